Source: an optimization exercise on an open RTL-to-GDS flow (aim: small area). Production flows keep margins and buffers that such runs may drop.
Where RTL was checked, it was by simulation tests only, not by an equivalence proof against the original.
Runs are listed by start time; runs that overlapped did not see each other's results, and the first one shown may already differ from the original design.
Some runs may be left out. An edit can pass the tests and still lose a function that they never use.
The RTL of runs 2 and 3 was laid out without a check of its function.
Power figures rest on the tool's default switching activity, not on a simulated workload.

[flow/config.mk]
export PLATFORM = sky130hd
export DESIGN_NAME = riscv32i_cpu
export DESIGN_NICKNAME = riscv32i_cpu
export VERILOG_FILES = /design/flow/design.v
export SDC_FILE = /design/flow/constraint.sdc
export NUM_CORES = 4
export LEC_CHECK = 0
export CAP_MARGIN = 20
export CORE_MARGIN = 2
export CORE_UTILIZATION = 40
export SETUP_SLACK_MARGIN = 1.0
export SLEW_MARGIN = 20
[flow/constraint.sdc]
create_clock -name core_clock -period 15.0 [get_ports {clk}]
set_input_delay 3.0000 -clock core_clock [delete_from_list [all_inputs] [get_ports {clk}]]
set_output_delay 3.0000 -clock core_clock [all_outputs]
set_load 0.01 [all_outputs]
[flow/run.sh]
#!/bin/bash
# synth_recipe.tcl (not shown) runs the flow's synth.tcl, then flattens the netlist and writes it again
# the make line also repeats each setting of config.mk as NAME=value (left out here)
make -C /OpenROAD-flow-scripts/flow DESIGN_CONFIG=/design/flow/config.mk WORK_HOME=/design/flow/orfs CLKGATE_MAP_FILE= SYNTH_SCRIPT=/design/flow/synth_recipe.tcl finish
[flow/design.v]
`timescale 1ns / 1ps
module adder #(parameter WIDTH = 32) (
    input       [WIDTH-1:0] a, b,
    output      [WIDTH-1:0] sum
);
assign sum = a + b;
endmodule
`timescale 1ns / 1ps
module mux2 #(parameter WIDTH = 8) (
    input       [WIDTH-1:0] d0, d1,
    input       sel,
    output      [WIDTH-1:0] y
);
assign y = sel ? d1 : d0;
endmodule
`timescale 1ns / 1ps
module mux4 #(parameter WIDTH = 8) (
    input       [WIDTH-1:0] d0, d1, d2, d3,
    input       [1:0] sel,
    output      [WIDTH-1:0] y
);
assign y = sel[1] ? (sel[0] ? d3 : d2) : (sel[0] ? d1 : d0);
endmodule
`timescale 1ns / 1ps
module reset_ff #(parameter WIDTH = 8) (
    input       clk, rst,
    input       stall_en,
    input       [WIDTH-1:0] d,
    output reg  [WIDTH-1:0] q
);
always @(posedge clk) begin
    if (rst) q <= 0;
    else if (!stall_en) q <= d;
end
endmodule
`timescale 1ns / 1ps
module imm_extend (
    input  [31:7]     instr,
    input  [ 1:0]     immsrc,
    output reg [31:0] immext
);
always @(*) begin
    case(immsrc)
        2'b00:   immext = {{20{instr[31]}}, instr[31:20]};
        2'b01:   immext = {{20{instr[31]}}, instr[31:25], instr[11:7]};
        2'b10:   immext = {{20{instr[31]}}, instr[7], instr[30:25], instr[11:8], 1'b0};
        2'b11:   immext = {{12{instr[31]}}, instr[19:12], instr[20], instr[30:21], 1'b0};
        default: immext = 32'bx;  
    endcase
end
endmodule
`timescale 1ns / 1ps
module reg_file #(parameter DATA_WIDTH = 32) (
    input       clk,
    input       wr_en, stall_en,
    input       [4:0] rd_addr1, rd_addr2, wr_addr,
    input       [DATA_WIDTH-1:0] wr_data,
    output      [DATA_WIDTH-1:0] rd_data1, rd_data2
);
reg [DATA_WIDTH-1:0] reg_file_arr [0:31];
always @(posedge clk) begin
    if (wr_en && !stall_en) reg_file_arr[wr_addr] <= wr_data;
end
assign rd_data1 = ( rd_addr1 != 0 ) ? reg_file_arr[rd_addr1] : 0;
assign rd_data2 = ( rd_addr2 != 0 ) ? reg_file_arr[rd_addr2] : 0;
endmodule
`timescale 1ns / 1ps
module alu #(parameter WIDTH = 32) (
    input signed [WIDTH-1:0] a, b,        
    input        [3:0] alu_ctrl,          
    output reg   [WIDTH-1:0] alu_out,     
    output       zero, overflow           
);
wire unsigned [WIDTH-1:0] ua = a;          
wire unsigned [WIDTH-1:0] ub = b;          
always @(*) begin
    case (alu_ctrl)
        4'b0000:  alu_out = a + b;           
        4'b0001:  alu_out = a + ~b + 1;      
        4'b0010:  alu_out = a & b;           
        4'b0011:  alu_out = a | b;           
        4'b0100:  alu_out = a ^ b;           
        4'b0101:  begin                       
                     if (a[31] != b[31]) alu_out = a[31] ? 1 : 0;
                     else alu_out = overflow;
                 end
        4'b0110:  alu_out = overflow;        
        4'b0111:  alu_out = a << b[4:0];     
        4'b1000:  alu_out = a >> b[4:0];     
        4'b1001:  alu_out = a >>> b[4:0];    
        default:  alu_out = 0;
    endcase
end
assign overflow = (ua < ub) ? 1'b1 : 1'b0;
assign zero = (alu_out == 0) ? 1'b1 : 1'b0;
endmodule
`timescale 1ns / 1ps
module alu_decoder (
    input            opb5,
    input [2:0]      funct3,
    input            funct7b5,
    input [1:0]      ALUOp,
    output reg [3:0] ALUControl
);
always @(*) begin
    case (ALUOp)
        2'b00: ALUControl = 4'b0000;              
        2'b01: ALUControl = 4'b0001;              
        default:
            case (funct3)  
                3'b000: begin
                    if   (funct7b5 & opb5) ALUControl = 4'b0001;  
                    else ALUControl = 4'b0000;  
                end
                3'b001:  ALUControl = 4'b0111;  
                3'b010:  ALUControl = 4'b0101;  
                3'b011:  ALUControl = 4'b0110;  
                3'b100:  ALUControl = 4'b0100;  
                3'b101:  begin
                    if   (funct7b5) ALUControl = 4'b1001;  
                    else ALUControl = 4'b1000;  
                end
                3'b110:  ALUControl = 4'b0011;  
                3'b111:  ALUControl = 4'b0010;  
                default: ALUControl = 4'bxxxx;  
            endcase
    endcase
end
endmodule
`timescale 1ns / 1ps
module main_decoder (
    input  [6:0] op,
    input  [2:0] funct3,
    input        Zero, ALUR31, Overflow,
    output [1:0] ResultSrc,
    output       MemWrite, Branch, ALUSrc,
    output       RegWrite, Jump, Jalr,
    output [1:0] ImmSrc,
    output [1:0] ALUOp
);
reg [10:0] controls;
reg TakeBranch;
always @(*) begin
    TakeBranch = 0;
    casez (op)
        7'b0000011: controls = 11'b1_00_1_0_01_00_0_0;  
        7'b0100011: controls = 11'b0_01_1_1_00_00_0_0;  
        7'b0110011: controls = 11'b1_xx_0_0_00_10_0_0;  
        7'b1100011: begin  
            controls = 11'b0_10_0_0_00_01_0_0;
            case (funct3)
                3'b000: TakeBranch =      Zero;  
                3'b001: TakeBranch =     !Zero;  
                3'b100: TakeBranch =    ALUR31;  
                3'b101: TakeBranch =   !ALUR31;  
                3'b110: TakeBranch =  Overflow;  
                3'b111: TakeBranch = !Overflow;  
            endcase
        end
        7'b0010011: controls = 11'b1_00_1_0_00_10_0_0;  
        7'b1101111: controls = 11'b1_11_0_0_10_00_1_0;  
        7'b1100111: controls = 11'b1_00_1_0_10_00_0_1;  
        7'b0?10111: controls = 11'b1_xx_x_0_11_xx_0_0;  
        default:    controls = 11'bx_xx_x_x_xx_xx_x_x;  
    endcase
end
assign Branch = TakeBranch;
assign {RegWrite, ImmSrc, ALUSrc, MemWrite, ResultSrc, ALUOp, Jump, Jalr} = controls;
endmodule
`timescale 1ns / 1ps
module controller (
    input [6:0]  op,
    input [2:0]  funct3,
    input        funct7b5,
    input        Zero, ALUR31, Overflow,
    output       [1:0] ResultSrc,
    output       MemWrite,
    output       PCSrc, ALUSrc,
    output       RegWrite, Jump, Jalr,
    output [1:0] ImmSrc,
    output [3:0] ALUControl
);
wire [1:0] ALUOp;
wire       Branch;
main_decoder    md (op, funct3, Zero, ALUR31, Overflow, ResultSrc, MemWrite, Branch,
                    ALUSrc, RegWrite, Jump, Jalr, ImmSrc, ALUOp);
alu_decoder     ad (op[5], funct3, funct7b5, ALUOp, ALUControl);
assign PCSrc = Branch | Jump;
endmodule
`timescale 1ns / 1ps
module datapath (
    input         clk, reset,
    input         Stall,
    input [1:0]   ResultSrc,
    input         PCSrc, ALUSrc,
    input         RegWrite,
    input [1:0]   ImmSrc,
    input [3:0]   ALUControl,
    input         Jalr,
    output        Zero, ALUR31, Overflow,
    output [31:0] PC,
    input  [31:0] Instr,
    output [31:0] Mem_WrAddr, Mem_WrData,
    input  [31:0] ReadData,
    output [31:0] Result
);
wire [31:0] PCNext, PCPlus4, PCTarget, AuiPC, UIResult, JalrNext;
wire [31:0] ImmExt, SrcA, SrcB, WriteData, ALUResult;
reset_ff #(32) pcreg(clk, reset, Stall, PCNext, PC);
adder          pcadd4(PC, 32'd4, PCPlus4);
adder          pcaddbranch(PC, ImmExt, PCTarget);
mux2 #(32)     pcmux(PCPlus4, PCTarget, PCSrc, JalrNext);
mux2 #(32)     jalrmux(JalrNext, ALUResult, Jalr, PCNext);
reg_file       rf (clk, RegWrite && !reset, Stall, Instr[19:15], Instr[24:20], Instr[11:7], Result, SrcA, WriteData);
imm_extend     ext (Instr[31:7], ImmSrc, ImmExt);
mux2 #(32)     srcbmux(WriteData, ImmExt, ALUSrc, SrcB);
alu            alu (SrcA, SrcB, ALUControl, ALUResult, Zero, Overflow);
adder #(32)    auipc({Instr[31:12], 12'b0}, PC, AuiPC);
mux2 #(32)     uiresult(AuiPC, {Instr[31:12], 12'b0}, Instr[5], UIResult);
mux4 #(32)     resultmux(ALUResult, ReadData, PCPlus4, UIResult, ResultSrc, Result);
assign ALUR31 = (SrcA[31] != SrcB[31]) ? SrcA[31] : ALUResult[31];
assign Mem_WrData = WriteData;
assign Mem_WrAddr = ALUResult;
endmodule
`timescale 1ns / 1ps
module riscv_cpu (
    input         clk, reset,
    input         Stall,
    output [31:0] PC,
    input  [31:0] Instr,
    output        MemWrite,
    output [31:0] Mem_WrAddr, Mem_WrData,
    input  [31:0] ReadData,
    output [31:0] Result
);
wire        ALUSrc, RegWrite, Jump, Jalr, Zero, ALUR31, Overflow;
wire [1:0]  ResultSrc, ImmSrc;
wire [3:0]  ALUControl;
controller  c   (Instr[6:0], Instr[14:12], Instr[30], Zero, ALUR31, Overflow,
                ResultSrc, MemWrite, PCSrc, ALUSrc, RegWrite, Jump, Jalr,
                ImmSrc, ALUControl);
datapath    dp  (clk, reset, Stall, ResultSrc, PCSrc,
                ALUSrc, RegWrite, ImmSrc, ALUControl, Jalr,
                Zero, ALUR31, Overflow, PC, Instr, Mem_WrAddr, Mem_WrData, ReadData, Result);
endmodule
`timescale 1ns / 1ps
module data_mem #(parameter DATA_WIDTH = 32, ADDR_WIDTH = 32, MEM_SIZE = 64) (
    input       clk,
    input       wr_en,
    input       stall_en,
    input [2:0] funct3,
    input       [ADDR_WIDTH-1:0] wr_addr, wr_data,
    output reg  [DATA_WIDTH-1:0] rd_data_mem
);
reg [DATA_WIDTH-1:0] data_ram [0:MEM_SIZE-1];
wire [ADDR_WIDTH-1:0] word_addr = wr_addr[DATA_WIDTH-1:2] % 64;
always @(posedge clk) begin
    if (wr_en && !stall_en) begin
        case (funct3)
            3'b000: begin  
                case(wr_addr[1:0])
                    2'b00: data_ram[word_addr][ 7: 0] = wr_data[7:0];
                    2'b01: data_ram[word_addr][15: 8] = wr_data[7:0];
                    2'b10: data_ram[word_addr][23:16] = wr_data[7:0];
                    2'b11: data_ram[word_addr][31:24] = wr_data[7:0];
                endcase
            end
            3'b001: begin  
                case(wr_addr[1])
                    1'b0: data_ram[word_addr][15: 0] = wr_data[15:0];
                    1'b1: data_ram[word_addr][31:16] = wr_data[15:0];
                endcase
            end
            3'b010: data_ram[word_addr] <= wr_data;  
        endcase
    end
end
always @(*) begin
    rd_data_mem = 0;
    begin
        case (funct3)
            3'b000: begin  
                case (wr_addr[1:0])
                    2'b00: rd_data_mem = {{24{data_ram[word_addr][ 7]}}, data_ram[word_addr][ 7: 0]};
                    2'b01: rd_data_mem = {{24{data_ram[word_addr][15]}}, data_ram[word_addr][15: 8]};
                    2'b10: rd_data_mem = {{24{data_ram[word_addr][23]}}, data_ram[word_addr][23:16]};
                    2'b11: rd_data_mem = {{24{data_ram[word_addr][31]}}, data_ram[word_addr][31:24]};
                endcase
            end
            3'b001: begin  
                case (wr_addr[1])
                    1'b0: rd_data_mem = {{16{data_ram[word_addr][15]}}, data_ram[word_addr][15: 0]};
                    1'b1: rd_data_mem = {{16{data_ram[word_addr][31]}}, data_ram[word_addr][31:16]};
                endcase
            end
            3'b100: begin  
                case (wr_addr[1:0])
                    2'b00: rd_data_mem = {24'b0, data_ram[word_addr][ 7: 0]};
                    2'b01: rd_data_mem = {24'b0, data_ram[word_addr][15: 8]};
                    2'b10: rd_data_mem = {24'b0, data_ram[word_addr][23:16]};
                    2'b11: rd_data_mem = {24'b0, data_ram[word_addr][31:24]};
                endcase
            end
            3'b101: begin  
                case (wr_addr[1])
                    1'b0: rd_data_mem = {16'b0, data_ram[word_addr][15: 0]};
                    1'b1: rd_data_mem = {16'b0, data_ram[word_addr][31:16]};
                endcase
            end
            3'b010: rd_data_mem = data_ram[word_addr];  
        endcase
    end
end
endmodule
`timescale 1ns / 1ps
module riscv32i_cpu (
    input         clk, reset,
    input         Stall,
    input  [31:0] Instr,
    input         Ext_MemWrite,
    input  [31:0] Ext_WriteData, Ext_DataAdr,
    output        MemWrite,
    output [31:0] WriteData, DataAdr, ReadData,
    output [31:0] PC, Result
);
wire [31:0] DataAdr_rv32, WriteData_rv32;
wire        MemWrite_rv32;
riscv_cpu rvcpu    (clk, reset, Stall, PC, Instr,
                    MemWrite_rv32, DataAdr_rv32,
                    WriteData_rv32, ReadData, Result);
wire [2:0] MemFunct3 = reset ? 3'b010 : Instr[14:12];
data_mem  datamem  (clk, MemWrite, Stall, MemFunct3, DataAdr, WriteData, ReadData);
assign MemWrite  = reset ? Ext_MemWrite : MemWrite_rv32;
assign WriteData = (Ext_MemWrite && reset) ? Ext_WriteData : WriteData_rv32;
assign DataAdr   = reset ? Ext_DataAdr : DataAdr_rv32;
endmodule
==> results of run 1 <==
## placed cells by master (no fill, tap or decap), types with 35 or more instances in the layout
cell type,instances
a22oi_1,99
inv_1,147
mux2i_1,395
xnor2_1,59
o31ai_1,35
ha_1,143
o22a_1,45
mux2_2,98
o21ai_1,36
buf_4,1107
nand2b_1,45
clkbuf_1,61
edfxtp_1,3072
nor2_1,838
nor3_1,130
a21oi_1,334
clkinv_2,54
a31oi_1,118
nor2_4,39
and3_1,54
o211ai_1,168
nand3_1,294
a221oi_1,49
nor2_2,47
o22ai_1,412
nand2_1,1039
buf_6,67
mux4_2,445
nand4_1,53
o21ai_0,362
clkdlybuf4s50_1,185
o221ai_1,107
buf_12,134
a211oi_1,106
clkbuf_16,339
a21o_1,42
clkinv_1,66
## worst min-delay path: stages (launching register included)
cell and delay, ps:
dfxtp_1 390, nand2_1 100, o22ai_1 70
## cell families (layout without fill, tap and decap cells)
kind of cell             Yosys count  after routing  synth area share [%]
adder cells (fa/ha/maj)          153            153                  1.34
other                              0             24                     0
AND/OR/NAND/NOR                 2823           2823                  8.57
multiplexers                     959            959                  10.7
XOR/XNOR                          81             81                 0.490
buffers and inverters            930           2333                  3.19
flip-flops                      3104           3104                  64.1
AO/OA/AOI/OAI                   2441           2441                  11.7
## repair_timing
item	CTS	global route
buffers inserted	71	49
pin swaps	56	68
setup endpoints to repair	64	62
gates cloned	12	8
resized for setup	281	239
## power by group through the flow
stage / combinational (mW) / sequential (mW) / clock [mW]
after detailed placement: 5.84 / 10.1 / 0
after CTS: 6.03 / 9.91 / 8.02
after global routing: 6.45 / 9.91 / 8.33
final: 6.38 / 9.91 / 8.00
after floorplan: 2.49 / 10.1 / 0
after global placement: 5.82 / 10.1 / 0
## per-layer routing
layer | track usage (%) | share of wire (%) | routed length [µm] | vias up
li1 | - | - | - | 43800
met1 | 44.0 | 36 | 237000 | 56300
met2 | 53.9 | 45 | 295000 | 8043
met3 | 7.09 | 10 | 69100 | 1885
met4 | 25.3 | 8.8 | 58000 | 20
met5 | 0 | 0.020 | 132 | -
## worst paths after layout
kind,endpoint,slack (ps)
max reg2reg,rvcpu.dp.pcreg.q[2],4540
max,Result[19],630
min,rvcpu.dp.pcreg.q[27],610
min reg2reg,rvcpu.dp.pcreg.q[27],610
## flip-flops by register name, summed over array words and instances, names as in the netlist
signal	flops
rvcpu.dp.rf.reg_file_arr	1024
rvcpu.dp.pcreg.q	32
datamem.data_ram	2048
## per-stage QoR
stage | setup WS [ps] | hold slack (ps) | util (%)
6_report | 632 | 610 | 48.4
5_1_grt | 738 | 642 | 48.4
2_1_floorplan | 851 | 518 | -
3_3_place_gp | -1410 | 594 | 44.6
3_5_place_dp | -1180 | 605 | 44.6
4_1_cts | 921 | 611 | 48.0
## area by class of cell
cell class | count | area [µm²]
flip-flops and latches | 3104 | 92900
diodes | 24 | 60.1
inverters | 172 | 684
fillers | 31200 | 186000
repair inverters | 1 | 8.76
clock buffers | 392 | 8510
well taps | 4794 | 6000
repair buffers | 1589 | 15200
clock inverters | 179 | 1760
multi-input cells | 6457 | 49800
==> flow_metrics.tcl, run 1 <==
set metrics [dict create \
    routabilityCongestion 1.07 \
    grt_max_degree 91 \
    wl_um 659000 \
    ys_async_sr_fraction_pct 0 \
    grt_overflow 0 \
    finalSetupViolCount 0 \
    powerDensity_mw_per_mm2 139 \
    syn2layout_area_growth_pct 20.7 \
    hp-class "reg -> reg" \
    worst_slew_pin_slew_ps 1390 \
    cp.depth 32 \
    fin_cells 16700 \
    p_total_mw 24.3 \
    htree_levels 5 \
    drv_cap 0 \
    cp_common_cell "buf_4" \
    internal-power_mw 16.5 \
    cts.clk_slew.worst_paths_ps 60 \
    period_needed_ps 14370 \
    place_area_mm2 0.161 \
    fin_nets 11900 \
    avgRoutedWirePerCell_um 39.5 \
    rr_worst_depth 45 \
    synth_area_mm2 0.145 \
    synth_area_per_cell_um2 13.8 \
    cts-hold-fix-buffers 0 \
    p_leak_nw 59.0 \
    crit_arrival_ps 11370 \
    dieArea_mm2 0.367 \
    drt_iter0_markers 16500 \
    port_buffers 260 \
    antenna_found_initial 42 \
    yosys-top-cells-count "edfxtp_1 (3072), nand2_1 (1054), nor2_1 (922)" \
    cp-startpoint "Instr[15]" \
    grtUsageTotal_pct 35.0 \
    ys_warn_count 8 \
    die_h_um 606 \
    ys_seq_area_share_pct 64.1 \
    grt_pass1_wl_um 886000 \
    ant_nets 0 \
    synthCells 10500 \
    routed_via_density 6.59 \
    synth_edf_count 3072 \
    dpl.hpwl_um 450000 \
    synth_top_area_share_pct 63.7 \
    power.clock.fraction_pct 32.9 \
    die_w_um 606 \
    clk-insertion-delay-late_ps 990 \
    final_max_slew_viol_count 0 \
    ys_ff_latch 3104 \
    finalInstanceArea_mm2 0.175 \
    num_rows 221 \
    status "finished clean" \
    rsz0062_at_grt "yes" \
    synth_top_flop_cell "edfxtp_1" \
    tritoncts "done" \
    net-switching-power_mw 7.77 \
    placedCellCount 16000 \
    ys_types 131 \
    max_clock_freq_ghz 0.0696 \
    end_kind "output port" \
    cts.sinks 3104 \
    crit_required_ps 12000 \
    crit_type "in -> out" \
    fin_worst_skew_ps 89.5 \
    hp-start "rvcpu.dp.pcreg.q[27]" \
    crit_buf_inv 14 \
    drive_gt1_share_pct 23.9 \
    slew_headroom_pct 7.36 \
    pin_count 261 \
    worstPathMaxFanout 26 \
    peakVddDrop_mv 0.126 \
    yosysTopAreaCell "edfxtp_1" \
    reg2reg_from "rvcpu.dp.rf.reg_file_arr[15][0]" \
    power_frac_comb_pct 26.3 \
    seqPwrFrac_pct 40.8 \
    yosysMostFrequentCell "edfxtp_1" \
    cp_slowest_cell "o21ai_0" \
    clk_path_buf_depth 4 \
    cp-start-kind "input port" \
    max_stage_delay_ps 690 \
    hold_viol 0 \
    p_sw_share_pct 32.0 \
    cts_buffers 328 \
    num_vias 110000 \
    start_util_pct 40.1 \
    hold_path_depth 2 \
    core-area_mm2 0.361 \
    cts_root_buf "clkbuf_16" \
    synth_area_leaders "edfxtp_1 (64%), mux4_2 (6.9%), mux2i_1 (2.8%), nand2_1 (2.7%), nor2_1 (2.4%)" \
    crit_family "compound AO/OA/AOI/OAI gates" \
    fin_crit_sh_pct 95.8 \
    grt_pass1_vias 105000 \
    drt_first_pass_iters 6 \
    drcViolationCount 0 \
    setup_tns_ps 0 \
]
==> inputs of run 2 (changes only) <==
==> flow/design.v (replaced) <==
`timescale 1ns / 1ps
module riscv32i_cpu (
    input         clk, reset,
    input         Stall,
    input  [31:0] Instr,
    input         Ext_MemWrite,
    input  [31:0] Ext_WriteData, Ext_DataAdr,
    output        MemWrite,
    output [31:0] WriteData, DataAdr, ReadData,
    output [31:0] PC, Result
);
wire [2:0] f3 = Instr[14:12];
wire [4:0] rs1 = Instr[19:15];
wire [4:0] rs2 = Instr[24:20];
wire [4:0] rd  = Instr[11:7];
wire i_alu    =  Instr[4] & ~Instr[2];                           
wire i_upper  =  Instr[4] &  Instr[2];                           
wire i_load   = ~Instr[4] & ~Instr[6] & ~Instr[5];
wire i_store  = ~Instr[4] & ~Instr[6] &  Instr[5];
wire i_branch = ~Instr[4] &  Instr[6] & ~Instr[2];
wire i_jump   = ~Instr[4] &  Instr[6] &  Instr[2];               
wire i_jal    = i_jump & Instr[3];
wire i_jalr   = i_jump & ~Instr[3];
wire regwrite = ~(i_store | i_branch);
reg  [31:0] rf [1:31];
wire        rf_we = regwrite & ~reset & ~Stall;
genvar gi;
generate
    for (gi = 1; gi < 32; gi = gi + 1) begin : g_rf
        always @(posedge clk)
            if (rf_we && rd == gi) rf[gi] <= Result;
    end
endgenerate
wire [31:0] oh1 = reset ? 32'b0 : (32'b1 << rs1);
wire [31:0] oh2 = reset ? 32'b0 : (32'b1 << rs2);
reg  [31:0] rd1, rd2;
integer k;
always @(*) begin
    rd1 = {32{reset}} & Ext_DataAdr;
    rd2 = {32{reset}} & Ext_WriteData;
    for (k = 1; k < 32; k = k + 1) begin
        rd1 = rd1 | ({32{oh1[k]}} & rf[k]);
        rd2 = rd2 | ({32{oh2[k]}} & rf[k]);
    end
end
wire use_rs2 = ~reset & Instr[5] & ~Instr[2] & (Instr[4] | Instr[6]);    
wire [11:0] imm12 = {Instr[31:25], i_store ? Instr[11:7] : Instr[24:20]} & {12{~reset}};
wire [31:0] srcA = rd1;
wire [31:0] srcB = use_rs2 ? rd2 : {{20{imm12[11]}}, imm12};
wire sub = ~reset & (i_branch | (i_alu & (f3[1] | (Instr[5] & Instr[30]))));
wire [31:0] bx = srcB ^ {32{sub}};
wire [32:0] sum33 = {1'b0, srcA} + {1'b0, bx} + {32'b0, sub};
wire [31:0] sum = sum33[31:0];
wire ltu = ~sum33[32];
wire lt  = (srcA[31] ^ srcB[31]) ? srcA[31] : ltu;
wire [31:0] xr = srcA ^ srcB;
wire eq = ~|xr;
wire [4:0]  shamt = srcB[4:0];
wire        left  = ~f3[2];
wire        fill  = f3[2] & Instr[30] & srcA[31];
wire [31:0] arev;
wire [31:0] shr;
generate
    for (gi = 0; gi < 32; gi = gi + 1) begin : g_rev
        assign arev[gi] = srcA[31-gi];
    end
endgenerate
wire [31:0] sin = left ? arev : srcA;
wire [32:0] sext = $signed({fill, sin}) >>> shamt;
assign shr = sext[31:0];
wire [31:0] shl;
generate
    for (gi = 0; gi < 32; gi = gi + 1) begin : g_rev2
        assign shl[gi] = shr[31-gi];
    end
endgenerate
wire [7:0] f3oh = 8'b1 << f3;
wire [31:0] alures = ({32{f3oh[0]}} & sum)
                   | ({32{f3oh[1]}} & shl)
                   | {31'b0, f3oh[2] & lt}
                   | {31'b0, f3oh[3] & ltu}
                   | ({32{f3oh[4]}} & xr)
                   | ({32{f3oh[5]}} & shr)
                   | ({32{f3oh[6]}} & (srcA | srcB))
                   | ({32{f3oh[7]}} & (srcA & srcB));
wire take = i_jal | (i_branch & ((f3[2] ? (f3[1] ? ltu : lt) : eq) ^ f3[0]));
reg  [31:0] pc_q;
assign PC = pc_q;
wire [31:0] pc4 = {pc_q[31:2] + 30'd1, pc_q[1:0]};
wire [31:0] immpc;
assign immpc[0]     = 1'b0;
assign immpc[4:1]   = i_upper ? 4'b0 : (i_jal ? Instr[24:21] : Instr[11:8]);
assign immpc[10:5]  = i_upper ? 6'b0 : Instr[30:25];
assign immpc[11]    = i_upper ? 1'b0 : (i_jal ? Instr[20] : Instr[7]);
assign immpc[19:12] = i_branch ? {8{Instr[31]}} : Instr[19:12];
assign immpc[30:20] = i_upper ? Instr[30:20] : {11{Instr[31]}};
assign immpc[31]    = Instr[31];
wire [31:0] pcadd = pc_q + immpc;
wire [31:0] pcnext = i_jalr ? sum : (take ? pcadd : pc4);
always @(posedge clk)
    if (reset) pc_q <= 32'b0;
    else if (!Stall) pc_q <= pcnext;
assign MemWrite  = reset ? Ext_MemWrite : i_store;
assign DataAdr   = sum;
assign WriteData = rd2;
wire [5:0]  madr = sum[7:2];
wire [63:0] moh  = 64'b1 << madr;
wire        mem_we = MemWrite & ~Stall;
wire        m_w = reset | f3[1];
wire [3:0]  be;
assign be[0] = m_w | (~sum[1] & (f3[0] | ~sum[0]));
assign be[1] = m_w | (~sum[1] & (f3[0] |  sum[0]));
assign be[2] = m_w | ( sum[1] & (f3[0] | ~sum[0]));
assign be[3] = m_w | ( sum[1] & (f3[0] |  sum[0]));
wire [31:0] wlane;
assign wlane[7:0]   = rd2[7:0];
assign wlane[15:8]  = (~m_w & ~f3[0]) ? rd2[7:0] : rd2[15:8];
assign wlane[23:16] = m_w ? rd2[23:16] : rd2[7:0];
assign wlane[31:24] = m_w ? rd2[31:24] : (f3[0] ? rd2[15:8] : rd2[7:0]);
reg [31:0] dm [0:63];
generate
    for (gi = 0; gi < 64; gi = gi + 1) begin : g_dm
        always @(posedge clk) begin
            if (mem_we && moh[gi] && be[0]) dm[gi][7:0]   <= wlane[7:0];
            if (mem_we && moh[gi] && be[1]) dm[gi][15:8]  <= wlane[15:8];
            if (mem_we && moh[gi] && be[2]) dm[gi][23:16] <= wlane[23:16];
            if (mem_we && moh[gi] && be[3]) dm[gi][31:24] <= wlane[31:24];
        end
    end
endgenerate
reg [31:0] rw;
always @(*) begin
    rw = 32'b0;
    for (k = 0; k < 64; k = k + 1)
        rw = rw | ({32{moh[k]}} & dm[k]);
end
wire        l_w = f3[1];
wire        l_b = ~f3[1] & ~f3[0];
wire [1:0]  bsel = {sum[1] & ~l_w, sum[0] & l_b};
wire [7:0]  lo8 = bsel[1] ? (bsel[0] ? rw[31:24] : rw[23:16])
                          : (bsel[0] ? rw[15:8]  : rw[7:0]);
wire [7:0]  hi8h = (sum[1] & ~l_w) ? rw[31:24] : rw[15:8];
wire        sgn  = ~f3[2] & (l_b ? lo8[7] : hi8h[7]);
wire [31:0] ld;
assign ld[7:0]   = lo8;
assign ld[15:8]  = l_b ? {8{sgn}} : hi8h;
assign ld[31:16] = l_w ? rw[31:16] : {16{sgn}};
wire i_lui   = i_upper &  Instr[5];
wire i_auipc = i_upper & ~Instr[5];
assign Result = ({32{i_alu}}   & alures)
              | ({32{i_load}}  & ld)
              | ({32{i_jump}}  & pc4)
              | ({32{i_auipc}} & pcadd)
              | ({32{i_lui}}   & {Instr[31:12], 12'b0});
assign ReadData = Result;
endmodule
--- a/flow/config.mk
+++ b/flow/config.mk
@@ -7,6 +7,7 @@
 export LEC_CHECK = 0
 export CAP_MARGIN = 20
 export CORE_MARGIN = 2
-export CORE_UTILIZATION = 40
-export SETUP_SLACK_MARGIN = 1.0
+export CORE_UTILIZATION = 70
+export PLACE_DENSITY = 0.8
+export SETUP_SLACK_MARGIN = 0
 export SLEW_MARGIN = 20
==> run 2 against run 1 <==
  * The flow now stops in global routing
  * Synthesized cell count fell by 11%
  * Area after synthesis fell by 9.5%
==> flow_metrics.tcl, run 2 <==
set metrics [dict create \
    worstEpCategory "primary output" \
    yosysMostFrequentCell "edfxtp_1" \
    grtUsageTotal_pct 80.3 \
    cts-hold-fix-buffers 0 \
    grt_max_degree 69 \
    clk_path_buf_depth 4 \
    status "stopped before the end" \
    synthCells 9324 \
    ys_seq_area_share_pct 70.1 \
    placedCellCount 12200 \
    yosys-top-cells-count "edfxtp_1 (3040), a22oi_1 (1514), nand2_1 (710)" \
    port_buffers 258 \
    synth_top_area_share_pct 69.6 \
    ys_warn_count 3 \
    synth_edf_count 3040 \
    synth_area_mm2 0.131 \
    ys_ff_latch 3072 \
    crit_endpoint "ReadData[13]" \
    die_w_um 437 \
    ys_types 105 \
    routabilityCongestion 1.17 \
    cts_buffers 312 \
    start_util_pct 70.6 \
    grt_overflow 220 \
    num_rows 158 \
    failing_step "global routing" \
    yosysTopAreaCell "edfxtp_1" \
    tool.error "[ERROR GRT-0232] Routing congestion too high. Check the congestion heatmap in the GUI." \
    ys_async_sr_fraction_pct 0 \
    synth_top_flop_cell "edfxtp_1" \
    cts.sinks 3072 \
    pin_count 261 \
    htree_levels 5 \
    die_h_um 437 \
    dpl.hpwl_um 401000 \
    synth_area_per_cell_um2 14.1 \
    cts_root_buf "clkbuf_16" \
    synth_area_leaders "edfxtp_1 (70%), a22oi_1 (8.7%), nand2_1 (2.0%), nor2_1 (1.6%), and3_1 (1.3%)" \
]
-- run 2: power groups by stage --
stage / Sequential (mW) / Clock, mW / Combinational (mW)
CTS: 9.88 / 7.76 / 5.02
detailed placement: 10.1 / 0 / 4.86
global placement: 10.1 / 0 / 4.76
floorplan: 10.1 / 0 / 1.96
-- run 2: kinds of logic after synthesis --
family                     share of synthesized area, %
AOI/OAI and AO/OA                                  14.6
DFF                                                70.1
muxes                                              1.57
buffers and inverters                              2.48
adders and majority gates                          1.23
xor gates and xnor gates                          0.741
and+or+nand+nor                                    9.29
-- run 2: worst min-delay path by stage --
| stage | startpoint | end | slack [ps] | cells after the start |
|---|---|---|---|---|
| 2_1_floorplan | pc_q[31] | pc_q[31] | 530 | 2 |
| 3_3_place_gp | pc_q[31] | pc_q[31] | 550 | 2 |
| 3_5_place_dp | pc_q[31] | pc_q[31] | 550 | 2 |
| 4_1_cts | pc_q[31] | pc_q[31] | 560 | 2 |
-- run 2: timing repair --
item / 4_1_cts
cloned: 1
hold endpoints to repair: 0
setup endpoints to repair: 61
pin swaps: 5
gates resized for setup: 21
setup buffers: 6
-- run 2: stage by stage --
step	cell area [µm²]	setup WS (ps)	power, mW	setup TNS (ps)
2_1_floorplan	131000	455	12.0	0
3_3_place_gp	142000	-467	14.8	-1720
3_5_place_dp	142000	-697	14.9	-6980
4_1_cts	152000	7.53	22.7	0
-- run 2: per-layer routing --
layer / overflow / track usage, %
met5: 2 / 42.3
met4: 105 / 75.8
met2: 87 / 91.9
met1: 18 / 81.1
met3: 8 / 71.4
==> inputs of run 3 (changes only) <==
--- a/flow/design.v
+++ b/flow/design.v
@@ -33,16 +33,18 @@
 endgenerate
 wire [31:0] oh1 = reset ? 32'b0 : (32'b1 << rs1);
 wire [31:0] oh2 = reset ? 32'b0 : (32'b1 << rs2);
-reg  [31:0] rd1, rd2;
-integer k;
-always @(*) begin
-    rd1 = {32{reset}} & Ext_DataAdr;
-    rd2 = {32{reset}} & Ext_WriteData;
-    for (k = 1; k < 32; k = k + 1) begin
-        rd1 = rd1 | ({32{oh1[k]}} & rf[k]);
-        rd2 = rd2 | ({32{oh2[k]}} & rf[k]);
+wire [31:0] rd1, rd2;
+wire [1023:0] rf_p1, rf_p2;
+generate
+    for (gi = 1; gi < 32; gi = gi + 1) begin : g_rfcat
+        assign rf_p1[gi*32 +: 32] = rf[gi];
+        assign rf_p2[gi*32 +: 32] = rf[gi];
     end
-end
+endgenerate
+assign rf_p1[31:0] = Ext_DataAdr;
+assign rf_p2[31:0] = Ext_WriteData;
+onehot_mux #(32) rp1 ({oh1[31:1], reset}, rf_p1, rd1);
+onehot_mux #(32) rp2 ({oh2[31:1], reset}, rf_p2, rd2);
 wire use_rs2 = ~reset & Instr[5] & ~Instr[2] & (Instr[4] | Instr[6]);    
 wire [11:0] imm12 = {Instr[31:25], i_store ? Instr[11:7] : Instr[24:20]} & {12{~reset}};
 wire [31:0] srcA = rd1;
@@ -128,12 +130,14 @@
         end
     end
 endgenerate
-reg [31:0] rw;
-always @(*) begin
-    rw = 32'b0;
-    for (k = 0; k < 64; k = k + 1)
-        rw = rw | ({32{moh[k]}} & dm[k]);
-end
+wire [31:0]   rw;
+wire [2047:0] dm_cat;
+generate
+    for (gi = 0; gi < 64; gi = gi + 1) begin : g_dmcat
+        assign dm_cat[gi*32 +: 32] = dm[gi];
+    end
+endgenerate
+onehot_mux #(64) mp (moh, dm_cat, rw);
 wire        l_w = f3[1];
 wire        l_b = ~f3[1] & ~f3[0];
 wire [1:0]  bsel = {sum[1] & ~l_w, sum[0] & l_b};
@@ -154,3 +158,24 @@
               | ({32{i_lui}}   & {Instr[31:12], 12'b0});
 assign ReadData = Result;
 endmodule
+module onehot_mux #(parameter N = 32) (
+    input  [N-1:0]      sel,
+    input  [N*32-1:0]   d,
+    output [31:0]       q
+);
+localparam G = (N + 2) / 3;
+reg [G-1:0] t [0:31];       
+integer b, g, j;
+reg [31:0] qq;
+always @(*) begin
+    for (b = 0; b < 32; b = b + 1) begin
+        for (g = 0; g < G; g = g + 1) begin
+            t[b][g] = 1'b0;
+            for (j = 3*g; j < 3*g + 3; j = j + 1)
+                if (j < N) t[b][g] = t[b][g] | (sel[j] & d[j*32 + b]);
+        end
+        qq[b] = |t[b];
+    end
+end
+assign q = qq;
+endmodule
--- a/flow/config.mk
+++ b/flow/config.mk
@@ -8,6 +8,7 @@
 export CAP_MARGIN = 20
 export CORE_MARGIN = 2
 export CORE_UTILIZATION = 70
+export CTS_BUF_LIST = sky130_fd_sc_hd__clkbuf_4 sky130_fd_sc_hd__clkbuf_8
 export PLACE_DENSITY = 0.8
 export SETUP_SLACK_MARGIN = 0
 export SLEW_MARGIN = 20
==> run 3 against run 2 <==
  * The flow again stops in global routing
  * Area after synthesis hardly changed
  * Synthesized cell count shrank 0.71%
==> flow_metrics.tcl, run 3 <==
set metrics [dict create \
    clk_path_buf_depth 4 \
    status "stopped before the end" \
    grt_pass1_wl_um 1000000 \
    cts-hold-fix-buffers 0 \
    yosysMostFrequentCell "edfxtp_1" \
    synth_edf_count 3040 \
    grtUsageTotal_pct 78.2 \
    place_area_mm2 0.145 \
    yosys-top-cells-count "edfxtp_1 (3040), a22oi_1 (1270), nand2_1 (585)" \
    grt_pass1_vias 119000 \
    placedCellCount 12400 \
    synthCells 9258 \
    ys_warn_count 7 \
    htree_levels 5 \
    synth_top_flop_cell "edfxtp_1" \
    ys_async_sr_fraction_pct 0 \
    num_rows 158 \
    start_util_pct 70.6 \
    synth_area_leaders "edfxtp_1 (70%), a22oi_1 (7.3%), nand2_1 (1.7%), nor2_1 (1.6%), and3_1 (1.5%)" \
    ys_seq_area_share_pct 70.1 \
    synth_top_area_share_pct 69.6 \
    cts_buffers 463 \
    die_w_um 437 \
    synth_area_per_cell_um2 14.2 \
    tool.error "[ERROR GRT-0116] Global routing finished with congestion. Check the congestion regions in the DRC Viewer." \
    cts.sinks 3072 \
    pin_count 261 \
    dpl.hpwl_um 407000 \
    port_buffers 258 \
    synth_area_mm2 0.131 \
    grt_overflow 2 \
    failing_step "global routing" \
    grt_max_degree 69 \
    die_h_um 437 \
    yosysTopAreaCell "edfxtp_1" \
    ys_ff_latch 3072 \
    cts_root_buf "clkbuf_8" \
    ys_types 102 \
    routabilityCongestion 1.21 \
]
run 3: cell types whose count changed after synthesis, moves of 45 or more:
cell      change
a221oi_1     +58
nand2_1     -125
and3_1       +51
a222oi_1     +54
nand3_1      +47
a22oi_1     -244
nor3_1       -45
run 3: logic make-up after synthesis:
kind of cell	share of synthesized area, %
fa+ha+maj	1.23
simple gates	9.46
xor+xnor	0.741
compound gates	14.2
flops	70.1
mux	1.72
buf+inv	2.54
run 3: worst max path at each step:
| stage | start | endpoint | cells after the start |
|---|---|---|---|
| 2_1_floorplan | reset | Result[30] | 31 |
| 3_3_place_gp | Instr[22] | ReadData[2] | 33 |
| 3_5_place_dp | Instr[22] | ReadData[2] | 33 |
| 4_1_cts | Instr[21] | Result[0] | 33 |
run 3: power groups by stage:
stage          registers (mW)  logic [mW]  clock network [mW]
2_1_floorplan            10.1        1.84                   0
4_1_cts                  9.87        4.91                6.98
3_5_place_dp             10.0        4.77                   0
3_3_place_gp             10.0        4.66                   0
run 3: what timing repair did:
action                                  in CTS
resized for setup                           18
setup buffers                                0
endpoints found under the setup margin      51
endpoints found under the hold margin        0
run 3: per-layer routing:
layer  track usage (%)  GRT overflow
met1              79.9             0
met2              90.1             0
met3              67.8             0
met4              73.0             2
met5              44.7             0
run 3: metrics by stage:
stage               total power [mW]  worst slack, ps  util [%]
CTS                             21.8             14.2      82.8
detailed placement              14.8             -417      77.9
global placement                14.7             -396      77.8
floorplan                       11.9              164         -
==> inputs of run 4 (changes only) <==
==> flow/design.v (replaced) <==
`timescale 1ns / 1ps
module riscv32i_cpu (
    input         clk, reset,
    input         Stall,
    input  [31:0] Instr,
    input         Ext_MemWrite,
    input  [31:0] Ext_WriteData, Ext_DataAdr,
    output        MemWrite,
    output [31:0] WriteData, DataAdr, ReadData,
    output [31:0] PC, Result
);
wire [2:0] f3 = Instr[14:12];
wire [4:0] rs1 = Instr[19:15];
wire [4:0] rs2 = Instr[24:20];
wire [4:0] rd  = Instr[11:7];
wire i_alu    =  Instr[4] & ~Instr[2];                           
wire i_upper  =  Instr[4] &  Instr[2];                           
wire i_load   = ~Instr[4] & ~Instr[6] & ~Instr[5];
wire i_store  = ~Instr[4] & ~Instr[6] &  Instr[5];
wire i_branch = ~Instr[4] &  Instr[6] & ~Instr[2];
wire i_jump   = ~Instr[4] &  Instr[6] &  Instr[2];               
wire i_jal    = i_jump & Instr[3];
wire i_jalr   = i_jump & ~Instr[3];
wire i_auipc  = i_upper & ~Instr[5];
wire regwrite = ~(i_store | i_branch);
wire [31:0] rf [1:31];
wire        rf_we = regwrite & ~reset & ~Stall;
wire [31:0] rd_oh = 32'b1 << rd;
genvar gi, gb;
generate
    for (gi = 1; gi < 32; gi = gi + 1) begin : g_rf
        wire        we = rf_we & rd_oh[gi];
        wire        wn = ~we;
        wire [31:0] d;
        reg  [31:0] q;
        for (gb = 0; gb < 32; gb = gb + 1) begin : g_b
            hold_m u (we, wn, Result[gb], q[gb], d[gb]);
        end
        always @(posedge clk) q <= d;
        assign rf[gi] = q;
    end
endgenerate
wire [31:0] oh1 = (reset | i_upper) ? 32'b0 : (32'b1 << rs1);
wire [31:0] oh2 = reset ? 32'b0 : (32'b1 << rs2);
wire [31:0] rd1, rd2;
wire [1023:0] rf_p1, rf_p2;
generate
    for (gi = 1; gi < 32; gi = gi + 1) begin : g_rfcat
        assign rf_p1[gi*32 +: 32] = rf[gi];
        assign rf_p2[gi*32 +: 32] = rf[gi];
    end
endgenerate
assign rf_p1[31:0] = Ext_DataAdr;
wire [31:0] pc_q;
assign rf_p2[31:0] = Ext_WriteData;
onehot_mux #(33) rp1 ({i_auipc & ~reset, oh1[31:1], reset}, {pc_q, rf_p1}, rd1);
onehot_mux #(32) rp2 ({oh2[31:1], reset}, rf_p2, rd2);
wire use_rs2 = ~reset & Instr[5] & ~Instr[2] & (Instr[4] | Instr[6]);    
wire [31:0] imm;         
wire        imm_lo = ~reset & ~i_upper;
assign imm[4:0]   = {5{imm_lo}} & (i_store ? Instr[11:7] : Instr[24:20]);
assign imm[11:5]  = {7{imm_lo}} & Instr[31:25];
assign imm[30:12] = {19{~reset}} & (i_upper ? Instr[30:12] : {19{Instr[31]}});
assign imm[31]    = ~reset & Instr[31];
wire [31:0] srcA = rd1;
wire [31:0] srcB = use_rs2 ? rd2 : imm;
wire sub = ~reset & (i_branch | (i_alu & ~f3[2] & (f3[1] | (Instr[5] & Instr[30]))));
wire [31:0] bx = srcB ^ {32{sub}};
wire [31:0] sum, xr, an;            
wire        cout;                    
bk_add32 alu_add (srcA, bx, sub, sum, cout, xr, an);
wire ltu = ~cout;
wire lt  = (srcA[31] ^ srcB[31]) ? srcA[31] : ltu;
wire eq = &xr;
wire [4:0]  shamt = srcB[4:0];
wire        left  = ~f3[2];
wire        fill  = f3[2] & Instr[30] & srcA[31];
wire [31:0] shx [0:5];       
generate
    for (gi = 0; gi < 32; gi = gi + 1) begin : g_sh
        mux2i_m u0 (srcA[gi], srcA[31-gi], left, shx[0][gi]);
    end
endgenerate
genvar gk;
generate
    for (gk = 0; gk < 5; gk = gk + 1) begin : g_shl
        wire f = (gk % 2 == 0) ? ~fill : fill;
        for (gi = 0; gi < 32; gi = gi + 1) begin : g_b
            if (gi + (1 << gk) < 32)
                mux2i_m u (shx[gk][gi], shx[gk][gi + (1 << gk)], shamt[gk], shx[gk+1][gi]);
            else
                mux2i_m u (shx[gk][gi], f, shamt[gk], shx[gk+1][gi]);
        end
    end
endgenerate
wire [31:0] shr = shx[5];
wire [31:0] shl;
generate
    for (gi = 0; gi < 32; gi = gi + 1) begin : g_rev2
        assign shl[gi] = shr[31-gi];
    end
endgenerate
wire [7:0] f3oh = i_upper ? 8'b1 : (8'b1 << f3);
wire       r_alu = i_alu | i_upper;
wire       s_sum = r_alu & f3oh[0];
wire       s_shl = r_alu & f3oh[1];
wire       s_lt  = r_alu & f3oh[2];
wire       s_ltu = r_alu & f3oh[3];
wire       s_xr  = r_alu & (f3oh[4] | f3oh[6]);
wire       s_shr = r_alu & f3oh[5];
wire       s_an  = r_alu & (f3oh[6] | f3oh[7]);
wire take = i_jal | (i_branch & ((f3[2] ? (f3[1] ? ltu : lt) : eq) ^ f3[0]));
reg  [31:0] pc_r;
assign pc_q = pc_r;
assign PC = pc_r;
wire [31:0] pc4;                  
wire [32:3] ic;
assign pc4[1:0] = pc_r[1:0];
assign pc4[2]   = ~pc_r[2];
assign ic[3]    = pc_r[2];
generate
    for (gi = 3; gi < 32; gi = gi + 1) begin : g_inc
        ha_m u (pc_r[gi], ic[gi], pc4[gi], ic[gi+1]);
    end
endgenerate
wire [31:0] immpc;       
assign immpc[0]     = 1'b0;
assign immpc[4:1]   = i_jal ? Instr[24:21] : Instr[11:8];
assign immpc[10:5]  = Instr[30:25];
assign immpc[11]    = i_jal ? Instr[20] : Instr[7];
assign immpc[19:12] = i_jal ? Instr[19:12] : {8{Instr[31]}};
assign immpc[31:20] = {12{Instr[31]}};
wire [31:0] pcadd, pca_p, pca_g;
wire        pca_c;
bk_add32 pc_add (pc_r, immpc, 1'b0, pcadd, pca_c, pca_p, pca_g);
wire        s_pcadd = take & ~i_jalr;
wire        s_pc4   = ~(take | i_jalr);
wire [31:0] pcn_t;
generate
    for (gi = 0; gi < 32; gi = gi + 1) begin : g_pcn
        aoi222 u (i_jalr, sum[gi], s_pcadd, pcadd[gi], s_pc4, pc4[gi], pcn_t[gi]);
    end
endgenerate
wire [31:0] pcnext = ~(pcn_t | {32{reset}});
always @(posedge clk)
    if (reset || !Stall) pc_r <= pcnext;
assign MemWrite  = reset ? Ext_MemWrite : i_store;
assign DataAdr   = sum;
assign WriteData = rd2;
wire [5:0]  madr = sum[7:2];
wire [63:0] moh  = 64'b1 << madr;
wire        mem_we = MemWrite & ~Stall;
wire        m_w = reset | f3[1];
wire [3:0]  be;
assign be[0] = m_w | (~sum[1] & (f3[0] | ~sum[0]));
assign be[1] = m_w | (~sum[1] & (f3[0] |  sum[0]));
assign be[2] = m_w | ( sum[1] & (f3[0] | ~sum[0]));
assign be[3] = m_w | ( sum[1] & (f3[0] |  sum[0]));
wire [31:0] wlane;
assign wlane[7:0]   = rd2[7:0];
assign wlane[15:8]  = (~m_w & ~f3[0]) ? rd2[7:0] : rd2[15:8];
assign wlane[23:16] = m_w ? rd2[23:16] : rd2[7:0];
assign wlane[31:24] = m_w ? rd2[31:24] : (f3[0] ? rd2[15:8] : rd2[7:0]);
wire [31:0] rw;
wire [31:0] wword;
assign wword[7:0]   = be[0] ? wlane[7:0]   : rw[7:0];
assign wword[15:8]  = be[1] ? wlane[15:8]  : rw[15:8];
assign wword[23:16] = be[2] ? wlane[23:16] : rw[23:16];
assign wword[31:24] = be[3] ? wlane[31:24] : rw[31:24];
wire [31:0] dm [0:63];
generate
    for (gi = 0; gi < 64; gi = gi + 1) begin : g_dm
        wire        we = mem_we & moh[gi];
        wire        wn = ~we;
        wire [31:0] d;
        reg  [31:0] q;
        for (gb = 0; gb < 32; gb = gb + 1) begin : g_b
            hold_m u (we, wn, wword[gb], q[gb], d[gb]);
        end
        always @(posedge clk) q <= d;
        assign dm[gi] = q;
    end
endgenerate
wire [2047:0] dm_cat;
generate
    for (gi = 0; gi < 64; gi = gi + 1) begin : g_dmcat
        assign dm_cat[gi*32 +: 32] = dm[gi];
    end
endgenerate
onehot_mux #(64) mp (moh, dm_cat, rw);
wire        l_w = f3[1];
wire        l_b = ~f3[1] & ~f3[0];
wire [1:0]  bsel = {sum[1] & ~l_w, sum[0] & l_b};
wire [7:0]  lo8 = bsel[1] ? (bsel[0] ? rw[31:24] : rw[23:16])
                          : (bsel[0] ? rw[15:8]  : rw[7:0]);
wire [7:0]  hi8h = (sum[1] & ~l_w) ? rw[31:24] : rw[15:8];
wire        sgn  = ~f3[2] & (l_b ? lo8[7] : hi8h[7]);
wire [31:0] ld;
assign ld[7:0]   = lo8;
assign ld[15:8]  = l_b ? {8{sgn}} : hi8h;
assign ld[31:16] = l_w ? rw[31:16] : {16{sgn}};
wire [31:0] rt1, rt2, rt3;        
generate
    for (gi = 0; gi < 32; gi = gi + 1) begin : g_res
        aoi222 u1 (s_sum, sum[gi], s_shl, shl[gi], s_xr, xr[gi], rt1[gi]);
        aoi222 u2 (s_shr, shr[gi], s_an, an[gi], i_load, ld[gi], rt2[gi]);
        if (gi == 0)
            aoi222 u3 (i_jump, pc4[gi], s_lt, lt, s_ltu, ltu, rt3[gi]);
        else
            assign rt3[gi] = ~(i_jump & pc4[gi]);
    end
endgenerate
assign Result = ~(rt1 & rt2 & rt3);
assign ReadData = Result;
endmodule
module onehot_mux #(parameter N = 32) (
    input  [N-1:0]      sel,
    input  [N*32-1:0]   d,
    output [31:0]       q
);
localparam G = (N + 2) / 3;
localparam NP = 3 * G;
wire [NP-1:0] s = {{(NP-N){1'b0}}, sel};
genvar b, g;
generate
    for (b = 0; b < 32; b = b + 1) begin : g_bit
        wire [G-1:0] t;              
        for (g = 0; g < G; g = g + 1) begin : g_grp
            if (3*g + 2 < N)
                aoi222 u (s[3*g], d[(3*g)*32 + b], s[3*g+1], d[(3*g+1)*32 + b],
                          s[3*g+2], d[(3*g+2)*32 + b], t[g]);
            else if (3*g + 1 < N)
                aoi22 u (s[3*g], d[(3*g)*32 + b], s[3*g+1], d[(3*g+1)*32 + b], t[g]);
            else
                assign t[g] = ~(s[3*g] & d[(3*g)*32 + b]);
        end
        assign q[b] = ~&t;
    end
endgenerate
endmodule
module aoi222 (input a0, b0, a1, b1, a2, b2, output y);
assign y = ~((a0 & b0) | (a1 & b1) | (a2 & b2));
endmodule
module aoi22 (input a0, b0, a1, b1, output y);
assign y = ~((a0 & b0) | (a1 & b1));
endmodule
module mux2i_m (input a, b, s, output y);
assign y = ~(s ? b : a);
endmodule
module bk_add32 (
    input  [31:0] a, b,
    input         cin,
    output [31:0] s,
    output        cout,
    output [31:0] p, g       
);
genvar i;
generate
    for (i = 0; i < 32; i = i + 1) begin : g_ha
        ha_m u (a[i], b[i], p[i], g[i]);
    end
endgenerate
wire g0c;
gcell_m u_g0 (g[0], p[0], cin, g0c);
wire G1;
gcell_m u_1 (g[1], p[1], g0c, G1);
wire G2, P2;
gp_m u_2 (g[3], p[3], g[2], p[2], G2, P2);
wire G3, P3;
gp_m u_3 (g[5], p[5], g[4], p[4], G3, P3);
wire G4, P4;
gp_m u_4 (g[7], p[7], g[6], p[6], G4, P4);
wire G5, P5;
gp_m u_5 (g[9], p[9], g[8], p[8], G5, P5);
wire G6, P6;
gp_m u_6 (g[11], p[11], g[10], p[10], G6, P6);
wire G7, P7;
gp_m u_7 (g[13], p[13], g[12], p[12], G7, P7);
wire G8, P8;
gp_m u_8 (g[15], p[15], g[14], p[14], G8, P8);
wire G9, P9;
gp_m u_9 (g[17], p[17], g[16], p[16], G9, P9);
wire G10, P10;
gp_m u_10 (g[19], p[19], g[18], p[18], G10, P10);
wire G11, P11;
gp_m u_11 (g[21], p[21], g[20], p[20], G11, P11);
wire G12, P12;
gp_m u_12 (g[23], p[23], g[22], p[22], G12, P12);
wire G13, P13;
gp_m u_13 (g[25], p[25], g[24], p[24], G13, P13);
wire G14, P14;
gp_m u_14 (g[27], p[27], g[26], p[26], G14, P14);
wire G15, P15;
gp_m u_15 (g[29], p[29], g[28], p[28], G15, P15);
wire G16, P16;
gp_m u_16 (g[31], p[31], g[30], p[30], G16, P16);
wire G17;
gcell_m u_17 (G2, P2, G1, G17);
wire G18, P18;
gp_m u_18 (G4, P4, G3, P3, G18, P18);
wire G19, P19;
gp_m u_19 (G6, P6, G5, P5, G19, P19);
wire G20, P20;
gp_m u_20 (G8, P8, G7, P7, G20, P20);
wire G21, P21;
gp_m u_21 (G10, P10, G9, P9, G21, P21);
wire G22, P22;
gp_m u_22 (G12, P12, G11, P11, G22, P22);
wire G23, P23;
gp_m u_23 (G14, P14, G13, P13, G23, P23);
wire G24, P24;
gp_m u_24 (G16, P16, G15, P15, G24, P24);
wire G25;
gcell_m u_25 (G18, P18, G17, G25);
wire G26, P26;
gp_m u_26 (G20, P20, G19, P19, G26, P26);
wire G27, P27;
gp_m u_27 (G22, P22, G21, P21, G27, P27);
wire G28, P28;
gp_m u_28 (G24, P24, G23, P23, G28, P28);
wire G29;
gcell_m u_29 (G26, P26, G25, G29);
wire G30, P30;
gp_m u_30 (G28, P28, G27, P27, G30, P30);
wire G31;
gcell_m u_31 (G30, P30, G29, G31);
wire G32;
gcell_m u_32 (G27, P27, G29, G32);
wire G33;
gcell_m u_33 (G19, P19, G25, G33);
wire G34;
gcell_m u_34 (G21, P21, G29, G34);
wire G35;
gcell_m u_35 (G23, P23, G32, G35);
wire G36;
gcell_m u_36 (G3, P3, G17, G36);
wire G37;
gcell_m u_37 (G5, P5, G25, G37);
wire G38;
gcell_m u_38 (G7, P7, G33, G38);
wire G39;
gcell_m u_39 (G9, P9, G29, G39);
wire G40;
gcell_m u_40 (G11, P11, G34, G40);
wire G41;
gcell_m u_41 (G13, P13, G32, G41);
wire G42;
gcell_m u_42 (G15, P15, G35, G42);
wire G43;
gcell_m u_43 (g[2], p[2], G1, G43);
wire G44;
gcell_m u_44 (g[4], p[4], G17, G44);
wire G45;
gcell_m u_45 (g[6], p[6], G36, G45);
wire G46;
gcell_m u_46 (g[8], p[8], G25, G46);
wire G47;
gcell_m u_47 (g[10], p[10], G37, G47);
wire G48;
gcell_m u_48 (g[12], p[12], G33, G48);
wire G49;
gcell_m u_49 (g[14], p[14], G38, G49);
wire G50;
gcell_m u_50 (g[16], p[16], G29, G50);
wire G51;
gcell_m u_51 (g[18], p[18], G39, G51);
wire G52;
gcell_m u_52 (g[20], p[20], G34, G52);
wire G53;
gcell_m u_53 (g[22], p[22], G40, G53);
wire G54;
gcell_m u_54 (g[24], p[24], G32, G54);
wire G55;
gcell_m u_55 (g[26], p[26], G41, G55);
wire G56;
gcell_m u_56 (g[28], p[28], G35, G56);
wire G57;
gcell_m u_57 (g[30], p[30], G42, G57);
wire [32:0] c;
assign c[0] = cin;
assign c[1] = g0c;
assign c[2] = G1;
assign c[3] = G43;
assign c[4] = G17;
assign c[5] = G44;
assign c[6] = G36;
assign c[7] = G45;
assign c[8] = G25;
assign c[9] = G46;
assign c[10] = G37;
assign c[11] = G47;
assign c[12] = G33;
assign c[13] = G48;
assign c[14] = G38;
assign c[15] = G49;
assign c[16] = G29;
assign c[17] = G50;
assign c[18] = G39;
assign c[19] = G51;
assign c[20] = G34;
assign c[21] = G52;
assign c[22] = G40;
assign c[23] = G53;
assign c[24] = G32;
assign c[25] = G54;
assign c[26] = G41;
assign c[27] = G55;
assign c[28] = G35;
assign c[29] = G56;
assign c[30] = G42;
assign c[31] = G57;
assign c[32] = G31;
generate
    for (i = 0; i < 32; i = i + 1) begin : g_s
        xor2_m u (p[i], c[i], s[i]);
    end
endgenerate
assign cout = c[32];
endmodule
module ha_m (input a, b, output s, c);
assign s = a ^ b;
assign c = a & b;
endmodule
module gp_m (input gh, ph, gl, pl, output g, p);
assign g = gh | (ph & gl);
assign p = ph & pl;
endmodule
module gcell_m (input gh, ph, gl, output g);
assign g = gh | (ph & gl);
endmodule
module xor2_m (input a, b, output y);
assign y = a ^ b;
endmodule
module hold_m (input e, en, d, q, output y);
assign y = (e & d) | (en & q);
endmodule
==> flow/flow/run.sh (new file) <==
#!/bin/bash
# Own layout flow: the standard ORFS flow (standard.sh), with
#  - clock tree synthesis without dummy loads, clkbuf_8 leaf clusters of up to 12 sinks
#    within 45 um,
#  - port buffers of buf_2 instead of the default delay buffer (which repair can then
#    only resize to other delay cells),
#  - power recovery after global routing (downsizes gates off the critical paths).
# ORFS writes each step's full log under orfs/logs/; make's own output goes to flow.log.
set -euo pipefail
export CTS_ARGS="-sink_clustering_enable -repair_clock_nets -dont_use_dummy_load -buf_list sky130_fd_sc_hd__clkbuf_8 -sink_clustering_size 12 -sink_clustering_max_diameter 45"
export BUFFER_PORTS_ARGS="-buffer_cell sky130_fd_sc_hd__buf_2"
export RECOVER_POWER=100
bash standard.sh > flow.log 2>&1
==> flow/standard.sh (new file) <==
#!/bin/bash
# synth_recipe.tcl (not shown) runs the flow's synth.tcl, then flattens the netlist and writes it again
# the make line also repeats each setting of config.mk as NAME=value (left out here)
make -C /OpenROAD-flow-scripts/flow DESIGN_CONFIG=/design/flow/config.mk WORK_HOME=/design/flow/orfs CLKGATE_MAP_FILE= SYNTH_SCRIPT=/design/flow/synth_recipe.tcl "${@:-finish}"
==> flow/config.mk (replaced) <==
export PLATFORM = sky130hd
export DESIGN_NAME = riscv32i_cpu
export DESIGN_NICKNAME = riscv32i_cpu
export VERILOG_FILES = /design/flow/design.v
export SDC_FILE = /design/flow/constraint.sdc
export NUM_CORES = 4
export LEC_CHECK = 0
export CAP_MARGIN = 20
export CORE_MARGIN = 2
export CORE_UTILIZATION = 58
export PLACE_DENSITY = 0.68
export SETUP_SLACK_MARGIN = 0.5
export SLEW_MARGIN = 20
export SYNTH_HIERARCHICAL = 1
removed: flow/run.sh
==> run 4 against run 3 <==
  * The layout now fails its checks (capacitance limit, slew limit, setup timing)
  * Area after synthesis decreased by 11%
  * Synthesized cell count increased by 4.2%
==> flow_metrics.tcl, run 4 <==
set metrics [dict create \
    status "finished with violations" \
    failed_checks "capacitance limit, slew limit, setup timing" \
    max_stage_delay_ps 760 \
    crit_type "in -> out" \
    drcViolationCount 0 \
    peakVddDrop_mv 0.168 \
    finalSetupViolCount 18 \
    holdPathEnd "g_dm[25].q[30]" \
    grt_max_degree 65 \
    regToRegEndpoint "g_dm[59].q[17]" \
    num_vias 114000 \
    drive_gt1_share_pct 15.3 \
    antenna_found_initial 77 \
    clk_path_buf_depth 4 \
    p_leak_nw 51.5 \
    cts_buffers 357 \
    fin_worst_skew_ps 159 \
    ant_nets 0 \
    crit_arrival_ps 12150 \
    grtUsageTotal_pct 49.8 \
    clk-insertion-delay-late_ps 1150 \
    final_max_slew_viol_count 2159 \
    rsz0062_at_grt "yes" \
    tritoncts "done" \
    finalInstanceArea_mm2 0.134 \
    fin_nets 11000 \
    core-area_mm2 0.200 \
    routabilityCongestion 1.08 \
    cp_common_cell "a222oi_1" \
    wl_um 544000 \
    r2r_slack_ps 2960 \
    avgRoutedWirePerCell_um 40.3 \
    num_rows 164 \
    dieArea_mm2 0.205 \
    dpl.hpwl_um 345000 \
    grt_pass1_vias 103000 \
    end_kind "output port" \
    hp-start "g_dm[25].q[30]" \
    final_cell_mix "a22o_1 (3040), dfxtp_1 (3040), a222oi_1 (1441)" \
    crit_family "simple AND/OR/NAND/NOR gates" \
    htree_levels 5 \
    largest_reg_flops 2048 \
    cp-startpoint "Instr[23]" \
    powerDensity_mw_per_mm2 133 \
    rr_worst_depth 27 \
    die_h_um 453 \
    fillCellCount 15200 \
    drt_first_pass_iters 14 \
    drt_iter0_markers 28000 \
    worstPathMaxFanout 12 \
    reg2reg_from "g_rf[21].q[0]" \
    slew_headroom_pct -236 \
    grt_pass1_wl_um 757000 \
    cts.sinks 3072 \
    hold_path_depth 1 \
    syn2layout_area_growth_pct 14.7 \
    cp-start-kind "input port" \
    max_clock_freq_ghz 0.0660 \
    routed_via_density 8.43 \
    period_needed_ps 15150 \
    synthCells 9651 \
    reg_top3 "g_dm.q x2048, g_rf.q x992, pc_r x32" \
    die_w_um 453 \
    fin_crit_sh_pct 101 \
    cp_slowest_cell "a222oi_1" \
    drv_cap 36 \
    crit_buf_inv 6 \
    grt_overflow 0 \
    synth_area_per_cell_um2 12.1 \
    synth_area_mm2 0.117 \
    holdWs_ps 469 \
    port_buffers 258 \
    hp-class "reg -> reg" \
    hold_viol 0 \
    regMostFlops "g_dm.q" \
    pin_count 261 \
    start_util_pct 58.4 \
    worst_slew_pin_slew_ps 5040 \
    cts_root_buf "clkbuf_8" \
    worst_slack_ps -150 \
    crit_required_ps 12000 \
    cts.clk_slew.worst_paths_ps 50 \
    place_area_mm2 0.126 \
    ys_warn_count 7 \
    cp.depth 28 \
]
run 4: cell type report:
cell class	count	area, µm²	share of cell area [%]
Multi-Input combinational cell	6412	56300	42.1
Sequential cell	3072	61800	46.2
Antenna cell	52	130	0.0972
Inverter	77	289	0.216
Tap cell	2656	3320	2.48
Clock buffer	357	4910	3.67
Timing Repair Buffer	889	6980	5.22
run 4: metrics by stage:
stage | TNS (ps) | total power, mW | util [%] | cells | setup WS (ps)
2_1_floorplan | 0 | 11.4 | - | 9653 | 513
3_3_place_gp | -25440 | 12.5 | 63.0 | 12900 | -626
3_5_place_dp | -24460 | 12.7 | 63.1 | 12900 | -633
4_1_cts | 0 | 17.5 | 66.0 | 13300 | 502
5_1_grt | 0 | 18.2 | 66.9 | 13500 | 174
6_report | -978 | 17.9 | 66.9 | 13500 | -150
run 4: how the worst max path moves through the flow:
stage,to
after detailed placement,ReadData[16]
after global routing,ReadData[2]
final,ReadData[2]
after global placement,ReadData[16]
after CTS,Result[26]
after floorplan,Result[21]
run 4: power breakdown:
group	total (mW)	internal [mW]	leakage [nW]	switching (mW)
clock network	4.96	2.11	2.57	2.85
registers	9.76	9.14	25.0	0.625
logic	3.12	1.14	23.9	1.98
run 4: worst reg2reg max path, cell delays in order, from the launching register on:
cell	delay (ps)
dfxtp_1	340
a222oi_1	910
buf_4	240
nand4_1	130
or3_1	510
o2bb2ai_4	250
xnor2_2	240
ha_4	230
a21o_1	180
a21o_4	220
a21o_4	220
a21o_4	220
a21o_1	230
xor2_4	400
buf_8	180
nor2b_2	320
nand3_1	200
buf_6	200
clkbuf_4	150
nor2_1	1050
a222oi_1	440
nand4_1	220
nor4_1	80
nand2_1	390
mux2i_1	210
a21oi_4	190
clkbuf_1	3360
a22o_1	630
run 4: timing repair:
item	CTS	global route
buffers inserted	31	81
hold buffers	0	0
endpoints found under the setup margin	64	64
pin swaps	76	150
cloned	12	16
hold endpoints to repair	0	0
gates resized for setup	99	193
run 4: metal layers:
layer | global-route usage, % | part of all wire (%) | up-vias
li1 | - | - | 44900
met1 | 65.3 | 36 | 56000
met2 | 66.1 | 38 | 10800
met3 | 25.7 | 18 | 2177
met4 | 25.5 | 7.2 | 72
met5 | 0.956 | 0.17 | -
==> inputs of run 5 (changes only) <==
==> flow/run.sh (new file) <==
#!/bin/bash
# synth_recipe.tcl (not shown) runs the flow's synth.tcl, then flattens the netlist and writes it again
# the make line also repeats each setting of config.mk as NAME=value (left out here)
make -C /OpenROAD-flow-scripts/flow DESIGN_CONFIG=/design/flow/config.mk WORK_HOME=/design/flow/orfs CLKGATE_MAP_FILE= SYNTH_SCRIPT=/design/flow/synth_recipe.tcl finish
--- a/flow/config.mk
+++ b/flow/config.mk
@@ -8,6 +8,9 @@
 export CAP_MARGIN = 20
 export CORE_MARGIN = 2
 export CORE_UTILIZATION = 58
+export CTS_BUF_LIST = sky130_fd_sc_hd__clkbuf_16
+export CTS_CLUSTER_DIAMETER = 70
+export CTS_CLUSTER_SIZE = 22
 export PLACE_DENSITY = 0.68
 export SETUP_SLACK_MARGIN = 0.5
 export SLEW_MARGIN = 20
removed: flow/flow/run.sh
removed: flow/standard.sh
==> run 5 against run 4 <==
  * Now clean on timing, DRC and antenna
  * Setup slack gained 320 ps
  * Power up 1.9%
  * Sequential share of layout area down 1.5 points
  * First-iteration DRC count is 1.0% higher
  * Fmax increased by 2.2%
  * Combinational power is 4% higher
  * Critical path depth is 3 higher
  * Count of clock-buffer cells in the layout shrank 181
  * Largest cell class unchanged
==> flow_metrics.tcl, run 5 <==
set metrics [dict create \
    drive_gt1_share_pct 15.8 \
    num_vias 115000 \
    slew_headroom_pct 13.2 \
    ant_nets 0 \
    hold_viol 0 \
    reg_top3 "g_dm.q x2048, g_rf.q x992, pc_r x32" \
    ys_warn_count 7 \
    regMostFlops "g_dm.q" \
    grt_max_degree 65 \
    met2_length_um 211000 \
    synthCells 9651 \
    crit_arrival_ps 11830 \
    die_h_um 453 \
    final_max_slew_viol_count 0 \
    p_total_mw 18.2 \
    hp-class "reg -> reg" \
    worst_slew_pin_slew_ps 1300 \
    antenna_found_initial 69 \
    period_needed_ps 14830 \
    crit_required_ps 12000 \
    largest_reg_flops 2048 \
    cts_root_buf "clkbuf_16" \
    die_w_um 453 \
    fin_crit_sh_pct 98.8 \
    avgRoutedWirePerCell_um 39.6 \
    synth_area_mm2 0.117 \
    end_kind "output port" \
    highest_layer "met5" \
    max_clock_freq_ghz 0.0675 \
    grt_pass1_wl_um 762000 \
    final_core_util_pct 69.2 \
    finalSetupViolCount 0 \
    pin_count 261 \
    cp-start-kind "input port" \
    grtUsageTotal_pct 50.2 \
    dieArea_mm2 0.205 \
    crit_type "in -> out" \
    fin_nets 11200 \
    clk-insertion-delay-late_ps 890 \
    routabilityCongestion 1.06 \
    start_util_pct 58.4 \
    routed_via_density 8.30 \
    crit_buf_inv 8 \
    final_cell_mix "a22o_1 (3040), dfxtp_1 (3040), a222oi_1 (1441)" \
    grt_pass1_vias 104000 \
    worstPathMaxFanout 32 \
    htree_levels 4 \
    drv_cap 0 \
    synth_area_per_cell_um2 12.1 \
    drt_first_pass_iters 15 \
    status "finished clean" \
    clk_path_buf_depth 3 \
    cts_buffers 173 \
    peakVddDrop_mv 0.190 \
    drcViolationCount 0 \
    max_stage_delay_ps 770 \
    num_rows 164 \
    dpl.hpwl_um 354000 \
    met3RoutedLength_um 101000 \
    tritoncts "done" \
    core-area_mm2 0.200 \
    syn2layout_area_growth_pct 18.5 \
    port_buffers 258 \
    cp_slowest_cell "nor2_4" \
    grt_overflow 0 \
    powerDensity_mw_per_mm2 132 \
    wl_um 546000 \
    p_leak_nw 53.8 \
    setup_tns_ps 0 \
    met1Wirelength_um 195000 \
    cts.sinks 3072 \
    cts.clk_slew.worst_paths_ps 80 \
    crit_family "simple AND/OR/NAND/NOR gates" \
    cp_common_cell "buf_4" \
    drt_iter0_markers 28300 \
    rsz0062_at_grt "yes" \
    fin_worst_skew_ps 49.4 \
]
==> run 5: worst paths after layout <==
kind                     to  cells after the start  slack (ps)            from
max            ReadData[17]                     31         170       Instr[15]
min          g_dm[27].q[30]                      1         480  g_dm[27].q[30]
max reg2reg  g_rf[17].q[28]                     34        6390    g_rf[6].q[0]
min reg2reg  g_dm[27].q[30]                      1         480  g_dm[27].q[30]
==> run 5: metrics by stage <==
step	instance area (µm²)	worst slack, ps	hold WS, ps	instances
6_report	138000	175	475	13800
5_1_grt	138000	440	483	13800
4_1_cts	137000	523	476	13700
3_5_place_dp	132000	-475	451	13400
3_3_place_gp	131000	-473	450	13400
2_1_floorplan	117000	513	438	9653
==> run 5: layout make-up <==
class	instances	area (µm²)
clock buffers	176	4400
well taps	2656	3320
flip-flops and latches	3072	61800
fillers	14500	61600
clock inverters	62	796
inverters	77	289
repair buffers	1299	11600
multi-input cells	6392	55900
diodes	66	165
==> run 5: metal layers <==
metal	track usage [%]	up-vias
met3	26.4	2113
met2	66.8	10800
li1	-	45500
met4	26.3	70
met5	1.94	-
met1	64.9	56100
==> run 5: repair_timing <==
item                                    4_1_cts  5_1_grt
cloned                                        0        3
setup buffers                                 8       19
hold buffers                                  0        0
pin swaps                                    26       82
endpoints found under the setup margin       64       64
endpoints found under the hold margin         0        0
resized for setup                            74      118
==> run 5: report_power, final <==
part	total, mW	switching (mW)	internal [mW]
Combinational	3.26	1.97	1.29
Clock	5.16	2.89	2.28
Sequential	9.77	0.633	9.13
==> run 5: worst register-to-register path: cells and delay by family (launching register included) <==
kind                       cells  cell delay, ps
AOI/OAI and AO/OA             14            3960
and+or+nand+nor               10            2150
buffers and inverters          7            1410
DFF                            1             340
xor gates and xnor gates       2             330
adders and majority gates      1             310
==> inputs of run 6 (changes only) <==
--- a/flow/design.v
+++ b/flow/design.v
@@ -142,8 +142,15 @@
     end
 endgenerate
 wire [31:0] pcnext = ~(pcn_t | {32{reset}});
-always @(posedge clk)
-    if (reset || !Stall) pc_r <= pcnext;
+wire        pc_we = reset | ~Stall;
+wire        pc_wn = ~pc_we;
+wire [31:0] pc_d;
+generate
+    for (gi = 0; gi < 32; gi = gi + 1) begin : g_pcd
+        hold_m u (pc_we, pc_wn, pcnext[gi], pc_r[gi], pc_d[gi]);
+    end
+endgenerate
+always @(posedge clk) pc_r <= pc_d;
 assign MemWrite  = reset ? Ext_MemWrite : i_store;
 assign DataAdr   = sum;
 assign WriteData = rd2;
==> flow/flow/run.sh (new file) <==
#!/bin/bash
# Own layout flow: the standard ORFS flow (standard.sh), with
#  - clock tree synthesis without dummy loads, clkbuf_16 leaf clusters of up to 22 sinks
#    within 70 um,
#  - port buffers of buf_2 instead of the default delay buffer (which repair can then
#    only resize to other delay cells),
# ORFS writes each step's full log under orfs/logs/; make's own output goes to flow.log.
set -euo pipefail
export CTS_ARGS="-sink_clustering_enable -repair_clock_nets -dont_use_dummy_load -buf_list sky130_fd_sc_hd__clkbuf_16 -sink_clustering_size 22 -sink_clustering_max_diameter 70"
export BUFFER_PORTS_ARGS="-buffer_cell sky130_fd_sc_hd__buf_2"
bash standard.sh > flow.log 2>&1
==> flow/standard.sh (new file) <==
#!/bin/bash
# synth_recipe.tcl (not shown) runs the flow's synth.tcl, then flattens the netlist and writes it again
# the make line also repeats each setting of config.mk as NAME=value (left out here)
make -C /OpenROAD-flow-scripts/flow DESIGN_CONFIG=/design/flow/config.mk WORK_HOME=/design/flow/orfs CLKGATE_MAP_FILE= SYNTH_SCRIPT=/design/flow/synth_recipe.tcl "${@:-finish}"
--- a/flow/config.mk
+++ b/flow/config.mk
@@ -8,10 +8,7 @@
 export CAP_MARGIN = 20
 export CORE_MARGIN = 2
 export CORE_UTILIZATION = 58
-export CTS_BUF_LIST = sky130_fd_sc_hd__clkbuf_16
-export CTS_CLUSTER_DIAMETER = 70
-export CTS_CLUSTER_SIZE = 22
 export PLACE_DENSITY = 0.68
-export SETUP_SLACK_MARGIN = 0.5
+export SETUP_SLACK_MARGIN = 1.0
 export SLEW_MARGIN = 20
 export SYNTH_HIERARCHICAL = 1
removed: flow/run.sh
==> run 6 against run 5 <==
  * Still clean on timing, DRC and antenna
  * Utilization is 1.5 points lower
  * Sequential share of layout area up 0.77 points
  * Count of clock-buffer cells in the layout fell by 5
  * Cell count fell by 1.9%
  * Setup slack improved by 400 ps
  * Design area fell by 2.2%
  * Non-clock buffer count is 252 lower
  * Clock power is 8.9% lower
  * Fmax increased by 2.8%
  * Critical endpoint is now Result[17]
  * Largest cell class unchanged
==> flow_metrics.tcl, run 6 <==
set metrics [dict create \
    grt_overflow 0 \
    grt_max_degree 65 \
    reg2reg_from "g_rf[21].q[0]" \
    die_h_um 453 \
    dieArea_mm2 0.205 \
    routabilityCongestion 1.06 \
    synthCells 9713 \
    reg_top3 "g_dm.q x2048, g_rf.q x992, pc_r x32" \
    core-area_mm2 0.200 \
    cp-start-kind "input port" \
    period_needed_ps 14430 \
    tritoncts "done" \
    fillCellCount 15000 \
    max_stage_delay_ps 670 \
    regMostFlops "g_dm.q" \
    cts.clk_slew.worst_paths_ps 50 \
    antenna_found_initial 61 \
    worstPathMaxFanout 14 \
    drv_cap 0 \
    num_vias 113000 \
    final_max_slew_viol_count 0 \
    fin_crit_sh_pct 96.2 \
    synth_area_mm2 0.117 \
    status "finished clean" \
    p_leak_nw 52.4 \
    start_util_pct 58.4 \
    cts.sinks 3072 \
    powerDensity_mw_per_mm2 129 \
    finalSetupViolCount 0 \
    drcViolationCount 0 \
    mostFrequentLayoutCell "a22o_1" \
    dpl.hpwl_um 362000 \
    crit_type "in -> out" \
    max_clock_freq_ghz 0.0693 \
    num_rows 164 \
    drt_iter0_markers 26100 \
    synth_area_per_cell_um2 12.0 \
    regToRegEndpoint "g_rf[12].q[24]" \
    cts_buffers 171 \
    pin_count 261 \
    final_cell_mix "a22o_1 (3073), dfxtp_1 (3072), a222oi_1 (1441)" \
    hold_viol 0 \
    peakVddDrop_mv 0.139 \
    syn2layout_area_growth_pct 15.8 \
    grt_pass1_vias 105000 \
    cp_slowest_cell "nand4_1" \
    rsz0062_at_grt "yes" \
    grtUsageTotal_pct 51.3 \
    ant_nets 0 \
    ys_warn_count 7 \
    die_w_um 453 \
    drt_first_pass_iters 15 \
    holdWs_ps 472 \
    end_kind "output port" \
    largest_reg_flops 2048 \
    place_area_mm2 0.127 \
    crit_arrival_ps 11430 \
    crit_required_ps 12000 \
    wl_um 556000 \
    holdPathEnd "g_dm[49].q[0]" \
    cts_root_buf "clkbuf_16" \
    cp-startpoint "Instr[23]" \
    port_buffers 258 \
    slew_headroom_pct 9.89 \
    worst_slew_pin_slew_ps 1350 \
    avgRoutedWirePerCell_um 41.1 \
    hold_path_depth 1 \
    hp-start "g_dm[49].q[0]" \
    rr_worst_depth 35 \
    r2r_slack_ps 6050 \
    grt_pass1_wl_um 776000 \
    hp-class "reg -> reg" \
    drive_gt1_share_pct 16.5 \
    clk_path_buf_depth 3 \
    routed_via_density 8.38 \
    finalInstanceArea_mm2 0.135 \
    htree_levels 4 \
    fin_worst_skew_ps 89.3 \
    cts-hold-fix-buffers 0 \
    fin_nets 11000 \
    clk-insertion-delay-late_ps 890 \
]
run 6: per-layer routing:
layer	routed length, µm	track usage (%)	vias to the layer above
met3	82800	19.3	2579
met4	65600	47.2	24
met2	227000	73.9	10400
met5	331	0.700	-
met1	180000	58.7	55400
li1	-	-	45100
run 6: worst max-delay path, delay by kind of cell:
family	cells	cell delay [ps]
compound gates	11	3010
xor+xnor	2	670
fa+ha+maj	1	270
buf+inv	9	1450
simple gates	11	3000
run 6: timing repair:
action / CTS / global route
buffers inserted: 73 / 83
pin swaps: 110 / 190
endpoints found under the setup margin: 64 / 64
gates cloned: 9 / 5
gates resized for setup: 153 / 221
run 6: metrics by stage:
| stage | std cells | setup WS, ps | setup TNS (ps) | util, % | power (mW) |
|---|---|---|---|---|---|
| 2_1_floorplan | 9715 | 1000 | 0 | - | 11.2 |
| 3_3_place_gp | 13100 | -200 | -1640 | 63.6 | 12.4 |
| 3_5_place_dp | 13100 | -355 | -7510 | 63.7 | 12.5 |
| 4_1_cts | 13400 | 997 | 0 | 66.5 | 17.1 |
| 5_1_grt | 13500 | 693 | 0 | 67.6 | 17.8 |
| 6_report | 13500 | 573 | 0 | 67.7 | 17.4 |
run 6: area by class of cell:
cell class / instances / area [µm²] / share of cell area, %
Antenna cell: 57 / 143 / 0.105
Inverter: 77 / 289 / 0.214
Clock buffer: 171 / 4280 / 3.16
Multi-Input combinational cell: 6459 / 57000 / 42.2
Tap cell: 2656 / 3320 / 2.46
Sequential cell: 3072 / 61500 / 45.5
Timing Repair Buffer: 1047 / 8650 / 6.40
run 6: worst max-delay path by stage:
stage | to | slack [ps] | cells after the start
3_3_place_gp | Result[31] | -200 | 35
6_report | Result[17] | 570 | 34
5_1_grt | ReadData[25] | 690 | 38
4_1_cts | Result[26] | 1000 | 34
2_1_floorplan | Result[21] | 1000 | 33
3_5_place_dp | Result[31] | -360 | 37
run 6: where the power goes:
group	internal, mW	switching, mW	total, mW
Sequential	9.07	0.602	9.67
Combinational	1.17	1.89	3.06
Clock	2.02	2.67	4.70
==> inputs of run 7 (changes only) <==
--- a/flow/config.mk
+++ b/flow/config.mk
@@ -9,6 +9,6 @@
 export CORE_MARGIN = 2
 export CORE_UTILIZATION = 58
 export PLACE_DENSITY = 0.68
-export SETUP_SLACK_MARGIN = 1.0
+export SETUP_SLACK_MARGIN = 0.8
 export SLEW_MARGIN = 20
 export SYNTH_HIERARCHICAL = 1
==> run 7 against run 6 <==
  * Power is 0.69% lower
  * Sequential share of layout area is 0.10 points higher
  * Count of clock-buffer cells in the layout is 4 lower
  * Area after synthesis stayed put
  * Clock skew is 18 ps higher
  * Clock power is 1% lower
  * First-iteration DRC count is 0.51% higher
  * Flip-flop and latch count stayed put
==> flow_metrics.tcl, run 7 <==
set metrics [dict create \
    worst_slew_pin_slew_ps 1280 \
    fin_cells 13600 \
    clk_path_buf_depth 3 \
    cts_buffers 167 \
    crit_required_ps 12000 \
    crit_type "in -> out" \
    drv_cap 0 \
    cts_root_buf "clkbuf_16" \
    synthCells 9713 \
    cp_common_cell "buf_4" \
    max_clock_freq_ghz 0.0686 \
    cts.sinks 3072 \
    clk-insertion-delay-late_ps 890 \
    cts.clk_slew.worst_paths_ps 80 \
    holdWs_ps 475 \
    reg_top3 "g_dm.q x2048, g_rf.q x992, pc_r x32" \
    core-area_mm2 0.200 \
    drt_iter0_markers 26200 \
    synth_area_per_cell_um2 12.0 \
    fin_nets 11100 \
    cts-hold-fix-buffers 0 \
    wl_um 547000 \
    worstPathMaxFanout 10 \
    peakVddDrop_mv 0.134 \
    grt_overflow 0 \
    end_kind "output port" \
    dieArea_mm2 0.205 \
    powerDensity_mw_per_mm2 128 \
    status "finished clean" \
    period_needed_ps 14570 \
    avgRoutedWirePerCell_um 40.1 \
    grt_max_degree 65 \
    p_total_mw 17.3 \
    grtUsageTotal_pct 50.5 \
    antenna_found_initial 60 \
    syn2layout_area_growth_pct 15.6 \
    routed_via_density 8.36 \
    rsz0062_at_grt "yes" \
    p_leak_nw 52.6 \
    max_stage_delay_ps 830 \
    num_vias 114000 \
    cp-start-kind "input port" \
    hold_viol 0 \
    synth_area_mm2 0.117 \
    final_cell_mix "a22o_1 (3073), dfxtp_1 (3072), a222oi_1 (1441)" \
    die_w_um 453 \
    crit_arrival_ps 11570 \
    final_max_slew_viol_count 0 \
    drive_gt1_share_pct 16.7 \
    mostFrequentLayoutCell "a22o_1" \
    cp_slowest_cell "a222oi_1" \
    slew_headroom_pct 14.4 \
    num_rows 164 \
    dpl.hpwl_um 349000 \
    routabilityCongestion 1.12 \
    tritoncts "done" \
    grt_pass1_vias 105000 \
    final_core_util_pct 67.5 \
    placedCellCount 13300 \
    finalSetupViolCount 0 \
    grt_pass1_wl_um 766000 \
    pin_count 261 \
    port_buffers 258 \
    htree_levels 4 \
    die_h_um 453 \
    drt_first_pass_iters 17 \
    largest_reg_flops 2048 \
    drcViolationCount 0 \
    hp-class "reg -> reg" \
    setup_tns_ps 0 \
    fin_crit_sh_pct 97.2 \
    ys_warn_count 7 \
    fin_worst_skew_ps 107 \
    start_util_pct 58.4 \
    regMostFlops "g_dm.q" \
    ant_nets 0 \
]
[run 7: worst max-delay path: cells and delay by family]
kind / cells / cell delay, ps
AND/OR/NAND/NOR: 11 / 3220
AO/OA/AOI/OAI: 9 / 2920
adder cells (fa/ha/maj): 1 / 320
buffers and inverters: 11 / 1830
XOR/XNOR: 1 / 210
[run 7: metrics by stage]
| stage | setup WS, ps | instance area, µm² |
|---|---|---|
| finish | 427 | 135000 |
| global route | 702 | 135000 |
| CTS | 802 | 133000 |
| detailed placement | -82.9 | 128000 |
| global placement | -35.3 | 128000 |
| floorplan | 814 | 117000 |
[run 7: per-layer routing]
| layer | GRT usage (%) | part of all wire (%) | vias up |
|---|---|---|---|
| met5 | 0.396 | 0.084 | - |
| met1 | 60.5 | 33 | 55400 |
| met3 | 16.7 | 14 | 2685 |
| li1 | - | - | 45200 |
| met4 | 44.5 | 11 | 42 |
| met2 | 72.1 | 41 | 10600 |
[run 7: worst paths after layout]
check | startpoint | endpoint | slack [ps] | depth (start not counted)
worst min-delay path | g_dm[55].q[28] | g_dm[55].q[28] | 480 | 1
worst max-delay path | Instr[2] | Result[14] | 430 | 33
worst max register to register | g_rf[2].q[5] | g_rf[27].q[6] | 6230 | 29
worst min register to register | g_dm[55].q[28] | g_dm[55].q[28] | 480 | 1
[run 7: repair_timing]
action / 4_1_cts / 5_1_grt
setup endpoints to repair: 64 / 64
pin swaps: 24 / 113
hold endpoints to repair: 0 / 0
resized for setup: 56 / 136
setup buffers: 26 / 78
gates cloned: 1 / 13
[run 7: area by class of cell]
type	count	area, µm²
clock buffers	167	4180
diodes	43	108
fillers	15200	64900
flip-flops and latches	3072	61500
repair buffers	1143	9030
well taps	2656	3320
multi-input cells	6462	56500
inverters	77	289
[run 7: report_power, final]
group	switching (mW)	total (mW)	internal [mW]
sequential	0.598	9.66	9.07
clock	2.66	4.64	1.98
combinational	1.83	3.01	1.17
total	5.09	17.3	12.2

-- afterwards: timing with drivers on the ports --
How much do the figures lean on ideal ports? The routed layouts below were timed once more, with nothing changed but the port constraints. Step 1 (the two cells are an assumption about what drives the block):
set clk [get_ports {clk}]
set_driving_cell -lib_cell sky130_fd_sc_hd__clkbuf_16 $clk
set_driving_cell -lib_cell sky130_fd_sc_hd__buf_2 [delete_from_list [all_inputs] $clk]
Step 2 moves the port delays by t, midway between the first and last clock arrival at a register: inputs arrive t later, outputs are due t later. That takes back most of the time a late clock gives input paths. Three values: no drivers, after step 1, after step 2; two values: the first two.
run | t, ns | slack for setup (ns) | latest minus earliest clock arrival (ns) | worst register clock-pin slew, ns
run 1 | 1.042 | 0.632 / 0.469 / 0.469 | 0.090 / 0.089 | 0.07 / 0.07
run 4 | 1.179 | -0.150 / -0.225 / -0.225 | 0.159 / 0.159 | 0.09 / 0.09
run 5 | 0.958 | 0.175 / 0.144 / 0.144 | 0.050 / 0.050 | 0.10 / 0.10
run 6 | 0.955 | 0.573 / 0.490 / 0.490 | 0.090 / 0.091 | 0.10 / 0.10
run 7 | 0.938 | 0.427 / 0.381 / 0.381 | 0.107 / 0.107 | 0.10 / 0.10
For run 1, which loses most, drivers alone change the setup slack by -0.163 ns; drivers and shift together by -0.163 ns.
